From an optimization exercise on the open Yosys and OpenROAD flow, aimed at small area; shortcuts taken in it are not production practice.
In this exercise RTL edits were held to simulation tests only and were not proved equivalent to the original.
Runs are listed by start time; runs that overlapped did not see each other's results, and the first one shown may already differ from the original design.
Some runs may be left out. An edit can pass the tests and still lose a function that they never use.
The clock cells of runs 11 to 16 come from the design's own scripts or RTL, not from TritonCTS.
The flow treats the clock pin as an ideal source. Dropping or thinning the clock tree relies on that and would not hold on a real chip.
No activity file was given, so power comes from the tool's default toggle rates.

==> flow/config.mk <==
export PLATFORM = sky130hd
export DESIGN_NAME = Top
export DESIGN_NICKNAME = Top
export VERILOG_FILES = /design/flow/design.v
export SDC_FILE = /design/flow/constraint.sdc
export NUM_CORES = 4
export LEC_CHECK = 0
export CAP_MARGIN = 20
export CORE_MARGIN = 2
export CORE_UTILIZATION = 40
export SLEW_MARGIN = 20
==> flow/constraint.sdc <==
create_clock -name core_clock -period 6.0 [get_ports {clk}]
set_input_delay 1.2000 -clock core_clock [delete_from_list [all_inputs] [get_ports {clk}]]
set_output_delay 1.2000 -clock core_clock [all_outputs]
set_load 0.01 [all_outputs]
==> flow/design.v <==
`timescale 1ns / 1ps
module BCD_To_7seg(
    input [3:0] Display,
    output reg [7:0] cathode
    );
    always@(*) begin
        case(Display)
            4'b0000 : cathode = 8'b00000011; 
            4'b0001 : cathode = 8'b10011111; 
            4'b0010 : cathode = 8'b00100101; 
            4'b0011 : cathode = 8'b00001101; 
            4'b0100 : cathode = 8'b10011001; 
            4'b0101 : cathode = 8'b01001001; 
            4'b0110 : cathode = 8'b01000001; 
            4'b0111 : cathode = 8'b00011111; 
            4'b1000 : cathode = 8'b00000001; 
            4'b1001 : cathode = 8'b00001001; 
            4'b1010 : cathode = 8'b11111110; 
            default : cathode = 8'b11111111;
        endcase
    end
endmodule
`timescale 1ns / 1ps
module BCD_control(
    input [3:0] digit1,
    input [3:0] digit2,
    input [3:0] digit3,
    input [3:0] digit4,
    input [3:0] digit5,
    input [3:0] digit6,
    input [2:0]Digit_Display,
    output reg[3:0] Output_Display,  
    output reg [7:0] anode
    );
    always@(*)
        begin
            case(Digit_Display)
                3'b000:
                    begin
                    Output_Display = digit1;  
                    anode = 8'b11101111;  
                    end
                3'b001:
                    begin
                    Output_Display = digit2;  
                    anode = 8'b11011111;  
                    end
                3'b010:
                    begin
                    Output_Display = digit3;  
                    anode = 8'b10111111;  
                    end
                3'b011:
                    begin
                    Output_Display = digit4;  
                    anode = 8'b01111111;  
                    end
                 3'b100:
                    begin
                    Output_Display = digit5;  
                    anode = 8'b11111110;  
                    end
                 3'b101:
                    begin
                    Output_Display = digit6;  
                    anode = 8'b11111101;  
                    end
                 default:
                    begin
                    Output_Display = 4'b1111;  
                    anode = 8'b11111111;
                    end
            endcase
        end
endmodule
`timescale 1ns / 1ps
module Binary_to_BCD(
    input clk,
    input reset,
    input tick,
    input[5:0] signal,  
    output reg [3:0] hundred,
    output reg [3:0] tens,
    output reg [3:0] ones
    );
always @(posedge clk) begin
if (reset) begin
hundred <= 0;
tens <= 0;
ones <= 0;
end
else if (tick) begin
hundred <= signal /100;
tens <= signal/10;
ones <= signal%10;
end
end
endmodule
`timescale 1ns / 1ps
module Clock_div #(parameter Div_value = 200 )(  
    input wire clk,
    input wire reset,
    output reg New_clk,
    output wire tick
    );
    integer couter;
    assign tick = (couter == Div_value) && (New_clk == 1'b0);
    always@(posedge clk)
        begin
            if (reset)
                couter <= 0;
            else if (couter == Div_value)
                couter <= 0;
            else
                couter <= couter+1;
        end
    always@(posedge clk)
    begin
        if (reset)
            New_clk <= 1'b0;
        else if (couter == Div_value)
            New_clk <= ~New_clk;
    end
endmodule
`timescale 1ns / 1ps
module Digit_Display(
    input clock,
    input reset,
    input tick,
    output reg [2:0]Digit_Display
    );
    always@(posedge clock)
    if (reset)
        Digit_Display <= 0;
    else if (tick) begin
        if(Digit_Display ==6)
            Digit_Display <=0;
        else
            Digit_Display <= Digit_Display +1;
    end
endmodule
`timescale 1ns / 1ps
module Digital_Clock(
    input clk,
    input tick,
    input en,
    input reset,
    input HourP,  
    input minuteP,  
    output [3:0] s1,  
    output [3:0] s2,  
    output [3:0] m1,  
    output [3:0] m2,  
    output [3:0] h1,   
    output [3:0] h2   
    );
    reg [5:0] hour, minute, second;
    integer clock;
    always@(posedge clk)
    begin
        if (reset == 1)  
        begin
            {hour,minute,second} <= 0;
            clock <= 0;
        end
        else if (tick == 1)
        begin
        if (HourP ==1)
            begin  
                if(hour ==23)  
                    hour<= 0;
                else
                    hour <= hour+1;
            end  
        else if(minuteP == 1)
            begin
                if (minute == 59)  
                    minute<=0;
                else 
                    minute <=  minute +1;
            end
        else if (en == 1)  
            if ( clock == 11) 
                begin  
                    clock <= 0;
                    if (second == 59)
                        begin 
                        second<=0;
                        if (minute == 59)
                            begin 
                                minute <= 0;
                                if (hour ==23)
                                    hour<=0;
                                else  
                                    hour <= hour +1;
                            end  
                        else  
                            minute <= minute +1;
                    end  
            else  
            second <= second +1;
         end 
        else
        clock <= clock +1;
        end
     end
     Binary_to_BCD secs(.clk(clk),.reset(reset),.tick(tick),.signal(second),.hundred(),.tens(s1),.ones(s2));
     Binary_to_BCD mins(.clk(clk),.reset(reset),.tick(tick),.signal(minute),.hundred(),.tens(m1),.ones(m2));
     Binary_to_BCD hours(.clk(clk),.reset(reset),.tick(tick),.signal(hour),.hundred(),.tens(h1),.ones(h2));
endmodule
`timescale 1ns / 1ps
module Top(
    input wire clk,
    input en,reset,HourP,minuteP,
    output wire [7:0]cathode,
    output wire [7:0]AN
    );
    wire [3:0]s1,s2,m1,m2,h1,h2;
    wire [2:0]DP;
    wire [3:0]display;
    wire New_clk, New_tick;
    wire Time_clk, Time_tick;
Clock_div #(200) Clock_div(.clk(clk),.reset(reset),.New_clk(New_clk),.tick(New_tick));   
Clock_div #(400) Clock_couter(.clk(clk),.reset(reset),.New_clk(Time_clk),.tick(Time_tick));
Digital_Clock Digital_Clock(.clk(clk),.tick(Time_tick),.en(en),.reset(reset),.HourP(HourP),.minuteP(minuteP),.s1(s1),.s2(s2),.m1(m1),.m2(m2),.h1(h1),.h2(h2));
Digit_Display Digit_Display(.clock(clk),.reset(reset),.tick(New_tick),.Digit_Display(DP));
BCD_control BCD_control(.digit5(s2),.digit6(s1),.digit1(m2),.digit2(m1),.digit3(h2),.digit4(h1),.Digit_Display(DP),.Output_Display(display),.anode(AN));
BCD_To_7seg bcd(.Display(display),.cathode(cathode));
endmodule
==> flow/run.sh <==
#!/bin/bash
# synth_recipe.tcl (not shown) runs the flow's synth.tcl, then flattens the netlist and writes it again
# the make line also repeats each setting of config.mk as NAME=value (left out here)
make -C /OpenROAD-flow-scripts/flow DESIGN_CONFIG=/design/flow/config.mk WORK_HOME=/design/flow/orfs CLKGATE_MAP_FILE= SYNTH_SCRIPT=/design/flow/synth_recipe.tcl finish
==> impl_metrics.json, run 1 <==
{
  "first_pass_iters": 4,
  "clkLatencyLatePin_ns": 0.42,
  "overflow": 0,
  "synth_ff_type": "dfxtp_1",
  "ys_seq_elements": 140,
  "io_pins": 21,
  "synth_top_cell_area_share_pct": 36.9,
  "wirelength_mm": 15.5,
  "drcViolationCount": 0,
  "cts_root_buf": "clkbuf_16",
  "synth_area_leader_cell": "dfxtp_1",
  "crit_family": "compound AO/OA/AOI/OAI gates",
  "crit_arrival_ns": 3.63,
  "tritoncts": "yes",
  "crit_required_ns": 4.80,
  "powerDensity_nw_per_um2": 237,
  "synth_edf_count": 0,
  "via_per_inst": 5.32,
  "area_delta_synth_final_pct": 12.1,
  "peakVddDrop_v": 0.000197,
  "die_y_um": 142,
  "syn_area_um2": 7590,
  "final_nets": 984,
  "vias": 6353,
  "drive_gt1_share_pct": 4.89,
  "max_freq_mhz": 207,
  "routed.top_layer": "met4",
  "placed_area_um2": 7920,
  "clock_path_buffers": 2,
  "wl_per_cell_um": 13.0,
  "dpl.hpwl_mm": 10.5,
  "placementRows": 50,
  "cts.sinks": 140,
  "drt_iter0_drc": 336,
  "die_w_um": 142,
  "critPathBufInv": 2,
  "grt_max_degree": 46,
  "setup_viol": 0,
  "maxCapViolations": 0,
  "io_buffers": 18,
  "setup_ws_ns": 1.17,
  "run_status": "timing/DRC/antenna clean",
  "total_power_uw": 2020,
  "antenna_found_initial": 0,
  "wl_met2_mm": 7.15,
  "design_area_um2": 8500,
  "grt_pass1_wl_mm": 26.7,
  "worst_path_max_delay_cell": "a2111oi_2",
  "yosysWarningCount": 7,
  "ant_nets": 0,
  "post_cts_buffers": 0,
  "synthTopCellsByArea": "dfxtp_1 37%, nor2_1 7.2%, xor2_1 6.2%",
  "fillCellCount": 1898,
  "slew_headroom_pct": 44.7,
  "clk_pin_slew_worst_paths_ns": 0.06,
  "grt_setup_unrepaired": "no",
  "cp-start-kind": "flop",
  "synth-async-reset-ratio_pct": 0,
  "postSynthAreaPerCell_um2": 7.96,
  "grt_pass1_vias": 5767,
  "hold_viol_final": 0,
  "path_cells": "and2_1 -> ha_1 -> nand2b_1 -> nor2_1 -> a2111oi_2 -> nand2b_1 -> inv_1 -> a22oi_1 -> clkdlybuf4s50_1",
  "maxSlewViolCount": 0,
  "criticalPathCategory": "reg -> out",
  "path_max_fanout": 17,
  "synth_common_cells": "145 x nor2_1, 140 x dfxtp_1, 72 x nand2_1",
  "wl_met3_um": 338,
  "post-place-ws_ns": 1.63,
  "period_share_pct": 80.4,
  "period_needed_ns": 4.83,
  "track_usage_pct": 15.9,
  "m1WireLength_mm": 7.86,
  "r2r_setup_slack_ns": 2.80,
  "hold_class": "reg -> reg",
  "syn_inst": 954,
  "yosysMostFrequentCell": "nor2_1",
  "synth_seq_area_share_pct": 36.9,
  "post_cts_resized": 0,
  "ctsHoldBuffers": 0,
  "diodes": 0,
  "place_congestion": 0.804,
  "core-area_um2": 18600,
  "initial_core_util_pct": 40.7,
  "crit_path_frequent_cell": "nand2b_1",
  "dieArea_um2": 20100,
  "synth.distinct_cells": 69,
  "leakagePower_uw": 0.00300,
  "max_stage_delay_ns": 0.76,
  "htreeDepth": 4,
  "cp-end-kind": "primary output",
  "cts-buffers-inserted": 17,
  "tns_ns": 0,
  "worst_pin_slew_ns": 0.822,
  "final.setup_skew_ns": 0.0114
}
## worst min-delay path, delay by kind of cell, from the launching register on
kind	cells	cell delay [ns]
AO/OA/AOI/OAI	1	0.05
AND/OR/NAND/NOR	1	0.05
flip-flops	1	0.31
## through the flow
| step | std cells | hold WS (ns) | util [%] |
|---|---|---|---|
| after floorplan | 955 | 0.426 | - |
| after global placement | 1165 | 0.443 | 42.5 |
| after CTS | 1195 | 0.457 | 45.6 |
| final | 1195 | 0.453 | 45.6 |
| after detailed placement | 1165 | 0.450 | 42.5 |
| after global routing | 1195 | 0.482 | 45.6 |
## final timing paths
check	cells past startpoint	endpoint	startpoint
worst max-delay path	9	cathode[3]	Digit_Display.Digit_Display[0]
worst max register to register	12	Digital_Clock.mins.ones[3]	Digital_Clock.minute[4]
worst min-delay path	2	Digital_Clock.mins.ones[1]	Digital_Clock.mins.ones[1]
worst min register to register	2	Digital_Clock.mins.ones[1]	Digital_Clock.mins.ones[1]
## placed cells by master (no fill, tap or decap), drive strengths merged, types with 7 or more instances in the layout
| cell type | count |
|---|---|
| o21a | 7 |
| inv | 40 |
| dfxtp | 140 |
| mux2i | 11 |
| a21oi | 49 |
| and4 | 12 |
| or3 | 20 |
| and3 | 24 |
| xnor2 | 29 |
| nand2b | 7 |
| nor2b | 8 |
| ha | 29 |
| clkbuf | 21 |
| nor3 | 16 |
| nor3b | 8 |
| nand4 | 28 |
| nand3 | 60 |
| o21ai | 40 |
| nor2 | 145 |
| a22oi | 8 |
| nor4 | 22 |
| clkdlybuf4s50 | 18 |
| nand2 | 72 |
| xor2 | 54 |
| a211oi | 8 |
## metal layers
metal  vias up  track usage (%)
li1       3338                -
met1      2942             21.2
met2        56             25.7
met3        17             2.73
met4         0             5.95
met5         -                0
## cell type report
type / instances / area, um^2 / share of cell area, %
repair buffers: 22 / 210 / 2.47
inverters: 40 / 150 / 1.77
well taps: 234 / 293 / 3.44
flip-flops and latches: 140 / 2800 / 33.0
clock inverters: 9 / 114 / 1.34
multi-input cells: 729 / 4460 / 52.5
clock buffers: 21 / 470 / 5.53
## cell families after synthesis
kind of cell,Yosys count,share of synthesized area (%)
multiplexers,14,1.90
other,1,0.0494
flip-flops,140,36.9
adder cells (fa/ha/maj),30,4.91
buffers and inverters,86,4.38
XOR/XNOR,83,9.58
AND/OR/NAND/NOR,454,30.3
AO/OA/AOI/OAI,146,11.9
## flip-flops by register name, indices dropped and copies added (netlist names)
signal                       cells
Clock_couter.couter             32
Clock_div.couter                32
Digital_Clock.clock             32
Digital_Clock.hour               6
Digital_Clock.minute             6
Digital_Clock.second             6
Digital_Clock.hours.ones         4
Digital_Clock.mins.ones          4
Digital_Clock.secs.ones          4
Digit_Display.Digit_Display      3
Digital_Clock.hours.tens         3
Digital_Clock.mins.tens          3
Digital_Clock.secs.tens          3
Clock_couter.New_clk             1
Clock_div.New_clk                1
## power by group
group          internal, uW  total [uW]  switching, uW
Combinational          10.4        35.9           25.5
Sequential              933         937           4.23
Clock                   642        1050            404
Total                  1590        2020            434
==> run 2: changes to the inputs <==
==> flow/design.v (replaced) <==
`timescale 1ns / 1ps
module Top(
    input wire clk,
    input en, reset, HourP, minuteP,
    output wire [7:0] cathode,
    output wire [7:0] AN
    );
    reg [8:0] rc;
    wire rtick = rc[8] & rc[7] & rc[4] & rc[0];           
    always @(posedge clk)
        if (reset)      rc <= 9'd201;
        else if (rtick) rc <= 9'd0;
        else            rc <= rc + 9'd1;
    reg [9:0] tc;
    wire ttick = tc[9] & tc[8] & tc[5] & tc[0];           
    always @(posedge clk)
        if (reset)      tc <= 10'd401;
        else if (ttick) tc <= 10'd0;
        else            tc <= tc + 10'd1;
    reg [2:0] DP;
    always @(posedge clk)
        if (reset)      DP <= 3'd0;
        else if (rtick) DP <= (DP[2] & DP[1]) ? 3'd0 : DP + 3'd1;
    localparam OP_NONE = 2'd0, OP_HOUR = 2'd1, OP_MIN = 2'd2, OP_SEC = 2'd3;
    reg [3:0] sub;
    reg [1:0] op;
    wire sub11 = sub[3] & sub[1] & sub[0];                 
    always @(posedge clk)
        if (reset) begin
            sub <= 4'd0;
            op  <= OP_NONE;
        end else if (ttick) begin
            if (HourP)        op <= OP_HOUR;
            else if (minuteP) op <= OP_MIN;
            else if (en) begin
                op  <= sub11 ? OP_SEC : OP_NONE;
                sub <= sub11 ? 4'd0 : sub + 4'd1;
            end else          op <= OP_NONE;
        end
    reg [3:0] s_o, m_o, h_o;
    reg [2:0] s_t, m_t;
    reg [1:0] h_t;
    wire s_o9 = s_o[3] & s_o[0];
    wire s_t5 = s_t[2] & s_t[0];
    wire m_o9 = m_o[3] & m_o[0];
    wire m_t5 = m_t[2] & m_t[0];
    wire h_o9 = h_o[3] & h_o[0];
    wire h_23 = h_t[1] & h_o[1] & h_o[0];
    wire inc_s = op == OP_SEC;
    wire inc_m = (op == OP_MIN) | (inc_s & s_t5 & s_o9);
    wire inc_h = (op == OP_HOUR) | (inc_s & s_t5 & s_o9 & m_t5 & m_o9);
    always @(posedge clk)
        if (reset) begin
            {s_o, s_t, m_o, m_t, h_o, h_t} <= 0;
        end else if (ttick) begin
            if (inc_s) begin
                s_o <= s_o9 ? 4'd0 : s_o + 4'd1;
                if (s_o9) s_t <= s_t5 ? 3'd0 : s_t + 3'd1;
            end
            if (inc_m) begin
                m_o <= m_o9 ? 4'd0 : m_o + 4'd1;
                if (m_o9) m_t <= m_t5 ? 3'd0 : m_t + 3'd1;
            end
            if (inc_h) begin
                if (h_23) begin
                    h_o <= 4'd0;
                    h_t <= 2'd0;
                end else if (h_o9) begin
                    h_o <= 4'd0;
                    h_t <= h_t + 2'd1;
                end else
                    h_o <= h_o + 4'd1;
            end
        end
    reg [3:0] digit;
    reg [7:0] an;
    always @(*)
        case (DP)
            3'd0: begin digit = m_o;          an = 8'b11101111; end
            3'd1: begin digit = {1'b0, m_t};  an = 8'b11011111; end
            3'd2: begin digit = h_o;          an = 8'b10111111; end
            3'd3: begin digit = {2'b0, h_t};  an = 8'b01111111; end
            3'd4: begin digit = s_o;          an = 8'b11111110; end
            3'd5: begin digit = {1'b0, s_t};  an = 8'b11111101; end
            default: begin digit = 4'bxxxx;   an = 8'b11111111; end
        endcase
    assign AN = an;
    reg [6:0] seg;
    always @(*)
        case (digit)
            4'd0: seg = 7'b0000001;
            4'd1: seg = 7'b1001111;
            4'd2: seg = 7'b0010010;
            4'd3: seg = 7'b0000110;
            4'd4: seg = 7'b1001100;
            4'd5: seg = 7'b0100100;
            4'd6: seg = 7'b0100000;
            4'd7: seg = 7'b0001111;
            4'd8: seg = 7'b0000000;
            4'd9: seg = 7'b0000100;
            default: seg = 7'bxxxxxxx;
        endcase
    assign cathode = {seg, 1'b1};
endmodule
==> run 2 against run 1 <==
  * Still clean
  * Global-route usage down 2.3 points
  * Non-clock buffer count down 4
  * Via count down 68%
  * Sequential power down 65%
  * Critical path depth up 1
  * Count of clock-buffer cells in the layout down 15
  * Routed wire length down 70%
  * Design area down 67%
  * Core utilization down 0.088 points
  * Register-to-register slack better by 1.3 ns
  * Clock skew down 0.0036 ns
==> impl_metrics.json, run 2 <==
{
  "wl_per_cell_um": 11.9,
  "die_y_um": 83.8,
  "overflow": 0,
  "hold-worst-slack_ns": 0.471,
  "ctsHoldBuffers": 0,
  "grt_pass1_wl_mm": 7.91,
  "slew_headroom_pct": 54.4,
  "final.setup_skew_ns": 0.00781,
  "multi_input_comb_area_um2": 1470,
  "drive_gt1_share_pct": 3.79,
  "final_common_cell": "dfxtp_1",
  "tns_ns": 0,
  "post_cts_buffers": 0,
  "post_cts_resized": 0,
  "maxSlewViolCount": 0,
  "cp-end-kind": "primary output",
  "track_usage_pct": 13.6,
  "core-area_um2": 6240,
  "final_nets": 337,
  "reg_top3": "tc: 10 flops, rc: 9 flops",
  "clkLatencyLatePin_ns": 0.30,
  "grt_pass1_vias": 1792,
  "crit_required_ns": 4.80,
  "cts_root_buf": "clkbuf_8",
  "syn_inst": 306,
  "clk_pin_slew_worst_paths_ns": 0.09,
  "criticalPathCategory": "reg -> out",
  "ant_nets": 0,
  "synth-async-reset-ratio_pct": 0,
  "io_pins": 21,
  "path_max_fanout": 14,
  "tritoncts": "yes",
  "htreeDepth": 2,
  "syn_area_um2": 2550,
  "hold_viol_final": 0,
  "wirelength_mm": 4.69,
  "yosysMostFrequentCell": "dfxtp_1",
  "setup_viol": 0,
  "fillCellCount": 622,
  "initial_core_util_pct": 40.9,
  "hold_class": "reg -> reg",
  "powerDensity_nw_per_um2": 196,
  "drt_iter0_drc": 122,
  "dieArea_um2": 7030,
  "cts.sinks": 48,
  "crit_arrival_ns": 3.27,
  "first_pass_iters": 5,
  "postSynthAreaPerCell_um2": 8.33,
  "diodes": 0,
  "synth_edf_count": 0,
  "critPathBufInv": 3,
  "via_per_inst": 5.14,
  "worst_path_max_delay_cell": "dfxtp_1",
  "synth_top_cell_area_share_pct": 37.7,
  "yosysWarningCount": 1,
  "layout_common_cells": "48 x dfxtp_1, 34 x nor2_1, 28 x nand2_1",
  "area_delta_synth_final_pct": 11.4,
  "critPathLaunch": "DP[2]",
  "synth_seq_area_share_pct": 37.7,
  "place_congestion": 0.830,
  "maxCapViolations": 0,
  "period_share_pct": 74.5,
  "dp_cells": 386,
  "synthTopCellsByArea": "dfxtp_1 38%, ha_1 7.9%, xnor2_1 5.5%",
  "grt_setup_unrepaired": "no",
  "min_from": "tc[0]",
  "worst_r2r_startpoint": "s_o[0]",
  "crit_family": "buffers and inverters",
  "final_cells": 394,
  "cp-start-kind": "flop",
  "top_register": "tc",
  "synth_common_cells": "48 x dfxtp_1, 34 x nor2_1, 28 x nand2_1",
  "vias": 2027,
  "largest_reg_flops": 10,
  "leakagePower_uw": 0.00103,
  "peakVddDrop_v": 0.000111,
  "io_buffers": 17,
  "placementRows": 29,
  "die_w_um": 83.8,
  "dpl.hpwl_mm": 3.36,
  "run_status": "timing/DRC/antenna clean",
  "max_stage_delay_ns": 0.57,
  "synth_area_leader_cell": "dfxtp_1",
  "period_needed_ns": 4.47,
  "grt_max_degree": 40,
  "worst_pin_slew_ns": 0.678,
  "antenna_found_initial": 0,
  "synth.distinct_cells": 43,
  "ys_seq_elements": 48,
  "path_cells": "inv_1 -> ha_1 -> a211o_1 -> or2_0 -> a31oi_1 -> inv_1 -> ha_1 -> nand2_1 -> a21boi_1 -> clkdlybuf4s50_1",
  "regArea_um2": 961,
  "max_freq_mhz": 224,
  "drcViolationCount": 0,
  "clock_path_buffers": 2,
  "cts-buffers-inserted": 5,
  "synth_ff_type": "dfxtp_1"
}
[run 2: cell types whose count changed in the layout (fill, tap and decap cells not counted), moves of 22 or more]
cell | before | now
nor2_1 | 145 | 34
dfxtp_1 | 140 | 48
xor2_1 | 54 | 6
nand2_1 | 72 | 28
nand3_1 | 60 | 20
a21oi_1 | 49 | 17
o21ai_0 | 37 | 8
inv_1 | 39 | 11
nand4_1 | 28 | 6
nor4_1 | 22 | 0
[run 2: worst paths after layout]
check | endpoint | slack (ns) | cells past startpoint
max | cathode[4] | 1.53 | 10
min | tc[0] | 0.47 | 1
max reg2reg | h_t[1] | 4.07 | 5
min reg2reg | tc[0] | 0.47 | 1
[run 2: worst reg2reg max path: stages (launching register included)]
cell	delay [ns]
dfxtp_1	0.46
nand4_1	0.19
o21ai_0	0.28
nor3b_1	0.52
nand2_1	0.11
a221oi_1	0.28
[run 2: cells by family (layout without fill, tap and decap cells)]
kind of cell,count (synthesis),after routing,synth area share (%)
mux,6,6,2.36
buf+inv,28,37,5.00
fa+ha+maj,16,16,7.85
other cells,1,3,0.147
xor+xnor,22,22,7.56
flops,48,48,37.7
compound gates,50,50,12.8
simple gates,135,135,26.6
[run 2: layer usage]
layer | GRT usage (%) | wire length, um | share of wire [%] | vias up
met5 | 0 | 0 | 0 | -
met4 | 5.43 | 86 | 1.8 | 0
met3 | 3.46 | 153 | 3.3 | 7
met2 | 21.5 | 2010 | 43 | 29
met1 | 17.9 | 2440 | 52 | 914
li1 | - | - | - | 1077
[run 2: stage by stage]
| step | setup slack, ns | total power [uW] | cell area [um^2] | utilization (%) |
|---|---|---|---|---|
| 4_1_cts | 1.52 | 567 | 2840 | 45.5 |
| 3_3_place_gp | 1.93 | 359 | 2750 | 44.0 |
| 3_5_place_dp | 1.86 | 360 | 2750 | 44.0 |
| 5_1_grt | 1.20 | 581 | 2840 | 45.5 |
| 6_report | 1.53 | 557 | 2840 | 45.5 |
| 2_1_floorplan | 2.37 | 353 | 2560 | - |
[run 2: area by class of cell]
type / instances / share of cell area [%]
clock buffer: 6 / 2.91
clock inverter: 2 / 0.484
inverter: 11 / 1.45
multi-input combinational: 232 / 51.7
sequential: 48 / 33.8
tap: 77 / 3.39
timing repair buffer: 18 / 6.25
[run 2: where the power goes]
group | total (uW) | switching [uW] | internal, uW
Combinational | 22.2 | 12.2 | 9.97
Sequential | 329 | 5.65 | 324
Clock | 205 | 111 | 94.4
Total | 557 | 129 | 428
==> run 3: changes to the inputs <==
--- a/flow/config.mk
+++ b/flow/config.mk
@@ -5,7 +5,10 @@
 export SDC_FILE = /design/flow/constraint.sdc
 export NUM_CORES = 4
 export LEC_CHECK = 0
+export ABC_AREA = 1
 export CAP_MARGIN = 20
 export CORE_MARGIN = 2
 export CORE_UTILIZATION = 40
+export CTS_CLUSTER_DIAMETER = 500
+export CTS_CLUSTER_SIZE = 100
 export SLEW_MARGIN = 20
==> run 3 against run 2 <==
  * Design area is 7.0% higher
  * Clock skew is 0.0025 ns lower
  * Critical path type unchanged
  * Still clean on timing, DRC and antenna
  * Non-clock buffer count stayed put
  * Core utilization is 1.6 points higher
  * Maximum frequency is 7.4% higher
  * Register-to-register slack better by 0.06 ns
  * Synthesized area is 6.2% higher
  * Power is 6.7% higher
  * Sequential power hardly changed
  * Cell count is 22% higher
==> impl_metrics.json, run 3 <==
{
  "drive_gt1_share_pct": 8.42,
  "clock_path_buffers": 2,
  "grt_setup_unrepaired": "no",
  "grt_max_degree": 17,
  "critPathLaunch": "DP[2]",
  "first_pass_iters": 4,
  "core-area_um2": 6460,
  "synth_compound_area_share_pct": 12.0,
  "cp-end-kind": "primary output",
  "clkLatencyLatePin_ns": 0.30,
  "cts-buffers-inserted": 5,
  "largest_reg_flops": 10,
  "period_share_pct": 69.3,
  "reg2reg_to": "s_o[0]",
  "placementRows": 29,
  "final_common_cell": "nand2_1",
  "syn_inst": 386,
  "syn_area_um2": 2710,
  "track_usage_pct": 16.1,
  "timing.reg2reg.worst_path_depth": 7,
  "synthTopCellsByArea": "dfxtp_1 35%, nand2_1 9.6%, ha_1 7.4%",
  "m1WireLength_mm": 2.71,
  "drt_iter0_drc": 94,
  "via_per_inst": 4.96,
  "cts.sinks": 48,
  "clk_pin_slew_worst_paths_ns": 0.09,
  "cp-start-kind": "flop",
  "crit_arrival_ns": 2.96,
  "area_delta_synth_final_pct": 12.3,
  "wl_per_cell_um": 11.5,
  "p_clk_share_pct": 40.7,
  "ant_nets": 0,
  "post_cts_buffers": 0,
  "cts_root_buf": "clkbuf_8",
  "initial_core_util_pct": 41.9,
  "tns_ns": 0,
  "maxSlewViolCount": 0,
  "wirelength_mm": 5.54,
  "hold_class": "reg -> reg",
  "p_comb_share_pct": 4.1,
  "synth_top_family_by_area": "simple AND/OR/NAND/NOR gates",
  "synth_edf_count": 0,
  "ys_seq_elements": 48,
  "fillCellCount": 688,
  "wl_met3_um": 109,
  "max_freq_mhz": 240,
  "synth-simple-area-share_pct": 32.5,
  "diodes": 0,
  "maxCapViolations": 0,
  "crit_required_ns": 4.80,
  "setup_ws_ns": 1.84,
  "die_y_um": 86.3,
  "min_from": "tc[0]",
  "drcViolationCount": 0,
  "path_max_fanout": 12,
  "synthMuxAreaShare_pct": 0,
  "place_congestion": 0.777,
  "p_int_uw": 459,
  "whs_path_depth": 1,
  "regArea_um2": 961,
  "htreeDepth": 2,
  "seq_power_share_pct": 55.2,
  "period_needed_ns": 4.16,
  "synth_top_cell_area_share_pct": 35.5,
  "grt_pass1_vias": 2266,
  "synth.distinct_cells": 37,
  "routed.top_layer": "met4",
  "reg_top3": "tc: 10 flops, rc: 9 flops",
  "r2r_setup_slack_ns": 4.13,
  "hold_viol_final": 0,
  "run_status": "timing/DRC/antenna clean",
  "criticalPathCategory": "reg -> out",
  "synth-async-reset-ratio_pct": 0,
  "total_power_uw": 594,
  "top_register": "tc",
  "synth_common_cells": "69 x nand2_1, 50 x inv_1, 49 x nor2_1",
  "layout_common_cells": "69 x nand2_1, 50 x inv_1, 49 x nor2_1",
  "tritoncts": "yes",
  "die_w_um": 86.3,
  "io_buffers": 17,
  "p_sw_uw": 135,
  "synth_area_leader_cell": "dfxtp_1",
  "dpl.hpwl_mm": 4.30,
  "final.setup_skew_ns": 0.00529,
  "final_nets": 424,
  "synth_ff_type": "dfxtp_1",
  "synth-xor-area-share_pct": 2.59,
  "worstHoldEndpoint": "tc[0]",
  "powerDensity_nw_per_um2": 195,
  "post-place-ws_ns": 2.18,
  "final_util_pct": 47.1,
  "wl_met2_mm": 2.65,
  "synth_seq_area_share_pct": 35.5,
  "peakVddDrop_v": 0.000102,
  "postSynthAreaPerCell_um2": 7.01,
  "vias": 2385,
  "ctsHoldBuffers": 0,
  "io_pins": 21,
  "final_cells": 481,
  "worst_pin_slew_ns": 0.639,
  "setup_viol": 0,
  "swShare_pct": 22.8,
  "yosysWarningCount": 1,
  "grt_pass1_wl_mm": 9.78,
  "post_cts_resized": 0,
  "yosysMostFrequentCell": "nand2_1",
  "dp_cells": 473,
  "overflow": 0,
  "dieArea_um2": 7440,
  "synth_fa_ha_area_share_pct": 7.39,
  "worst_r2r_startpoint": "tc[5]",
  "antenna_found_initial": 0,
  "leakagePower_uw": 0.00129,
  "slew_headroom_pct": 57.4,
  "multi_input_comb_area_um2": 1490
}
-- run 3: through the flow --
step                hold slack (ns)  cell area (um^2)
floorplan                     0.396              2720
global placement              0.418              2930
detailed placement            0.423              2930
CTS                           0.445              3040
global route                  0.458              3040
finish                        0.438              3040
-- run 3: worst max-delay path by stage --
stage,end,slack (ns)
6_report,cathode[2],1.84
5_1_grt,cathode[4],1.55
4_1_cts,cathode[4],1.83
3_5_place_dp,cathode[4],2.18
3_3_place_gp,cathode[4],2.26
2_1_floorplan,cathode[4],3.00
-- run 3: metal layers --
| metal | vias up | global-route usage [%] |
|---|---|---|
| met5 | - | 0 |
| met4 | 0 | 5.26 |
| met3 | 6 | 3.14 |
| met2 | 17 | 27.8 |
| met1 | 1078 | 20.3 |
| li1 | 1284 | - |
-- run 3: kinds of logic after synthesis --
| family | after synthesis |
|---|---|
| other | 1 |
| XOR/XNOR | 8 |
| AND/OR/NAND/NOR | 191 |
| flip-flops | 48 |
| AO/OA/AOI/OAI | 58 |
| adder cells (fa/ha/maj) | 16 |
| buffers and inverters | 64 |
-- run 3: final cells by class --
| type | count | share of cell area, % |
|---|---|---|
| Multi-Input combinational cell | 276 | 48.9 |
| Sequential cell | 48 | 31.6 |
| Inverter | 54 | 6.71 |
| Timing Repair Buffer | 18 | 5.84 |
| Tap cell | 77 | 3.17 |
| Clock buffer | 5 | 2.26 |
| Clock inverter | 3 | 1.52 |
-- run 3: power groups by stage --
| stage | logic, uW | registers [uW] | clock network, uW |
|---|---|---|---|
| after floorplan | 18.3 | 335 | 0 |
| after global placement | 24.2 | 336 | 0 |
| after detailed placement | 25.0 | 336 | 0 |
| after CTS | 24.9 | 328 | 251 |
| after global routing | 28.8 | 329 | 261 |
| final | 24.5 | 328 | 242 |
-- run 3: critical path: stages, from the launching register on --
cell and delay, ns:
dfxtp_1 0.58, inv_2 0.18, ha_1 0.30, nor2_4 0.18, nand2_2 0.10, inv_2 0.09, nand2_1 0.05, nand2_1 0.08
inv_1 0.07, ha_1 0.23, nor2_1 0.11, nor2_1 0.05, nor2_1 0.09, clkdlybuf4s50_1 0.54
==> run 4: changes to the inputs <==
--- a/flow/config.mk
+++ b/flow/config.mk
@@ -5,7 +5,7 @@
 export SDC_FILE = /design/flow/constraint.sdc
 export NUM_CORES = 4
 export LEC_CHECK = 0
-export ABC_AREA = 1
+export ABC_CLOCK_PERIOD_IN_PS = 6000
 export CAP_MARGIN = 20
 export CORE_MARGIN = 2
 export CORE_UTILIZATION = 40
==> run 4 against run 3 <==
  * Count of clock-buffer cells in the layout is 1 higher
  * Power is 6.3% lower
  * Clock skew increased by 0.0025 ns
  * Design area decreased by 6.6%
  * Sequential share of layout area increased by 2.2 points
  * Critical endpoint is now cathode[4]
==> impl_metrics.json, run 4 <==
{
  "grt_pass1_wl_mm": 7.91,
  "criticalPathCategory": "reg -> out",
  "max_freq_mhz": 224,
  "max_stage_delay_ns": 0.57,
  "die_y_um": 83.8,
  "htreeDepth": 2,
  "peakVddDrop_v": 0.000111,
  "grt_max_degree": 40,
  "path_cells": "inv_1 -> ha_1 -> a211o_1 -> or2_0 -> a31oi_1 -> inv_1 -> ha_1 -> nand2_1 -> a21boi_1 -> clkdlybuf4s50_1",
  "tritoncts": "yes",
  "cts-buffers-inserted": 5,
  "cp-end-kind": "primary output",
  "via_per_inst": 5.14,
  "yosysWarningCount": 1,
  "post_cts_resized": 0,
  "hold_viol_final": 0,
  "placementRows": 29,
  "setup_viol": 0,
  "setup_ws_ns": 1.53,
  "period_needed_ns": 4.47,
  "syn_inst": 306,
  "reg_top3": "tc: 10 flops, rc: 9 flops",
  "overflow": 0,
  "grt_util_met2_pct": 21.5,
  "synth_area_leader_cell": "dfxtp_1",
  "syn_area_um2": 2550,
  "crit_arrival_ns": 3.27,
  "post_cts_buffers": 0,
  "dpl.hpwl_mm": 3.36,
  "cts.sinks": 48,
  "ctsHoldBuffers": 0,
  "first_pass_iters": 5,
  "multi_input_comb_area_um2": 1470,
  "cp-start-kind": "flop",
  "wl_per_cell_um": 11.9,
  "worst_path_max_delay_cell": "dfxtp_1",
  "met3_usage_pct": 3.46,
  "drive_gt1_share_pct": 3.79,
  "run_status": "timing/DRC/antenna clean",
  "largest_reg_flops": 10,
  "final_util_pct": 45.5,
  "maxSlewViolCount": 0,
  "cts_root_buf": "clkbuf_8",
  "dieArea_um2": 7030,
  "crit_required_ns": 4.80,
  "diodes": 0,
  "maxCapViolations": 0,
  "fillCellCount": 622,
  "path_max_fanout": 14,
  "wirelength_mm": 4.69,
  "vias": 2027,
  "drt_iter0_drc": 122,
  "critPathBufInv": 3,
  "regArea_um2": 961,
  "slew_headroom_pct": 54.4,
  "place_congestion": 0.830,
  "layout_common_cells": "48 x dfxtp_1, 34 x nor2_1, 28 x nand2_1",
  "leakagePower_uw": 0.00103,
  "synthTopCellsByArea": "dfxtp_1 38%, ha_1 7.9%, xnor2_1 5.5%",
  "ant_nets": 0,
  "drcViolationCount": 0,
  "worst_pin_slew_ns": 0.678,
  "io_pins": 21,
  "clk_pin_slew_worst_paths_ns": 0.09,
  "ys_seq_elements": 48,
  "tns_ns": 0,
  "final_cells": 394,
  "crit_family": "buffers and inverters",
  "postSynthAreaPerCell_um2": 8.33,
  "final.setup_skew_ns": 0.00781,
  "io_buffers": 17,
  "yosysMostFrequentCell": "dfxtp_1",
  "top_usage_layer": "met2",
  "dp_cells": 386,
  "area_delta_synth_final_pct": 11.4,
  "synth.distinct_cells": 43,
  "grt_pass1_vias": 1792,
  "top_register": "tc",
  "met1_usage_pct": 17.9,
  "post-place-ws_ns": 1.86,
  "r2r_setup_slack_ns": 4.07,
  "hold_class": "reg -> reg",
  "synth_common_cells": "48 x dfxtp_1, 34 x nor2_1, 28 x nand2_1",
  "track_usage_pct": 13.6,
  "core-area_um2": 6240,
  "synth_seq_area_share_pct": 37.7,
  "final_nets": 337,
  "clock_path_buffers": 2,
  "synth_ff_type": "dfxtp_1",
  "clkLatencyLatePin_ns": 0.30,
  "synth-async-reset-ratio_pct": 0,
  "period_share_pct": 74.5,
  "die_w_um": 83.8,
  "final_common_cell": "dfxtp_1",
  "grt_setup_unrepaired": "no",
  "antenna_found_initial": 0,
  "synth_edf_count": 0,
  "initial_core_util_pct": 40.9,
  "powerDensity_nw_per_um2": 196,
  "synth_top_cell_area_share_pct": 37.7
}
==> run 4: cell count changes after synthesis, sizes merged, moves of 10 or more <==
cell | previous run | this run
nand2 | 77 | 28
a21oi | 29 | 17
xnor2 | 2 | 16
nand3 | 30 | 20
o21ai | 21 | 8
nor2 | 55 | 34
inv | 53 | 11
==> run 4: logic make-up after synthesis <==
logic type                 synth area share (%)
and+or+nand+nor                            26.6
AOI/OAI and AO/OA                          12.8
DFF                                        37.7
buffers and inverters                      5.00
xor gates and xnor gates                   7.56
adders and majority gates                  7.85
muxes                                      2.36
other                                     0.147
==> run 4: metal layers <==
metal | vias to the layer above | routed length, um | share of wire (%)
li1 | 1077 | - | -
met1 | 914 | 2440 | 52
met2 | 29 | 2010 | 43
met3 | 7 | 153 | 3.3
met4 | 0 | 86 | 1.8
met5 | - | 0 | 0
==> run 4: worst reg2reg max path: cells and delay by family (launching register included) <==
kind            cells  cell delay (ns)
simple gates        3             0.82
flops               1             0.46
compound gates      2             0.56
==> run 4: stage by stage <==
stage | hold slack [ns] | cell area [um^2] | power, uW
after detailed placement | 0.449 | 2750 | 360
after global routing | 0.492 | 2840 | 581
final | 0.471 | 2840 | 557
after CTS | 0.472 | 2840 | 567
after global placement | 0.441 | 2750 | 359
after floorplan | 0.415 | 2560 | 353
==> run 4: final timing paths <==
| path | start | to | cells past startpoint |
|---|---|---|---|
| max reg2reg | s_o[0] | h_t[1] | 5 |
| min | tc[0] | tc[0] | 1 |
| min reg2reg | tc[0] | tc[0] | 1 |
| max | DP[2] | cathode[4] | 10 |
==> run 4: layout make-up <==
class / count / share of cell area (%)
sequential: 48 / 33.8
multi-input combinational: 232 / 51.7
timing repair buffer: 18 / 6.25
inverter: 11 / 1.45
clock buffer: 6 / 2.91
tap: 77 / 3.39
clock inverter: 2 / 0.484
==> run 4: power by group <==
part	internal (uW)	total, uW	leakage [uW]	switching (uW)
clock network	94.4	205	0.0000516	111
registers	324	329	0.000388	5.65
logic	9.97	22.2	0.000592	12.2
==> run 5: changes to the inputs <==
--- a/flow/design.v
+++ b/flow/design.v
@@ -6,21 +6,19 @@
     output wire [7:0] AN
     );
     reg [8:0] rc;
-    wire rtick = rc[8] & rc[7] & rc[4] & rc[0];           
+    wire rtick = rc[3] & ~(rc[1] | rc[2] | rc[4] | rc[5] | rc[6] | rc[7]);
     always @(posedge clk)
-        if (reset)      rc <= 9'd201;
-        else if (rtick) rc <= 9'd0;
-        else            rc <= rc + 9'd1;
+        if (reset) rc <= 9'd182;
+        else       rc <= {rc[7:0], rc[8] ^ rc[4] ^ rtick};
     reg [9:0] tc;
-    wire ttick = tc[9] & tc[8] & tc[5] & tc[0];           
+    wire ttick = ~(tc[1] | tc[2] | tc[3] | tc[4] | tc[5] | tc[6] | tc[7]);
     always @(posedge clk)
-        if (reset)      tc <= 10'd401;
-        else if (ttick) tc <= 10'd0;
-        else            tc <= tc + 10'd1;
+        if (reset) tc <= 10'd282;
+        else       tc <= {tc[8:0], tc[9] ^ tc[6] ^ ttick};
     reg [2:0] DP;
     always @(posedge clk)
-        if (reset)      DP <= 3'd0;
-        else if (rtick) DP <= (DP[2] & DP[1]) ? 3'd0 : DP + 3'd1;
+        if (reset)      DP <= 3'b001;
+        else if (rtick) DP <= {DP[1:0], DP[2] ^ DP[1]};
     localparam OP_NONE = 2'd0, OP_HOUR = 2'd1, OP_MIN = 2'd2, OP_SEC = 2'd3;
     reg [3:0] sub;
     reg [1:0] op;
@@ -76,12 +74,12 @@
     reg [7:0] an;
     always @(*)
         case (DP)
-            3'd0: begin digit = m_o;          an = 8'b11101111; end
-            3'd1: begin digit = {1'b0, m_t};  an = 8'b11011111; end
-            3'd2: begin digit = h_o;          an = 8'b10111111; end
-            3'd3: begin digit = {2'b0, h_t};  an = 8'b01111111; end
-            3'd4: begin digit = s_o;          an = 8'b11111110; end
-            3'd5: begin digit = {1'b0, s_t};  an = 8'b11111101; end
+            3'b001: begin digit = m_o;          an = 8'b11101111; end
+            3'b010: begin digit = {1'b0, m_t};  an = 8'b11011111; end
+            3'b101: begin digit = h_o;          an = 8'b10111111; end
+            3'b011: begin digit = {2'b0, h_t};  an = 8'b01111111; end
+            3'b111: begin digit = s_o;          an = 8'b11111110; end
+            3'b110: begin digit = {1'b0, s_t};  an = 8'b11111101; end
             default: begin digit = 4'bxxxx;   an = 8'b11111111; end
         endcase
     assign AN = an;
==> flow/config.mk (replaced) <==
export PLATFORM = sky130hd
export DESIGN_NAME = Top
export DESIGN_NICKNAME = Top
export VERILOG_FILES = /design/flow/design.v
export SDC_FILE = /design/flow/constraint.sdc
export NUM_CORES = 4
export LEC_CHECK = 0
export CAP_MARGIN = 20
export CORE_MARGIN = 2
export CORE_UTILIZATION = 40
export SLEW_MARGIN = 20
==> run 5 against run 4 <==
  * Still clean
  * Routed wire length shrank 12%
  * Sequential cell count is the same
  * Core utilization is 1.2 points higher
  * Sequential share of layout area grew 2.9 points
==> impl_metrics.json, run 5 <==
{
  "dp_cells": 342,
  "overflow": 0,
  "clock_path_buffers": 2,
  "powerDensity_nw_per_um2": 199,
  "final_nets": 291,
  "dieArea_um2": 6530,
  "syn_area_um2": 2360,
  "hold_class": "reg -> reg",
  "synth_common_cells": "48 x dfxtp_1, 25 x nor2_1, 22 x nand2_1",
  "cts.sinks": 48,
  "diodes": 0,
  "crit_arrival_ns": 2.94,
  "slew_headroom_pct": 46.7,
  "maxSlewViolCount": 0,
  "final_cells": 347,
  "layout_common_cells": "48 x dfxtp_1, 25 x nor2_1, 22 x nand2_1",
  "die_w_um": 80.8,
  "synth_top_cell_area_share_pct": 40.7,
  "cp-start-kind": "flop",
  "grt_setup_unrepaired": "no",
  "fillCellCount": 559,
  "reg_top3": "tc: 10 flops, rc: 9 flops",
  "ctsHoldBuffers": 0,
  "synth_area_leader_cell": "dfxtp_1",
  "grt_pass1_vias": 1508,
  "max_freq_mhz": 242,
  "period_needed_ns": 4.14,
  "ys_seq_elements": 48,
  "antenna_found_initial": 0,
  "grt_pass1_wl_mm": 7.06,
  "post_cts_buffers": 0,
  "drive_gt1_share_pct": 8.36,
  "final.setup_skew_ns": 0.00470,
  "cts_root_buf": "clkbuf_8",
  "synth_seq_area_share_pct": 40.7,
  "ant_nets": 0,
  "io_buffers": 17,
  "crit_required_ns": 4.80,
  "peakVddDrop_v": 0.000112,
  "post_cts_resized": 0,
  "die_y_um": 80.8,
  "dpl.hpwl_mm": 3.02,
  "worst_pin_slew_ns": 0.788,
  "track_usage_pct": 13.7,
  "core-area_um2": 5610,
  "io_pins": 21,
  "synth_ff_type": "dfxtp_1",
  "final_common_cell": "dfxtp_1",
  "clk_pin_slew_worst_paths_ns": 0.07,
  "wl_per_cell_um": 11.9,
  "setup_viol": 0,
  "hold_viol_final": 0,
  "wirelength_mm": 4.13,
  "synth_edf_count": 0,
  "synth.distinct_cells": 49,
  "top_register": "tc",
  "clkLatencyLatePin_ns": 0.29,
  "htreeDepth": 2,
  "area_delta_synth_final_pct": 11.0,
  "vias": 1782,
  "run_status": "timing/DRC/antenna clean",
  "synth-async-reset-ratio_pct": 0,
  "tns_ns": 0,
  "cts-buffers-inserted": 5,
  "path_max_fanout": 15,
  "maxCapViolations": 0,
  "leakagePower_uw": 0.000986,
  "via_per_inst": 5.14,
  "period_share_pct": 68.9,
  "final_util_pct": 46.7,
  "tritoncts": "yes",
  "initial_core_util_pct": 42.1,
  "yosysMostFrequentCell": "dfxtp_1",
  "drcViolationCount": 0,
  "synthTopCellsByArea": "dfxtp_1 41%, ha_1 4.8%, mux2i_1 4.7%",
  "postSynthAreaPerCell_um2": 8.87,
  "grt_max_degree": 27,
  "yosysWarningCount": 1,
  "syn_inst": 266,
  "placementRows": 27,
  "cp-end-kind": "primary output",
  "drt_iter0_drc": 110,
  "first_pass_iters": 4,
  "largest_reg_flops": 10,
  "criticalPathCategory": "reg -> out",
  "place_congestion": 0.870
}
run 5: cell type report:
cell class / instances / area (um^2) / share of cell area, %
flip-flops and latches: 48 / 961 / 36.7
clock buffers: 5 / 68.8 / 2.63
repair buffers: 18 / 178 / 6.78
inverters: 8 / 30.0 / 1.15
well taps: 72 / 90.1 / 3.44
multi-input cells: 196 / 1290 / 49.3
run 5: final timing paths:
check,start,endpoint,slack (ns),cells after the start
min reg2reg,rc[0],rc[1],0.41,1
max,DP[1],cathode[7],1.86,9
max reg2reg,tc[2],m_t[2],3.80,5
min,rc[0],rc[1],0.41,1
run 5: per-stage QoR:
step	cell area (um^2)	total power (uW)	hold slack, ns	worst slack (ns)
6_report	2620	520	0.411	1.86
5_1_grt	2620	546	0.443	1.58
4_1_cts	2620	529	0.410	1.86
3_5_place_dp	2550	361	0.394	2.17
3_3_place_gp	2550	361	0.392	2.25
2_1_floorplan	2370	355	0.389	2.96
run 5: routing by layer:
layer / track usage [%] / routed length (um)
met1: 19.4 / 2180
met2: 20.3 / 1760
met3: 3.44 / 163
met4: 4.92 / 36
met5: 0 / 0
run 5: power by group:
| group | internal [uW] | leakage, uW | switching [uW] |
|---|---|---|---|
| Clock | 75.2 | 0.0000359 | 92.0 |
| Combinational | 10.1 | 0.000558 | 10.9 |
| Sequential | 327 | 0.000392 | 4.66 |
| Total | 413 | 0.000986 | 108 |
run 5: critical path, cell delays in order (launching register included):
cell and delay [ns]:
dfxtp_1 0.60, ha_1 0.39, nand2b_1 0.11, nand3_1 0.10, nor2_1 0.04, o22ai_1 0.40, ha_1 0.25, inv_1 0.04
o22ai_1 0.15, clkdlybuf4s50_1 0.56
run 5: logic make-up (layout without fill, tap and decap cells):
family          Yosys count  after routing  share of synthesized area [%]
simple gates            120            120                           27.9
flops                    48             48                           40.7
compound gates           42             42                           12.8
buf+inv                  24             31                           4.83
xor+xnor                 11             11                           4.08
mux                      11             11                           4.67
fa+ha+maj                 9              9                           4.77
other cells               1              3                          0.159
==> run 6: changes to the inputs <==
--- a/flow/config.mk
+++ b/flow/config.mk
@@ -8,4 +8,7 @@
 export CAP_MARGIN = 20
 export CORE_MARGIN = 2
 export CORE_UTILIZATION = 40
+export CTS_BUF_LIST = sky130_fd_sc_hd__clkbuf_2 sky130_fd_sc_hd__clkbuf_4
+export CTS_CLUSTER_DIAMETER = 500
+export CTS_CLUSTER_SIZE = 30
 export SLEW_MARGIN = 20
==> run 6 against run 5 <==
  * Count of clock-buffer cells in the layout is the same
  * Register-to-register slack barely moved
  * Cell count did not move
==> impl_metrics.json, run 6 <==
{
  "initial_core_util_pct": 42.1,
  "clock_path_buffers": 2,
  "crit_arrival_ns": 3.00,
  "total_power_uw": 481,
  "syn_inst": 266,
  "largest_reg_flops": 10,
  "leakagePower_uw": 0.000973,
  "synth.distinct_cells": 49,
  "place_congestion": 0.870,
  "post_cts_buffers": 0,
  "synth_edf_count": 0,
  "peakVddDrop_v": 0.000102,
  "worst_path_max_delay_cell": "dfxtp_1",
  "io_pins": 21,
  "post-place-ws_ns": 2.17,
  "cp-end-kind": "primary output",
  "path_cells": "ha_1 -> nand2b_1 -> nand3_1 -> nor2_1 -> o22ai_1 -> ha_1 -> inv_1 -> o22ai_1 -> clkdlybuf4s50_1",
  "dieArea_um2": 6530,
  "clk_pin_slew_worst_paths_ns": 0.11,
  "drt_iter0_drc": 105,
  "wl_per_cell_um": 12.0,
  "p_sw_uw": 104,
  "synth_area_leader_cell": "dfxtp_1",
  "critPathBufInv": 2,
  "cts-buffers-inserted": 5,
  "core-area_um2": 5610,
  "grt_setup_unrepaired": "no",
  "worst_pin_slew_ns": 0.788,
  "top_register": "tc",
  "powerDensity_nw_per_um2": 186,
  "yosysWarningCount": 1,
  "syn_area_um2": 2360,
  "antenna_found_initial": 0,
  "ant_nets": 0,
  "setup_viol": 0,
  "seq_power_share_pct": 69.0,
  "hold_viol_final": 0,
  "slew_headroom_pct": 46.7,
  "htreeDepth": 2,
  "clkLatencyLatePin_ns": 0.34,
  "via_per_inst": 5.17,
  "ctsHoldBuffers": 0,
  "wirelength_mm": 4.15,
  "layout_common_cells": "48 x dfxtp_1, 25 x nor2_1, 22 x nand2_1",
  "grt_pass1_vias": 1533,
  "period_share_pct": 70.1,
  "placementRows": 27,
  "max_freq_mhz": 238,
  "tritoncts": "yes",
  "ys_seq_elements": 48,
  "grt_pass1_wl_mm": 7.08,
  "drcViolationCount": 0,
  "synth_seq_area_share_pct": 40.7,
  "final_nets": 291,
  "drive_gt1_share_pct": 8.36,
  "synthTopCellsByArea": "dfxtp_1 41%, ha_1 4.8%, mux2i_1 4.7%",
  "crit_required_ns": 4.80,
  "area_delta_synth_final_pct": 9.70,
  "die_w_um": 80.8,
  "hold_class": "reg -> reg",
  "overflow": 0,
  "synth-async-reset-ratio_pct": 0,
  "grt_max_degree": 27,
  "cts_root_buf": "clkbuf_4",
  "crit_family": "adder cells",
  "p_comb_share_pct": 4.4,
  "path_max_fanout": 15,
  "postSynthAreaPerCell_um2": 8.87,
  "run_status": "timing/DRC/antenna clean",
  "criticalPathCategory": "reg -> out",
  "setup_ws_ns": 1.80,
  "synth_common_cells": "48 x dfxtp_1, 25 x nor2_1, 22 x nand2_1",
  "vias": 1795,
  "final_common_cell": "dfxtp_1",
  "swShare_pct": 21.7,
  "diodes": 0,
  "p_clk_share_pct": 26.6,
  "synth_top_cell_area_share_pct": 40.7,
  "max_stage_delay_ns": 0.62,
  "dpl.hpwl_mm": 3.02,
  "first_pass_iters": 4,
  "io_buffers": 17,
  "maxSlewViolCount": 0,
  "p_int_uw": 377,
  "maxCapViolations": 0,
  "track_usage_pct": 13.9,
  "cp-start-kind": "flop",
  "period_needed_ns": 4.20,
  "reg_top3": "tc: 10 flops, rc: 9 flops",
  "yosysMostFrequentCell": "dfxtp_1",
  "post_cts_resized": 0,
  "die_y_um": 80.8,
  "tns_ns": 0,
  "cts.sinks": 48,
  "final.setup_skew_ns": 0.00583,
  "synth_ff_type": "dfxtp_1"
}
## run 6: cell count changes in the layout (fill, tap and decap cells not counted)
cell      before  now
clkbuf_8       5    0
clkbuf_4       0    5
## run 6: logic make-up (layout without fill, tap and decap cells)
| kind of cell | after synthesis | after routing | share of synthesized area (%) |
|---|---|---|---|
| compound gates | 42 | 42 | 12.8 |
| other cells | 1 | 3 | 0.159 |
| mux | 11 | 11 | 4.67 |
| flops | 48 | 48 | 40.7 |
| simple gates | 120 | 120 | 27.9 |
| fa+ha+maj | 9 | 9 | 4.77 |
| buf+inv | 24 | 31 | 4.83 |
| xor+xnor | 11 | 11 | 4.08 |
## run 6: final timing paths
kind	depth (start not counted)	to	start	slack, ns
setup / recovery	9	cathode[7]	DP[1]	1.80
hold / removal	1	rc[1]	rc[0]	0.42
setup reg to reg	5	m_t[2]	tc[2]	3.79
hold reg to reg	1	rc[1]	rc[0]	0.42
## run 6: cell type report
type | instances | area, um^2
clock buffer | 5 | 37.5
fill | 558 | 3020
inverter | 8 | 30.0
multi-input combinational | 196 | 1290
sequential | 48 | 961
tap | 72 | 90.1
timing repair buffer | 18 | 178
## run 6: worst register-to-register path, delay by kind of cell, from the launching register on
kind / cells / cell delay (ns)
AO/OA/AOI/OAI: 2 / 0.76
flip-flops: 1 / 0.32
AND/OR/NAND/NOR: 3 / 1.02
## run 6: metrics by stage
| stage | hold WS [ns] | instances | utilization (%) | instance area [um^2] |
|---|---|---|---|---|
| 4_1_cts | 0.419 | 347 | 46.2 | 2590 |
| 2_1_floorplan | 0.389 | 268 | - | 2370 |
| 5_1_grt | 0.457 | 347 | 46.2 | 2590 |
| 3_5_place_dp | 0.394 | 342 | 45.5 | 2550 |
| 3_3_place_gp | 0.392 | 342 | 45.5 | 2550 |
| 6_report | 0.420 | 347 | 46.2 | 2590 |
## run 6: power groups by stage
stage	Combinational [uW]	Sequential [uW]	Clock, uW
6_report	21.1	332	128
5_1_grt	23.7	334	148
4_1_cts	21.4	332	135
3_5_place_dp	21.2	339	0
3_3_place_gp	21.2	339	0
2_1_floorplan	17.3	338	0
## run 6: routing by layer
metal  track usage (%)  share of wire [%]  up-vias  routed length [um]
met3              2.78                3.8        5                 158
li1                  -                  -      945                   -
met5                 0                  0        -                   0
met2              20.7                 43       28                1770
met1              19.1                 52      817                2180
met4              6.95                1.1        0                  47
==> run 7: changes to the inputs <==
==> flow/flow/run.sh (new file) <==
#!/bin/bash
# Standard layout, with the port buffers made from the smallest buffer.
set -euo pipefail
export BUFFER_PORTS_ARGS="-buffer_cell sky130_fd_sc_hd__buf_1"
export CTS_ARGS="-sink_clustering_enable -repair_clock_nets -sink_clustering_size 50 -sink_clustering_max_diameter 500 -buf_list sky130_fd_sc_hd__clkbuf_8 -dont_use_dummy_load"
bash standard.sh > standard_flow.log 2>&1
==> flow/standard.sh (new file) <==
#!/bin/bash
# synth_recipe.tcl (not shown) runs the flow's synth.tcl, then flattens the netlist and writes it again
# the make line also repeats each setting of config.mk as NAME=value (left out here)
make -C /OpenROAD-flow-scripts/flow DESIGN_CONFIG=/design/flow/config.mk WORK_HOME=/design/flow/orfs CLKGATE_MAP_FILE= SYNTH_SCRIPT=/design/flow/synth_recipe.tcl "${@:-finish}"
--- a/flow/config.mk
+++ b/flow/config.mk
@@ -8,7 +8,4 @@
 export CAP_MARGIN = 20
 export CORE_MARGIN = 2
 export CORE_UTILIZATION = 40
-export CTS_BUF_LIST = sky130_fd_sc_hd__clkbuf_2 sky130_fd_sc_hd__clkbuf_4
-export CTS_CLUSTER_DIAMETER = 500
-export CTS_CLUSTER_SIZE = 30
 export SLEW_MARGIN = 20
removed: flow/run.sh
==> run 7 against run 6 <==
  * Hold slack worse by 0.0078 ns
  * Sequential share of layout area up 1.2 points
  * Design area down 3.1%
  * Routed wire length up 1.3%
  * Critical path type unchanged
  * Cell count down 0.29%
  * First-iteration DRC count down 19%
==> impl_metrics.json, run 7 <==
{
  "maxSlewViolCount": 0,
  "period_share_pct": 63.2,
  "placed_area_um2": 2440,
  "path_max_fanout": 15,
  "slew_headroom_pct": 37.2,
  "synth_seq_area_share_pct": 40.7,
  "ys_seq_elements": 48,
  "via_per_inst": 5.23,
  "setup_viol": 0,
  "yosysWarningCount": 1,
  "peakVddDrop_v": 0.000131,
  "top_register": "tc",
  "io_buffers": 17,
  "synth_common_cells": "48 x dfxtp_1, 25 x nor2_1, 22 x nand2_1",
  "maxCapViolations": 0,
  "synthTopCellsByArea": "dfxtp_1 41%, ha_1 4.8%, mux2i_1 4.7%",
  "post_cts_resized": 0,
  "syn_area_um2": 2360,
  "criticalPathCategory": "reg -> out",
  "postSynthAreaPerCell_um2": 8.87,
  "vias": 1810,
  "synth-async-reset-ratio_pct": 0,
  "whs_path_depth": 1,
  "grt_pass1_vias": 1512,
  "post_cts_buffers": 0,
  "place_congestion": 0.895,
  "period_needed_ns": 3.79,
  "largest_reg_flops": 10,
  "grt_pass1_wl_mm": 6.94,
  "ant_nets": 0,
  "final_common_cell": "dfxtp_1",
  "io_pins": 21,
  "dp_cells": 341,
  "track_usage_pct": 13.5,
  "overflow": 0,
  "ctsHoldBuffers": 0,
  "hold_class": "reg -> reg",
  "timing.reg2reg.worst_path_depth": 5,
  "grt_max_degree": 50,
  "syn_inst": 266,
  "wl_per_cell_um": 12.2,
  "synth.distinct_cells": 49,
  "antenna_found_initial": 0,
  "htreeDepth": 2,
  "yosysMostFrequentCell": "dfxtp_1",
  "max_freq_mhz": 264,
  "clk_pin_slew_worst_paths_ns": 0.09,
  "crit_arrival_ns": 2.59,
  "synth_ff_type": "dfxtp_1",
  "drt_iter0_drc": 85,
  "dieArea_um2": 6530,
  "leakagePower_uw": 0.000938,
  "cts_root_buf": "clkbuf_8",
  "layout_common_cells": "48 x dfxtp_1, 25 x nor2_1, 22 x nand2_1",
  "grt_setup_unrepaired": "no",
  "die_y_um": 80.8,
  "total_power_uw": 521,
  "initial_core_util_pct": 42.1,
  "cp-end-kind": "primary output",
  "cts-buffers-inserted": 5,
  "die_w_um": 80.8,
  "synth_top_cell_area_share_pct": 40.7,
  "hold_viol_final": 0,
  "tritoncts": "yes",
  "wirelength_mm": 4.21,
  "powerDensity_nw_per_um2": 208,
  "final_cells": 346,
  "cts.sinks": 48,
  "synth_edf_count": 0,
  "worst_pin_slew_ns": 0.942,
  "final_nets": 290,
  "final.setup_skew_ns": 0.0142,
  "clkLatencyLatePin_ns": 0.30,
  "area_delta_synth_final_pct": 6.26,
  "dpl.hpwl_mm": 2.95,
  "clock_path_buffers": 2,
  "crit_required_ns": 4.80,
  "drcViolationCount": 0,
  "reg_top3": "tc: 10 flops, rc: 9 flops",
  "cp-start-kind": "flop",
  "first_pass_iters": 4,
  "core-area_um2": 5610,
  "design_area_um2": 2510,
  "placementRows": 27,
  "run_status": "timing/DRC/antenna clean",
  "diodes": 0,
  "synth_area_leader_cell": "dfxtp_1",
  "tns_ns": 0,
  "drive_gt1_share_pct": 8.39
}
run 7: through the flow:
stage	util, %	hold slack [ns]	worst slack [ns]
2_1_floorplan	-	0.389	2.96
3_3_place_gp	43.5	0.392	2.64
3_5_place_dp	43.5	0.397	2.55
4_1_cts	44.7	0.416	2.22
5_1_grt	44.7	0.419	1.95
6_report	44.7	0.412	2.21
run 7: worst max-delay path: stages (launching register included):
cell and delay, ns:
dfxtp_1 0.61, ha_1 0.39, nand2b_1 0.11, nand3_1 0.09, nor2_1 0.04, o22ai_1 0.43, ha_1 0.34, inv_1 0.06
o22ai_1 0.07, buf_1 0.15
run 7: kinds of logic after synthesis:
kind of cell | share of synthesized area (%)
flops | 40.7
compound gates | 12.8
fa+ha+maj | 4.77
mux | 4.67
simple gates | 27.9
buf+inv | 4.83
xor+xnor | 4.08
other cells | 0.159
run 7: path summary, 6_finish.rpt:
check,from,end,slack [ns]
setup / recovery,DP[1],cathode[4],2.21
hold / removal,tc[0],tc[1],0.41
setup reg to reg,tc[2],m_t[2],3.78
hold reg to reg,tc[0],tc[1],0.41
run 7: area by class of cell:
class | count | area (um^2)
sequential | 48 | 961
tap | 72 | 90.1
inverter | 8 | 30.0
clock buffer | 5 | 68.8
timing repair buffer | 17 | 65.1
multi-input combinational | 196 | 1290
fill | 587 | 3100
run 7: layer usage:
metal | vias to the layer above | wire length [um] | global-route usage, %
met1 | 818 | 2250 | 19.2
met3 | 7 | 187 | 3.33
met5 | - | 0 | 0
li1 | 943 | - | -
met4 | 0 | 50 | 4.58
met2 | 42 | 1710 | 19.9
run 7: power by group:
group          leakage [uW]  switching [uW]  total (uW)  internal (uW)
Sequential         0.000392            4.55         332            327
Clock             0.0000359            94.7         170           75.3
Combinational      0.000510            10.9        19.0           8.09
Total              0.000938             110         521            411
==> run 8: changes to the inputs <==
==> flow/flow/run.sh (replaced) <==
#!/bin/bash
# Standard layout, with the port buffers made from the smallest buffer, a
# clock tree of clkbuf_8 only, and logic cells downsized after placement.
set -euo pipefail
HERE=$(cd "$(dirname "$0")" && pwd)
export BUFFER_PORTS_ARGS="-buffer_cell sky130_fd_sc_hd__buf_1"
export CTS_ARGS="-sink_clustering_enable -repair_clock_nets -sink_clustering_size 50 -sink_clustering_max_diameter 500 -buf_list sky130_fd_sc_hd__clkbuf_8 -dont_use_dummy_load"
export POST_RESIZE_TCL="$HERE/downsize.tcl"
bash standard.sh > standard_flow.log 2>&1
==> flow/flow/downsize.tcl (new file) <==
# Swap every logic cell for the smallest-area cell of the same function
# (same name but drive strength), then let repair_design fix any slew or
# capacitance violation this makes. Flip-flops and buffers are left alone.
set db [ord::get_db]
set block [ord::get_db_block]
set n 0
foreach inst [$block getInsts] {
  set m [$inst getMaster]
  set name [$m getName]
  if {![regexp {^(sky130_fd_sc_hd__[a-z0-9]+)_([0-9]+)$} $name -> base drive]} { continue }
  if {[regexp {df|dl|buf|conb|tap|fill|decap|diode} $base]} { continue }
  set best $name
  set bestw [$m getWidth]
  foreach d {0 1 2 3 4 6 8 12 16} {
    set cm [$db findMaster ${base}_$d]
    if {$cm == "NULL" || $cm == ""} { continue }
    if {[$cm getWidth] < $bestw} { set best ${base}_$d; set bestw [$cm getWidth] }
  }
  if {$best ne $name} {
    replace_cell [$inst getName] $best
    incr n
  }
}
puts "downsize: swapped $n cells"
estimate_parasitics -placement
repair_design
report_worst_slack
==> run 8 against run 7 <==
  * Core utilization down 0.83 points
  * Still clean
  * Sequential cell count is the same
  * Maximum frequency grew 0.44%
  * Count of clock-buffer cells in the layout unchanged
==> impl_metrics.json, run 8 <==
{
  "run_status": "timing/DRC/antenna clean",
  "synth-async-reset-ratio_pct": 0,
  "grt_setup_unrepaired": "no",
  "tritoncts": "yes",
  "cp-end-kind": "primary output",
  "drcViolationCount": 0,
  "htreeDepth": 2,
  "clk_pin_slew_worst_paths_ns": 0.08,
  "final_util_pct": 43.9,
  "ant_nets": 0,
  "die_y_um": 80.8,
  "antenna_found_initial": 0,
  "vias": 1780,
  "dpl.hpwl_mm": 2.94,
  "maxSlewViolCount": 0,
  "synth_ff_type": "dfxtp_1",
  "total_power_uw": 520,
  "path_max_fanout": 15,
  "via_per_inst": 5.13,
  "ctsHoldBuffers": 0,
  "synth_seq_area_share_pct": 40.7,
  "powerDensity_nw_per_um2": 211,
  "syn_inst": 266,
  "grt_max_degree": 50,
  "reg_top3": "tc: 10 flops, rc: 9 flops",
  "hold_class": "reg -> reg",
  "setup_viol": 0,
  "synth.distinct_cells": 49,
  "synthTopCellsByArea": "dfxtp_1 41%, ha_1 4.8%, mux2i_1 4.7%",
  "io_pins": 21,
  "postSynthAreaPerCell_um2": 8.87,
  "top_register": "tc",
  "syn_area_um2": 2360,
  "synth_area_leader_cell": "dfxtp_1",
  "hold-worst-slack_ns": 0.417,
  "post_cts_resized": 0,
  "whs_path_depth": 1,
  "slew_headroom_pct": 30.8,
  "layout_common_cells": "48 x dfxtp_1, 25 x nor2_1, 22 x nand2_1",
  "cts.sinks": 48,
  "leakagePower_uw": 0.000940,
  "grt_pass1_wl_mm": 6.96,
  "ys_seq_elements": 48,
  "criticalPathCategory": "reg -> out",
  "max_freq_mhz": 265,
  "reg2reg_to": "s_t[0]",
  "first_pass_iters": 4,
  "r2r_setup_slack_ns": 3.45,
  "min_from": "rc[0]",
  "worst_pin_slew_ns": 1.03,
  "peakVddDrop_v": 0.000154,
  "synth_edf_count": 0,
  "worst_r2r_startpoint": "tc[2]",
  "final_common_cell": "dfxtp_1",
  "final_nets": 291,
  "hold_viol_final": 0,
  "period_needed_ns": 3.77,
  "yosysMostFrequentCell": "dfxtp_1",
  "wirelength_mm": 4.21,
  "crit_required_ns": 4.80,
  "area_delta_synth_final_pct": 4.29,
  "core-area_um2": 5610,
  "cp-start-kind": "flop",
  "wl_per_cell_um": 12.1,
  "largest_reg_flops": 10,
  "drive_gt1_share_pct": 6.55,
  "io_buffers": 17,
  "critPathLaunch": "DP[1]",
  "final.setup_skew_ns": 0.00614,
  "place_congestion": 0.895,
  "maxCapViolations": 0,
  "worstHoldEndpoint": "rc[1]",
  "post_cts_buffers": 0,
  "dieArea_um2": 6530,
  "diodes": 0,
  "placementRows": 27,
  "initial_core_util_pct": 42.1,
  "die_w_um": 80.8,
  "synth_top_cell_area_share_pct": 40.7,
  "drt_iter0_drc": 106,
  "cts-buffers-inserted": 5,
  "clkLatencyLatePin_ns": 0.29,
  "yosysWarningCount": 1,
  "tns_ns": 0,
  "period_share_pct": 62.9,
  "overflow": 0,
  "track_usage_pct": 13.7,
  "cts_root_buf": "clkbuf_8",
  "crit_arrival_ns": 2.57,
  "clock_path_buffers": 2,
  "grt_pass1_vias": 1507,
  "timing.reg2reg.worst_path_depth": 5,
  "synth_common_cells": "48 x dfxtp_1, 25 x nor2_1, 22 x nand2_1"
}
==> run 8: routing by layer <==
metal,vias up,global-route usage (%),wire length (um)
li1,947,-,-
met5,-,0,0
met4,0,6.10,50
met2,34,20.0,1680
met3,4,3.67,206
met1,795,18.9,2270
==> run 8: cells by family after synthesis <==
group,share of synthesized area (%)
other,0.159
xor gates and xnor gates,4.08
adders and majority gates,4.77
and+or+nand+nor,27.9
DFF,40.7
AOI/OAI and AO/OA,12.8
buffers and inverters,4.83
muxes,4.67
==> run 8: worst max-delay path by stage <==
stage / slack, ns / cells past startpoint / to
after floorplan: 2.96 / 8 / cathode[7]
after global placement: 2.64 / 9 / cathode[4]
after detailed placement: 2.57 / 9 / cathode[4]
after CTS: 2.22 / 9 / cathode[4]
after global routing: 1.94 / 9 / cathode[4]
final: 2.23 / 9 / cathode[4]
==> run 8: stage by stage <==
stage	setup WS (ns)	instances	instance area [um^2]
finish	2.23	347	2460
detailed placement	2.57	342	2390
global placement	2.64	341	2440
floorplan	2.96	268	2370
CTS	2.22	347	2460
global route	1.94	347	2460
==> run 8: where the power goes <==
part	internal [uW]	switching [uW]
combinational	7.84	9.97
clock	75.3	95.3
sequential	327	4.15
total	410	109
==> run 8: critical path: stages, from the launching register on <==
cell      delay [ns]
dfxtp_1         0.61
ha_1            0.38
nand2b_1        0.11
nand3_1         0.09
nor2_1          0.04
o22ai_1         0.42
ha_1            0.34
inv_1           0.06
o22ai_1         0.08
buf_1           0.15
==> run 8: layout make-up <==
class | count | area (um^2)
flip-flops and latches | 48 | 961
well taps | 72 | 90.1
repair buffers | 18 | 70.1
clock buffers | 5 | 68.8
inverters | 8 | 30.0
fillers | 584 | 3150
multi-input cells | 196 | 1240
==> run 9: changes to the inputs <==
==> flow/flow/run.sh (replaced) <==
#!/bin/bash
# The standard layout (standard.sh) with these changes:
#  - synthesis maps the logic with an area-oriented ABC script (area.abc)
#    instead of ORFS's speed script; everything else in synthesis is
#    the standard flow's own script (synth_recipe.tcl), so the registers are the same;
#  - the port buffers are the smallest buffer (buf_1);
#  - the clock tree uses clkbuf_8 only and no dummy loads;
#  - after placement, logic cells are downsized (downsize.tcl).
set -euo pipefail
HERE=$(cd "$(dirname "$0")" && pwd)
WORK=$(pwd)
cat > my_synth.tcl <<TCL
proc abc {args} {
  set i [lsearch -exact \$args -script]
  if {\$i >= 0} { lset args [expr {\$i + 1}] $HERE/area.abc }
  yosys abc {*}\$args
}
source $WORK/synth_recipe.tcl
TCL
sed "s#SYNTH_SCRIPT=[^ ]*#SYNTH_SCRIPT=$WORK/my_synth.tcl#" standard.sh > my_standard.sh
grep -q "SYNTH_SCRIPT=$WORK/my_synth.tcl" my_standard.sh
export BUFFER_PORTS_ARGS="-buffer_cell sky130_fd_sc_hd__buf_1"
export CTS_ARGS="-sink_clustering_enable -repair_clock_nets -sink_clustering_size 50 -sink_clustering_max_diameter 500 -buf_list sky130_fd_sc_hd__clkbuf_8 -dont_use_dummy_load"
export POST_RESIZE_TCL="$HERE/downsize.tcl"
bash my_standard.sh > flow.log 2>&1
==> flow/flow/area.abc (new file) <==
strash
balance
rewrite
refactor
balance
rewrite -z
refactor -z
rewrite -z
balance
dch -f
amap
==> run 9 against run 8 <==
  * Sequential cell count unchanged
  * Routed wire length down 3.2%
  * Critical path type unchanged
  * Highest routed layer unchanged
  * Via count down 0.45%
  * Largest cell class unchanged
  * Design area down 4.7%
  * Sequential share of layout area up 1.9 points
  * Maximum frequency down 11%
  * Global-route usage up 0.97 points
  * Still clean
==> impl_metrics.json, run 9 <==
{
  "syn_area_um2": 2130,
  "tritoncts": "yes",
  "grt_pass1_wl_mm": 7.12,
  "layout_common_cells": "48 x dfxtp_1, 35 x clkinv_1, 27 x nor2_1",
  "die_w_um": 76.9,
  "synth_area_leader_cell": "dfxtp_1",
  "synth.distinct_cells": 34,
  "diodes": 0,
  "ctsHoldBuffers": 0,
  "postSynthAreaPerCell_um2": 8.40,
  "hold-worst-slack_ns": 0.441,
  "worst_r2r_startpoint": "tc[2]",
  "endpoint": "cathode[1]",
  "top_register": "tc",
  "track_usage_pct": 14.7,
  "synth_top_cell_area_share_pct": 45.2,
  "cts_root_buf": "clkbuf_8",
  "fillCellCount": 526,
  "reg_top3": "tc: 10 flops, rc: 9 flops",
  "timing.reg2reg.worst_path_depth": 10,
  "dieArea_um2": 5910,
  "overflow": 0,
  "syn_inst": 253,
  "first_pass_iters": 4,
  "cts.sinks": 48,
  "grt_pass1_vias": 1658,
  "hold_viol_final": 0,
  "r2r_setup_slack_ns": 2.75,
  "peakVddDrop_v": 0.000153,
  "area_delta_synth_final_pct": 10.4,
  "drcViolationCount": 0,
  "leakagePower_uw": 0.000792,
  "post_cts_resized": 0,
  "period_needed_ns": 4.22,
  "antenna_found_initial": 0,
  "path_max_fanout": 9,
  "die_y_um": 76.9,
  "synth_edf_count": 0,
  "wirelength_mm": 4.08,
  "synth_ff_type": "dfxtp_1",
  "vias": 1772,
  "min_from": "tc[0]",
  "reg2reg_to": "h_t[1]",
  "placementRows": 26,
  "synth_common_cells": "48 x dfxtp_1, 35 x clkinv_1, 27 x nor2_1",
  "worst_pin_slew_ns": 0.750,
  "period_share_pct": 70.4,
  "yosysMostFrequentCell": "dfxtp_1",
  "grt_setup_unrepaired": "no",
  "core-area_um2": 5110,
  "maxSlewViolCount": 0,
  "post_cts_buffers": 0,
  "maxCapViolations": 0,
  "io_buffers": 17,
  "criticalPathCategory": "reg -> out",
  "crit_required_ns": 4.80,
  "slew_headroom_pct": 49.5,
  "tns_ns": 0,
  "synth_seq_area_share_pct": 45.2,
  "synth-async-reset-ratio_pct": 0,
  "max_freq_mhz": 237,
  "final_common_cell": "dfxtp_1",
  "io_pins": 21,
  "ys_seq_elements": 48,
  "clk_pin_slew_worst_paths_ns": 0.10,
  "initial_core_util_pct": 41.6,
  "largest_reg_flops": 10,
  "yosysWarningCount": 1,
  "crit_arrival_ns": 3.02,
  "htreeDepth": 2,
  "setup_viol": 0,
  "synthTopCellsByArea": "dfxtp_1 45%, clkinv_1 6.2%, ha_1 5.3%",
  "cp-end-kind": "primary output",
  "clkLatencyLatePin_ns": 0.30,
  "setup_ws_ns": 1.78,
  "place_congestion": 0.743,
  "clock_path_buffers": 2,
  "powerDensity_nw_per_um2": 222,
  "drive_gt1_share_pct": 2.54,
  "wl_per_cell_um": 11.8,
  "grt_max_degree": 34,
  "critPathLaunch": "DP[0]",
  "ant_nets": 0,
  "cp-start-kind": "flop",
  "hold_class": "reg -> reg",
  "drt_iter0_drc": 50,
  "post-place-ws_ns": 2.13,
  "cts-buffers-inserted": 5,
  "final_nets": 292,
  "final.setup_skew_ns": 0.0199,
  "dpl.hpwl_mm": 2.97,
  "via_per_inst": 5.12,
  "run_status": "timing/DRC/antenna clean"
}
==> run 9: changes by cell type in the layout (fill, tap and decap cells not counted), moves of 5 or more <==
cell / change
a221oi_1: +6
mux2i_1: -11
o21a_1: +9
xnor2_1: -7
nand2b_1: -6
nand3_1: -5
or2_0: +9
o21ai_0: +11
clkinv_1: +35
nand2_1: -5
inv_1: -8
or2_2: -11
==> run 9: layout make-up <==
type                            count  area, um^2  area share, %
Clock buffer                        5        68.8           2.93
Multi-Input combinational cell    169        1020           43.4
Inverter                           35         131           5.60
Timing Repair Buffer               19        78.8           3.36
Tap cell                           70        87.6           3.73
Sequential cell                    48         961           41.0
==> run 9: where the power goes <==
group / switching (uW) / internal, uW / total (uW) / leakage [uW]
combinational: 9.42 / 6.37 / 15.8 / 0.000364
sequential: 3.78 / 327 / 331 / 0.000392
clock: 98.3 / 75.4 / 174 / 0.0000359
total: 112 / 409 / 520 / 0.000792
==> run 9: logic make-up after synthesis <==
| logic type | after synthesis | share of synthesized area [%] |
|---|---|---|
| AOI/OAI and AO/OA | 67 | 21.2 |
| adders and majority gates | 9 | 5.30 |
| buffers and inverters | 38 | 7.24 |
| DFF | 48 | 45.2 |
| other | 1 | 0.176 |
| and+or+nand+nor | 90 | 20.9 |
==> run 9: worst min-delay path by stage <==
stage,end,cells past startpoint
global placement,tc[1],1
detailed placement,rc[1],1
finish,tc[1],1
global route,rc[6],1
CTS,tc[1],1
floorplan,rc[1],1
==> run 9: critical path, stage by stage (launching register included) <==
cell	delay [ns]
dfxtp_1	0.39
clkinv_1	0.23
nor3_1	0.55
nor3_1	0.23
o22ai_1	0.44
clkinv_1	0.15
or3_1	0.39
o21a_1	0.12
nor2_1	0.08
buf_1	0.16
==> run 9: metrics by stage <==
step                cell area, um^2  instances  total power [uW]  util (%)
floorplan                      2130        255               348         -
global placement               2280        341               354      44.6
detailed placement             2280        341               354      44.6
CTS                            2350        346               526      45.9
global route                   2350        346               543      45.9
finish                         2350        346               520      45.9
==> run 9: per-layer routing <==
metal	vias up	part of all wire [%]	track usage, %
li1	946	-	-
met1	795	50	18.2
met4	0	1.2	4.91
met5	-	0	0
met2	24	45	24.8
met3	7	3.0	3.53
==> run 10: changes to the inputs <==
--- a/flow/flow/run.sh
+++ b/flow/flow/run.sh
@@ -3,6 +3,8 @@
 #  - synthesis maps the logic with an area-oriented ABC script (area.abc)
 #    instead of ORFS's speed script; everything else in synthesis is
 #    the standard flow's own script (synth_recipe.tcl), so the registers are the same;
+#  - synthesis leaves adders to ABC instead of mapping them to half-adder
+#    cells (ADDER_MAP_FILE empty);
 #  - the port buffers are the smallest buffer (buf_1);
 #  - the clock tree uses clkbuf_8 only and no dummy loads;
 #  - after placement, logic cells are downsized (downsize.tcl).
@@ -17,7 +19,9 @@
 }
 source $WORK/synth_recipe.tcl
 TCL
-sed "s#SYNTH_SCRIPT=[^ ]*#SYNTH_SCRIPT=$WORK/my_synth.tcl#" standard.sh > my_standard.sh
+sed -e "s#SYNTH_SCRIPT=[^ ]*#SYNTH_SCRIPT=$WORK/my_synth.tcl#" \
+    -e "s#CLKGATE_MAP_FILE= #CLKGATE_MAP_FILE= ADDER_MAP_FILE= #" standard.sh > my_standard.sh
+grep -q "ADDER_MAP_FILE= " my_standard.sh
 grep -q "SYNTH_SCRIPT=$WORK/my_synth.tcl" my_standard.sh
 export BUFFER_PORTS_ARGS="-buffer_cell sky130_fd_sc_hd__buf_1"
 export CTS_ARGS="-sink_clustering_enable -repair_clock_nets -sink_clustering_size 50 -sink_clustering_max_diameter 500 -buf_list sky130_fd_sc_hd__clkbuf_8 -dont_use_dummy_load"
==> run 10 against run 9 <==
  * Largest power group unchanged
  * Cell count decreased by 9.2%
  * Routed wire length decreased by 10%
  * Power decreased by 0.62%
  * Register-to-register slack improved by 0.15 ns
  * First-iteration DRC count increased by 40%
  * Maximum frequency increased by 6.5%
  * Global-route usage increased by 0.45 points
  * Non-clock buffer count unchanged
  * Combinational power about the same
==> impl_metrics.json, run 10 <==
{
  "run_status": "timing/DRC/antenna clean",
  "post_cts_resized": 0,
  "wl_per_cell_um": 11.6,
  "setup_ws_ns": 2.03,
  "seq_power_share_pct": 63.9,
  "die_y_um": 73.7,
  "slew_headroom_pct": 39.0,
  "crit_arrival_ns": 2.77,
  "cp-start-kind": "flop",
  "antenna_found_initial": 0,
  "via_per_inst": 5.05,
  "clkLatencyLatePin_ns": 0.29,
  "ctsHoldBuffers": 0,
  "p_sw_uw": 109,
  "htreeDepth": 2,
  "dieArea_um2": 5420,
  "synth_fa_ha_area_share_pct": 0,
  "max_freq_mhz": 252,
  "yosysWarningCount": 1,
  "reg_top3": "tc: 10 flops, rc: 9 flops",
  "io_pins": 21,
  "worst_path_max_delay_cell": "dfxtp_1",
  "ys_seq_elements": 48,
  "largest_reg_flops": 10,
  "synth_area_leader_cell": "dfxtp_1",
  "synth_top_family_by_area": "simple AND/OR/NAND/NOR gates",
  "yosysMostFrequentCell": "dfxtp_1",
  "cts.sinks": 48,
  "initial_core_util_pct": 41.4,
  "grt_pass1_wl_mm": 6.31,
  "vias": 1587,
  "worst_pin_slew_ns": 0.907,
  "p_clk_share_pct": 33.0,
  "maxCapViolations": 0,
  "wirelength_mm": 3.65,
  "path_max_fanout": 6,
  "overflow": 0,
  "synth_edf_count": 0,
  "tritoncts": "yes",
  "clk_pin_slew_worst_paths_ns": 0.08,
  "critPathBufInv": 5,
  "area_delta_synth_final_pct": 10.3,
  "max_stage_delay_ns": 0.41,
  "drcViolationCount": 0,
  "maxSlewViolCount": 0,
  "period_share_pct": 66.1,
  "cts-buffers-inserted": 5,
  "crit_required_ns": 4.80,
  "syn_inst": 237,
  "final_nets": 267,
  "tns_ns": 0,
  "clock_path_buffers": 2,
  "grt_max_degree": 37,
  "powerDensity_nw_per_um2": 241,
  "path_cells": "clkinv_1 -> nor3_1 -> clkinv_1 -> o22ai_1 -> a211oi_1 -> o21ai_0 -> clkinv_1 -> o21ai_0 -> clkinv_1 -> nor2_1 -> buf_1",
  "placementRows": 25,
  "synth.distinct_cells": 28,
  "crit_path_frequent_cell": "clkinv_1",
  "top_register": "tc",
  "drt_iter0_drc": 70,
  "final.setup_skew_ns": 0.0149,
  "first_pass_iters": 4,
  "postSynthAreaPerCell_um2": 8.19,
  "synth_compound_area_share_pct": 18.0,
  "syn_area_um2": 1940,
  "synth_common_cells": "48 x dfxtp_1, 40 x clkinv_1, 38 x nor2_1",
  "setup_viol": 0,
  "diodes": 0,
  "hold_viol_final": 0,
  "post_cts_buffers": 0,
  "post-place-ws_ns": 2.35,
  "final_common_cell": "dfxtp_1",
  "die_w_um": 73.7,
  "layout_common_cells": "48 x dfxtp_1, 40 x clkinv_1, 38 x nor2_1",
  "track_usage_pct": 15.1,
  "cp-end-kind": "primary output",
  "synth_seq_area_share_pct": 49.5,
  "synth_top_cell_area_share_pct": 49.5,
  "synthTopCellsByArea": "dfxtp_1 50%, clkinv_1 7.7%, nor2_1 7.4%",
  "peakVddDrop_v": 0.000146,
  "p_comb_share_pct": 3.0,
  "synth-simple-area-share_pct": 23.4,
  "synth-xor-area-share_pct": 0,
  "crit_family": "buffers and inverters",
  "period_needed_ns": 3.97,
  "synth-async-reset-ratio_pct": 0,
  "core-area_um2": 4690,
  "criticalPathCategory": "reg -> out",
  "leakagePower_uw": 0.000714,
  "final_util_pct": 45.6,
  "dpl.hpwl_mm": 2.68,
  "place_congestion": 0.751,
  "ant_nets": 0,
  "swShare_pct": 21.0,
  "grt_setup_unrepaired": "no",
  "hold_class": "reg -> reg",
  "io_buffers": 17,
  "drive_gt1_share_pct": 2.69,
  "synthMuxAreaShare_pct": 0,
  "cts_root_buf": "clkbuf_8",
  "synth_ff_type": "dfxtp_1",
  "grt_pass1_vias": 1436,
  "p_int_uw": 408
}
[run 10: per-layer routing]
layer  track usage (%)  vias up  routed length [um]
li1                  -      862                   -
met4              6.67        0                  61
met2              22.9       30                1530
met3              4.12        5                 183
met5                 0        -                   0
met1              20.1      690                1880
[run 10: kinds of logic after synthesis]
| logic type | Yosys count |
|---|---|
| buf+inv | 43 |
| simple gates | 96 |
| other cells | 1 |
| flops | 48 |
| compound gates | 49 |
[run 10: cell type report]
class,count,area [um^2]
inverters,40,150
clock buffers,5,68.8
well taps,54,67.6
multi-input cells,148,815
fillers,473,2550
flip-flops and latches,48,961
repair buffers,19,78.8
[run 10: worst paths after layout]
path / from / endpoint / slack [ns] / cells after the start
setup / recovery: DP[1] / cathode[2] / 2.03 / 11
hold / removal: rc[5] / rc[6] / 0.43 / 2
setup reg to reg: tc[2] / sub[2] / 2.90 / 11
hold reg to reg: rc[5] / rc[6] / 0.43 / 2
[run 10: worst min-delay path, stage by stage (launching register included)]
cell      delay [ns]
dfxtp_1         0.31
clkinv_1        0.05
nor2_1          0.04
[run 10: power by group through the flow]
stage               sequential (uW)  clock [uW]  combinational, uW
floorplan                       337           0               10.9
finish                          331         171               15.7
global route                    332         189               18.1
detailed placement              338           0               15.9
CTS                             331         177               16.0
global placement                338           0               15.7
[run 10: per-stage QoR]
step                instances  hold WS [ns]  power, uW  area [um^2]
floorplan                 239         0.391        348         1950
global placement          309         0.400        354         2070
detailed placement        309         0.408        354         2070
CTS                       314         0.429        524         2140
global route              314         0.443        538         2140
finish                    314         0.425        517         2140
==> run 11: changes to the inputs <==
--- a/flow/flow/run.sh
+++ b/flow/flow/run.sh
@@ -7,7 +7,9 @@
 #    cells (ADDER_MAP_FILE empty);
 #  - the port buffers are the smallest buffer (buf_1);
 #  - the clock tree uses clkbuf_8 only and no dummy loads;
-#  - after placement, logic cells are downsized (downsize.tcl).
+#  - after placement, logic cells are downsized (downsize.tcl);
+#  - after CTS, the clock tree is replaced by ONEBUF_K buffers fed by the
+#    clock port, each driving the flip-flops nearest to it (kbuf.tcl).
 set -euo pipefail
 HERE=$(cd "$(dirname "$0")" && pwd)
 WORK=$(pwd)
@@ -26,4 +28,8 @@
 export BUFFER_PORTS_ARGS="-buffer_cell sky130_fd_sc_hd__buf_1"
 export CTS_ARGS="-sink_clustering_enable -repair_clock_nets -sink_clustering_size 50 -sink_clustering_max_diameter 500 -buf_list sky130_fd_sc_hd__clkbuf_8 -dont_use_dummy_load"
 export POST_RESIZE_TCL="$HERE/downsize.tcl"
+export POST_CTS_TCL="$HERE/kbuf.tcl"
+export ONEBUF_CLK_PORT=clk
+export ONEBUF_CELL=sky130_fd_sc_hd__clkbuf_16
+export ONEBUF_K=2
 bash my_standard.sh > flow.log 2>&1
==> flow/flow/kbuf.tcl (new file) <==
# Replace the clock tree that CTS built with one clock buffer that drives
# every flip-flop: the tree's buffers are removed and their sinks moved to
# the new buffer's net. The buffer is placed at the sinks' centroid and
# legalised.
set db [ord::get_db]
set block [ord::get_db_block]
set clk_port_net [[$block findBTerm $::env(ONEBUF_CLK_PORT)] getNet]
set master [$db findMaster $::env(ONEBUF_CELL)]
# the clock tree: every buffer reached from the clock port through buffers
set tree {}
set sinks {}
set front [list $clk_port_net]
while {[llength $front]} {
  set net [lindex $front 0]
  set front [lrange $front 1 end]
  foreach it [$net getITerms] {
    if {![$it isInputSignal]} { continue }
    set inst [$it getInst]
    set mname [[$inst getMaster] getName]
    if {[regexp {clkbuf|clkinv|__buf_|__inv_} $mname] && ![string match clkleaf_* [$inst getName]]} {
      lappend tree $inst
      foreach o [$inst getITerms] {
        if {[$o isOutputSignal] && [$o getNet] ne "NULL"} { lappend front [$o getNet] }
      }
    } else {
      lappend sinks $it
    }
  }
}
puts "onebuf: [llength $tree] tree buffers, [llength $sinks] sinks"
# k-means of the sinks' positions into K groups, one buffer per group
set K $::env(ONEBUF_K)
set pts {}
foreach it $sinks {
  set bb [[$it getInst] getBBox]
  lappend pts [list [expr {([$bb xMin] + [$bb xMax]) / 2.0}] [expr {([$bb yMin] + [$bb yMax]) / 2.0}]]
}
set n [llength $pts]
set sorted [lsort -real -index 0 $pts]
set cents {}
for {set k 0} {$k < $K} {incr k} {
  lappend cents [lindex $sorted [expr {int(($k + 0.5) * $n / $K)}]]
}
for {set iter 0} {$iter < 50} {incr iter} {
  set assign {}
  foreach p $pts {
    set best 0; set bd 1e30
    for {set k 0} {$k < $K} {incr k} {
      set c [lindex $cents $k]
      set d [expr {abs([lindex $p 0] - [lindex $c 0]) + abs([lindex $p 1] - [lindex $c 1])}]
      if {$d < $bd} { set bd $d; set best $k }
    }
    lappend assign $best
  }
  set newc {}
  for {set k 0} {$k < $K} {incr k} {
    set sx 0; set sy 0; set c 0
    foreach p $pts a $assign {
      if {$a == $k} { set sx [expr {$sx + [lindex $p 0]}]; set sy [expr {$sy + [lindex $p 1]}]; incr c }
    }
    if {$c > 0} { lappend newc [list [expr {$sx / $c}] [expr {$sy / $c}]] } else { lappend newc [lindex $cents $k] }
  }
  set cents $newc
}
for {set k 0} {$k < $K} {incr k} {
  set newnet [odb::dbNet_create $block clknet_leaf_$k]
  $newnet setSigType CLOCK
  set buf [odb::dbInst_create $block $master clkleaf_$k]
  set c [lindex $cents $k]
  $buf setLocation [expr {int([lindex $c 0])}] [expr {int([lindex $c 1])}]
  $buf setPlacementStatus PLACED
  foreach it [$buf getITerms] {
    set mt [$it getMTerm]
    if {[$mt getName] eq "A"} { $it connect $clk_port_net }
    if {[$mt getName] eq "X"} { $it connect $newnet }
  }
  set cnt 0
  foreach it $sinks a $assign {
    if {$a == $k} { $it disconnect; $it connect $newnet; incr cnt }
  }
  puts "onebuf: leaf $k drives $cnt sinks"
}
foreach inst $tree {
  foreach it [$inst getITerms] {
    set net [$it getNet]
    if {$net ne "NULL" && [$it isOutputSignal]} {
      $it disconnect
      if {[llength [$net getITerms]] == 0 && [llength [$net getBTerms]] == 0} { odb::dbNet_destroy $net }
    } elseif {$net ne "NULL"} {
      $it disconnect
    }
  }
  odb::dbInst_destroy $inst
}
detailed_placement
if {[info commands report_clock_min_period] ne ""} {}
check_placement -verbose
estimate_parasitics -placement
report_clock_min_period
puts "onebuf: done"
--- a/flow/config.mk
+++ b/flow/config.mk
@@ -7,5 +7,5 @@
 export LEC_CHECK = 0
 export CAP_MARGIN = 20
 export CORE_MARGIN = 2
-export CORE_UTILIZATION = 40
+export CORE_UTILIZATION = 70
 export SLEW_MARGIN = 20
==> run 11 against run 10 <==
  * Sequential share of layout area grew 1.0 points
  * Still clean
  * Global-route usage grew 11 points
  * Combinational power grew 5%
==> impl_metrics.json, run 11 <==
{
  "ant_nets": 0,
  "grt_max_degree": 30,
  "yosysMostFrequentCell": "dfxtp_1",
  "timing.reg2reg.worst_path_depth": 12,
  "final_nets": 265,
  "ys_seq_elements": 48,
  "hold_viol_final": 0,
  "reg_top3": "tc: 10 flops, rc: 9 flops",
  "max_freq_mhz": 258,
  "synth.distinct_cells": 28,
  "drcViolationCount": 0,
  "cp-start-kind": "flop",
  "clkLatencyLatePin_ns": 0.16,
  "p_sw_uw": 93.0,
  "placed_area_um2": 2040,
  "initial_core_util_pct": 72.2,
  "grt_pass1_vias": 1554,
  "tns_ns": 0,
  "syn_inst": 237,
  "whs_path_depth": 1,
  "layout_common_cells": "48 x dfxtp_1, 40 x clkinv_1, 38 x nor2_1",
  "final_util_pct": 77.9,
  "grt_setup_unrepaired": "no",
  "synth_ff_type": "dfxtp_1",
  "io_pins": 21,
  "wl_per_cell_um": 13.5,
  "die_w_um": 56.7,
  "dieArea_um2": 3210,
  "powerDensity_nw_per_um2": 233,
  "maxSlewViolCount": 0,
  "vias": 1647,
  "yosysWarningCount": 1,
  "final.setup_skew_ns": 0.0180,
  "criticalPathCategory": "reg -> out",
  "grt_pass1_wl_mm": 6.62,
  "io_buffers": 17,
  "final_common_cell": "dfxtp_1",
  "core-area_um2": 2690,
  "synthTopCellsByArea": "dfxtp_1 50%, clkinv_1 7.7%, nor2_1 7.4%",
  "leakagePower_uw": 0.000703,
  "synth-async-reset-ratio_pct": 0,
  "setup_viol": 0,
  "drive_gt1_share_pct": 1.56,
  "track_usage_pct": 25.9,
  "synth_common_cells": "48 x dfxtp_1, 40 x clkinv_1, 38 x nor2_1",
  "design_area_um2": 2090,
  "cp-end-kind": "primary output",
  "via_per_inst": 5.72,
  "seq_power_share_pct": 68.0,
  "hold_class": "reg -> reg",
  "syn_area_um2": 1940,
  "largest_reg_flops": 10,
  "placementRows": 19,
  "worst_pin_slew_ns": 0.914,
  "wirelength_mm": 3.88,
  "maxCapViolations": 0,
  "run_status": "timing/DRC/antenna clean",
  "p_int_uw": 394,
  "overflow": 0,
  "crit_arrival_ns": 2.67,
  "first_pass_iters": 4,
  "antenna_found_initial": 0,
  "clk_pin_slew_worst_paths_ns": 0.10,
  "place_congestion": 0.874,
  "synth_seq_area_share_pct": 49.5,
  "p_comb_share_pct": 3.4,
  "fillCellCount": 203,
  "peakVddDrop_v": 0.000306,
  "diodes": 0,
  "area_delta_synth_final_pct": 7.87,
  "total_power_uw": 487,
  "hold-worst-slack_ns": 0.432,
  "postSynthAreaPerCell_um2": 8.19,
  "slew_headroom_pct": 38.5,
  "crit_required_ns": 4.80,
  "synth_area_leader_cell": "dfxtp_1",
  "p_clk_share_pct": 28.6,
  "dpl.hpwl_mm": 2.78,
  "synth_top_cell_area_share_pct": 49.5,
  "synth_edf_count": 0,
  "path_max_fanout": 6,
  "die_y_um": 56.7,
  "period_share_pct": 64.5,
  "period_needed_ns": 3.87,
  "drt_iter0_drc": 98,
  "cts.sinks": 48,
  "swShare_pct": 19.1,
  "top_register": "tc"
}
==> run 11: final timing paths <==
path	start	end	slack (ns)
hold reg to reg	rc[0]	rc[1]	0.43
hold / removal	rc[0]	rc[1]	0.43
setup reg to reg	tc[2]	sub[2]	3.48
setup / recovery	DP[1]	cathode[1]	2.13
==> run 11: cell families (layout without fill, tap and decap cells) <==
family          after synthesis  after routing  synth area share, %
other cells                   1              3                0.193
flops                        48             48                 49.5
simple gates                 96             96                 23.4
buf+inv                      43             61                 8.90
compound gates               49             49                 18.0
==> run 11: stage by stage <==
| step | std cells | worst slack, ns |
|---|---|---|
| after global routing | 288 | 1.76 |
| final | 288 | 2.13 |
| after global placement | 286 | 2.33 |
| after detailed placement | 286 | 2.35 |
| after floorplan | 239 | 2.64 |
==> run 11: layout make-up <==
cell class	instances	area [um^2]	area share, %
Tap cell	31	38.8	1.85
Multi-Input combinational cell	148	815	38.9
Buffer	2	50.0	2.39
Sequential cell	48	961	45.9
Timing Repair Buffer	19	78.8	3.77
Inverter	40	150	7.17
==> run 11: worst max-delay path, cell delays in order (launching register included) <==
cell and delay [ns]:
dfxtp_1 0.42, clkinv_1 0.20, nor3_1 0.37, clkinv_1 0.19, o22ai_1 0.19, a211oi_1 0.07
o21ai_0 0.21, clkinv_1 0.16, o21ai_0 0.31, clkinv_1 0.14, nor2_1 0.11, buf_1 0.15
==> run 11: metal layers <==
metal,wire (um),track usage [%],up-vias
li1,-,-,856
met1,1840,33.1,755
met2,1840,45.2,30
met3,126,4.15,6
met4,70,6.80,0
met5,0,0,-
==> run 11: power by group through the flow <==
stage / sequential, uW / combinational [uW] / clock, uW
after floorplan: 337 / 10.9 / 0
after global placement: 338 / 15.3 / 0
after detailed placement: 338 / 15.9 / 0
after global routing: 332 / 18.5 / 150
final: 331 / 16.5 / 139
==> run 12: changes to the inputs <==
--- a/flow/flow/run.sh
+++ b/flow/flow/run.sh
@@ -30,6 +30,7 @@
 export POST_RESIZE_TCL="$HERE/downsize.tcl"
 export POST_CTS_TCL="$HERE/kbuf.tcl"
 export ONEBUF_CLK_PORT=clk
-export ONEBUF_CELL=sky130_fd_sc_hd__clkbuf_16
-export ONEBUF_K=2
+export ONEBUF_CELL=sky130_fd_sc_hd__clkbuf_8
+export ONEBUF_K=3
+export SKIP_REPAIR_TIE_FANOUT=1
 bash my_standard.sh > flow.log 2>&1
--- a/flow/flow/kbuf.tcl
+++ b/flow/flow/kbuf.tcl
@@ -93,7 +93,6 @@
   odb::dbInst_destroy $inst
 }
 detailed_placement
-if {[info commands report_clock_min_period] ne ""} {}
 check_placement -verbose
 estimate_parasitics -placement
 report_clock_min_period
==> run 12 against run 11 <==
  * Worst setup slack improved by 0.014 ns
  * Sequential cell count did not move
  * Critical path depth stayed put
  * Clock power shrank 12%
  * First-iteration DRC count decreased by 52%
  * Power is 3.4% lower
  * Cell count fell by 0.35%
  * Register-to-register slack improved by 0.05 ns
  * Sequential power is essentially flat
  * Highest routed layer unchanged
==> impl_metrics.json, run 12 <==
{
  "grt_max_degree": 23,
  "synth_top_cell_area_share_pct": 49.5,
  "multi_input_comb_area_um2": 807,
  "first_pass_iters": 4,
  "final_common_cell": "dfxtp_1",
  "clk_pin_slew_worst_paths_ns": 0.10,
  "io_buffers": 17,
  "antenna_found_initial": 0,
  "grt_pass1_vias": 1571,
  "diodes": 0,
  "final_cells": 287,
  "die_w_um": 56.7,
  "placementRows": 19,
  "final.setup_skew_ns": 0.0241,
  "area_delta_synth_final_pct": 7.03,
  "max_freq_mhz": 259,
  "vias": 1633,
  "reg_top3": "tc: 10 flops, rc: 9 flops",
  "fillCellCount": 196,
  "syn_area_um2": 1940,
  "final_nets": 264,
  "dieArea_um2": 3210,
  "path_max_fanout": 6,
  "track_usage_pct": 25.7,
  "maxCapViolations": 0,
  "slew_headroom_pct": 34.4,
  "top_register": "tc",
  "core-area_um2": 2690,
  "hold_class": "reg -> reg",
  "crit_arrival_ns": 2.66,
  "drcViolationCount": 0,
  "leakagePower_uw": 0.000693,
  "dpl.hpwl_mm": 2.83,
  "synth-async-reset-ratio_pct": 0,
  "yosysWarningCount": 1,
  "powerDensity_nw_per_um2": 227,
  "cp-end-kind": "primary output",
  "setup_viol": 0,
  "drive_gt1_share_pct": 1.95,
  "dp_cells": 284,
  "maxSlewViolCount": 0,
  "ys_seq_elements": 48,
  "largest_reg_flops": 10,
  "clkLatencyLatePin_ns": 0.16,
  "yosysMostFrequentCell": "dfxtp_1",
  "synth_seq_area_share_pct": 49.5,
  "layout_common_cells": "48 x dfxtp_1, 40 x clkinv_1, 38 x nor2_1",
  "ant_nets": 0,
  "cp-start-kind": "flop",
  "worst_pin_slew_ns": 0.976,
  "die_y_um": 56.7,
  "tns_ns": 0,
  "synth_ff_type": "dfxtp_1",
  "drt_iter0_drc": 47,
  "synth_edf_count": 0,
  "run_status": "timing/DRC/antenna clean",
  "postSynthAreaPerCell_um2": 8.19,
  "synth_common_cells": "48 x dfxtp_1, 40 x clkinv_1, 38 x nor2_1",
  "hold_viol_final": 0,
  "grt_pass1_wl_mm": 6.50,
  "io_pins": 21,
  "initial_core_util_pct": 72.2,
  "crit_required_ns": 4.80,
  "synthTopCellsByArea": "dfxtp_1 50%, clkinv_1 7.7%, nor2_1 7.4%",
  "overflow": 0,
  "grt_setup_unrepaired": "no",
  "wl_per_cell_um": 12.9,
  "synth_area_leader_cell": "dfxtp_1",
  "via_per_inst": 5.69,
  "syn_inst": 237,
  "period_needed_ns": 3.86,
  "criticalPathCategory": "reg -> out",
  "wirelength_mm": 3.71,
  "period_share_pct": 64.3,
  "cts.sinks": 48,
  "place_congestion": 0.878,
  "regArea_um2": 961,
  "peakVddDrop_v": 0.000266,
  "synth.distinct_cells": 28
}
[run 12: cells by family (layout without fill, tap and decap cells)]
group                  Yosys count  after routing  share of synthesized area [%]
and+or+nand+nor                 96             96                           23.4
AOI/OAI and AO/OA               49             49                           18.0
DFF                             48             48                           49.5
buffers and inverters           43             62                           8.90
other                            1              1                          0.193
[run 12: layer usage]
layer	wire length (um)	global-route usage [%]	vias to the layer above
li1	-	-	856
met1	1650	30.1	739
met2	1850	47.5	29
met3	136	4.38	9
met4	64	7.48	0
met5	0	0	-
[run 12: critical path: stages (launching register included)]
cell	delay (ns)
dfxtp_1	0.42
clkinv_1	0.19
nor3_1	0.36
clkinv_1	0.18
o22ai_1	0.18
a211oi_1	0.07
o21ai_0	0.20
clkinv_1	0.16
o21ai_0	0.32
clkinv_1	0.15
nor2_1	0.12
buf_1	0.15
[run 12: final timing paths]
kind	startpoint	end	slack, ns	depth (start not counted)
setup / recovery	DP[1]	cathode[2]	2.14	11
setup reg to reg	tc[1]	sub[2]	3.53	12
hold / removal	rc[0]	rc[1]	0.44	1
hold reg to reg	rc[0]	rc[1]	0.44	1
[run 12: metrics by stage]
stage / power [uW] / hold slack [ns] / setup slack, ns / area, um^2 / utilization [%]
after global routing: 486 / 0.458 / 1.77 / 2080 / 77.3
after floorplan: 348 / 0.391 / 2.64 / 1940 / -
final: 471 / 0.438 / 2.14 / 2080 / 77.3
after global placement: 353 / 0.411 / 2.32 / 2040 / 75.8
after detailed placement: 355 / 0.405 / 2.33 / 2040 / 75.8
[run 12: report_power, final]
part           switching [uW]  total (uW)  internal [uW]
logic                    10.2        16.4           6.18
registers                4.81         332            327
clock network            76.1         122           46.3
[run 12: layout make-up]
class	instances	area share (%)
sequential	48	46.3
buffer	3	1.99
inverter	40	7.23
tap	31	1.87
multi-input combinational	146	38.9
timing repair buffer	19	3.80
==> run 13: changes to the inputs <==
--- a/flow/design.v
+++ b/flow/design.v
@@ -19,7 +19,7 @@
     always @(posedge clk)
         if (reset)      DP <= 3'b001;
         else if (rtick) DP <= {DP[1:0], DP[2] ^ DP[1]};
-    localparam OP_NONE = 2'd0, OP_HOUR = 2'd1, OP_MIN = 2'd2, OP_SEC = 2'd3;
+    localparam OP_NONE = 2'd0, OP_HOUR = 2'd3, OP_MIN = 2'd2, OP_SEC = 2'd1;
     reg [3:0] sub;
     reg [1:0] op;
     wire sub11 = sub[3] & sub[1] & sub[0];                 
@@ -80,7 +80,7 @@
             3'b011: begin digit = {2'b0, h_t};  an = 8'b01111111; end
             3'b111: begin digit = s_o;          an = 8'b11111110; end
             3'b110: begin digit = {1'b0, s_t};  an = 8'b11111101; end
-            default: begin digit = 4'bxxxx;   an = 8'b11111111; end
+            default: begin digit = m_o;          an = 8'b11111111; end
         endcase
     assign AN = an;
     reg [6:0] seg;
--- a/flow/flow/run.sh
+++ b/flow/flow/run.sh
@@ -9,7 +9,8 @@
 #  - the clock tree uses clkbuf_8 only and no dummy loads;
 #  - after placement, logic cells are downsized (downsize.tcl);
 #  - after CTS, the clock tree is replaced by ONEBUF_K buffers fed by the
-#    clock port, each driving the flip-flops nearest to it (kbuf.tcl).
+#    clock port, each driving the flip-flops nearest to it (kbuf.tcl);
+#  - one tie cell drives all the constant outputs (SKIP_REPAIR_TIE_FANOUT).
 set -euo pipefail
 HERE=$(cd "$(dirname "$0")" && pwd)
 WORK=$(pwd)
--- a/flow/config.mk
+++ b/flow/config.mk
@@ -6,6 +6,6 @@
 export NUM_CORES = 4
 export LEC_CHECK = 0
 export CAP_MARGIN = 20
-export CORE_MARGIN = 2
-export CORE_UTILIZATION = 70
+export CORE_AREA = 2 2 62 62
+export DIE_AREA = 0 0 64 64
 export SLEW_MARGIN = 20
==> run 13 against run 12 <==
  * Via count decreased by 0.18%
  * Worst setup slack got worse by 0.49 ns
  * Cell count increased by 8.0%
  * Largest power group unchanged
  * Combinational power decreased by 4%
  * Register-to-register slack got worse by 0.13 ns
  * Still clean on timing, DRC and antenna
  * Critical endpoint is now cathode[7]
==> impl_metrics.json, run 13 <==
{
  "run_status": "timing/DRC/antenna clean",
  "synth_edf_count": 0,
  "layout_common_cells": "48 x dfxtp_1, 45 x nor2_1, 37 x clkinv_1",
  "worst_r2r_startpoint": "tc[2]",
  "area_delta_synth_final_pct": 8.30,
  "hold_viol_final": 0,
  "path_cells": "clkinv_1 -> nor3_1 -> clkinv_1 -> nand2_1 -> nor2_1 -> a2111oi_0 -> clkinv_1 -> nor2_1 -> nor2_1 -> o21ai_0 -> nor2_1 -> buf_1",
  "reg_top3": "tc: 10 flops, rc: 9 flops",
  "wl_per_cell_um": 11.9,
  "period_share_pct": 72.5,
  "drive_gt1_share_pct": 2.27,
  "crit_family": "compound AO/OA/AOI/OAI gates",
  "die_y_um": 64,
  "synth-async-reset-ratio_pct": 0,
  "first_pass_iters": 4,
  "slew_headroom_pct": 31.5,
  "grt_max_degree": 35,
  "cp-start-kind": "flop",
  "final_cells": 310,
  "synth.distinct_cells": 28,
  "final_nets": 272,
  "synth_top_cell_area_share_pct": 49.0,
  "drcViolationCount": 0,
  "crit_required_ns": 4.80,
  "die_w_um": 64,
  "top_register": "tc",
  "final.setup_skew_ns": 0.00480,
  "clkLatencyLatePin_ns": 0.15,
  "maxCapViolations": 0,
  "crit_path_frequent_cell": "nor2_1",
  "synthTopCellsByArea": "dfxtp_1 49%, nor2_1 8.6%, clkinv_1 7.1%",
  "ys_seq_elements": 48,
  "fillCellCount": 306,
  "worst_path_max_delay_cell": "a2111oi_0",
  "overflow": 0,
  "final_common_cell": "dfxtp_1",
  "worst_pin_slew_ns": 1.00,
  "synth_area_leader_cell": "dfxtp_1",
  "drt_iter0_drc": 96,
  "placed_area_um2": 2080,
  "cp-end-kind": "primary output",
  "via_per_inst": 5.26,
  "io_buffers": 17,
  "max_stage_delay_ns": 0.86,
  "grt_pass1_vias": 1538,
  "path_max_fanout": 6,
  "initial_core_util_pct": 57.8,
  "track_usage_pct": 20.3,
  "placementRows": 21,
  "criticalPathCategory": "reg -> out",
  "core-area_um2": 3390,
  "postSynthAreaPerCell_um2": 8.03,
  "dieArea_um2": 4100,
  "critPathLaunch": "DP[2]",
  "period_needed_ns": 4.35,
  "critPathBufInv": 4,
  "syn_inst": 244,
  "syn_area_um2": 1960,
  "crit_arrival_ns": 3.15,
  "min_from": "rc[5]",
  "yosysMostFrequentCell": "dfxtp_1",
  "grt_setup_unrepaired": "no",
  "tns_ns": 0,
  "hold_class": "reg -> reg",
  "setup_viol": 0,
  "antenna_found_initial": 0,
  "grt_pass1_wl_mm": 6.64,
  "design_area_um2": 2120,
  "wirelength_mm": 3.68,
  "powerDensity_nw_per_um2": 222,
  "r2r_setup_slack_ns": 3.40,
  "leakagePower_uw": 0.000675,
  "final_util_pct": 62.6,
  "vias": 1630,
  "maxSlewViolCount": 0,
  "total_power_uw": 470,
  "dp_cells": 307,
  "largest_reg_flops": 10,
  "place_congestion": 0.861,
  "cts.sinks": 48,
  "synth_common_cells": "48 x dfxtp_1, 45 x nor2_1, 37 x clkinv_1",
  "clk_pin_slew_worst_paths_ns": 0.09,
  "synth_ff_type": "dfxtp_1",
  "ant_nets": 0,
  "peakVddDrop_v": 0.000201,
  "dpl.hpwl_mm": 2.76,
  "io_pins": 21,
  "synth_seq_area_share_pct": 49.0,
  "diodes": 0,
  "yosysWarningCount": 1,
  "max_freq_mhz": 230
}
==> run 13: cell count changes in the layout (fill, tap and decap cells not counted), moves of 3 or more <==
cell / previous run / this run
clkinv_1: 40 / 37
nor4_1: 3 / 7
nor2b_1: 5 / 8
nor2_1: 38 / 45
a21oi_1: 3 / 7
nand2_1: 11 / 5
nor3_1: 15 / 19
o21a_1: 7 / 3
==> run 13: layout make-up <==
| cell class | instances | area, um^2 | share of cell area, % |
|---|---|---|---|
| flip-flops and latches | 48 | 961 | 45.3 |
| multi-input cells | 156 | 837 | 39.4 |
| inverters | 37 | 139 | 6.54 |
| repair buffers | 20 | 86.3 | 4.07 |
| well taps | 46 | 57.6 | 2.71 |
| plain buffers | 3 | 41.3 | 1.95 |
==> run 13: metrics by stage <==
stage                     hold slack, ns  setup slack (ns)
after global routing               0.458              1.31
final                              0.427              1.65
after floorplan                    0.391              2.23
after detailed placement           0.402              1.89
after global placement             0.393              1.96
==> run 13: path summary, 6_finish.rpt <==
check | end | cells past startpoint
min reg2reg | rc[6] | 2
max reg2reg | h_o[3] | 9
max | cathode[7] | 12
min | rc[6] | 2
==> run 13: logic make-up after synthesis <==
group                  synth area share, %
AOI/OAI and AO/OA                     15.3
buffers and inverters                 8.24
DFF                                   49.0
other                                0.191
and+or+nand+nor                       27.3
==> run 13: power by group <==
part	total (uW)	internal [uW]	switching (uW)
clock	124	46.3	77.3
sequential	331	327	3.77
combinational	15.7	6.17	9.57
total	470	380	90.7
==> run 13: tightest hold or removal path: stages (launching register included) <==
cell and delay [ns]:
dfxtp_1 0.31, clkinv_1 0.05, nor2_1 0.04
==> run 13: routing by layer <==
layer  GRT usage (%)  wire length (um)
met2            33.3              1610
met1            25.9              1830
met4            5.98                53
met5               0                 0
met3            5.63               186
==> run 14: changes to the inputs <==
--- a/flow/flow/run.sh
+++ b/flow/flow/run.sh
@@ -1,8 +1,9 @@
 #!/bin/bash
 # The standard layout (standard.sh) with these changes:
-#  - synthesis maps the logic with an area-oriented ABC script (area.abc)
-#    instead of ORFS's speed script; everything else in synthesis is
-#    the standard flow's own script (synth_recipe.tcl), so the registers are the same;
+#  - synthesis maps the logic with a pool of area-oriented ABC scripts and
+#    keeps the smallest mapping (multi_abc.tcl), instead of ORFS's speed
+#    script; everything else in synthesis is the standard flow's own script
+#    (synth_recipe.tcl), so the registers are the same;
 #  - synthesis leaves adders to ABC instead of mapping them to half-adder
 #    cells (ADDER_MAP_FILE empty);
 #  - the port buffers are the smallest buffer (buf_1);
@@ -15,11 +16,7 @@
 HERE=$(cd "$(dirname "$0")" && pwd)
 WORK=$(pwd)
 cat > my_synth.tcl <<TCL
-proc abc {args} {
-  set i [lsearch -exact \$args -script]
-  if {\$i >= 0} { lset args [expr {\$i + 1}] $HERE/area.abc }
-  yosys abc {*}\$args
-}
+source $HERE/multi_abc.tcl
 source $WORK/synth_recipe.tcl
 TCL
 sed -e "s#SYNTH_SCRIPT=[^ ]*#SYNTH_SCRIPT=$WORK/my_synth.tcl#" \
==> flow/flow/multi_abc.tcl (new file) <==
set ABC_PRE {
  {}
  {balance; rewrite; refactor; balance; rewrite -z; refactor -z; rewrite -z; balance}
  {dc2}
  {dc2; dc2}
  {resub -K 6; rewrite -z; resub -K 8}
  {&get -n; &st; &syn2; &put}
  {&get -n; &st; &dc2; &put}
  {&get -n; &st; &synch2; &put}
  {ifraig; dc2}
  {balance; rewrite -z; refactor -z}
  {dc2; resub -K 6; dc2}
  {&get -n; &st; &syn3; &put}
  {&get -n; &st; &syn4; &put}
  {rewrite; rewrite -z; resub -K 6 -N 2}
  {dc2; balance; rewrite -z; refactor -z}
  {&get -n; &st; &syn2; &dc2; &put}
}
set ABC_MAP {
  {dch; amap}
  {dch -f; amap}
  {dch; amap -m}
  {dch -f; amap -F 5 -A 5}
  {dch; map -a}
  {dch -f; amap -F 10 -A 10}
}
proc abc {args} {
  set i [lsearch -exact $args -script]
  if {$i < 0} { yosys abc {*}$args; return }
  set lib [lindex $args [expr {[lsearch -exact $args -liberty] + 1}]]
  design -save multi_pre
  set best ""
  set besta 1e30
  set k 0
  foreach pre $::ABC_PRE {
    foreach map $::ABC_MAP {
      set f [file join $::env(OBJECTS_DIR) multi_abc_$k.abc]
      set fh [open $f w]
      puts $fh [join [split "strash; $pre; $map" ";"] "\n"]
      close $fh
      design -load multi_pre
      lset args [expr {$i + 1}] $f
      if {[catch {yosys abc {*}$args} err]} {
        puts "multi-abc: script $k failed"
        incr k
        continue
      }
      set st [tee -q -s result.string stat -liberty $lib]
      if {[regexp {Chip area for module '[^']*': ([0-9.]+)} $st -> a]} {
        puts "multi-abc: script $k ($pre | $map) area $a"
        if {$a < $besta} { set besta $a; set best $k; design -save multi_best }
      }
      incr k
    }
  }
  puts "multi-abc: using script $best ($besta)"
  design -load multi_best
}
removed: flow/flow/area.abc
==> run 14 against run 13 <==
  * Cell count is 2.9% lower
  * Synthesized area is 2.5% lower
  * Routed wire length is 3.8% lower
  * Hold slack better by 0.0049 ns
  * Clock skew is 0.026 ns higher
==> impl_metrics.json, run 14 <==
{
  "powerDensity_nw_per_um2": 228,
  "cp-start-kind": "flop",
  "placementRows": 21,
  "vias": 1558,
  "die_y_um": 64,
  "grt_util_met2_pct": 30.5,
  "met1_usage_pct": 24.6,
  "synth_edf_count": 0,
  "hold_viol_final": 0,
  "met3_usage_pct": 5.46,
  "worst_pin_slew_ns": 0.698,
  "cp-end-kind": "primary output",
  "wirelength_mm": 3.54,
  "reg_top3": "tc: 10 flops, rc: 9 flops",
  "synth.distinct_cells": 27,
  "antenna_found_initial": 0,
  "max_stage_delay_ns": 0.38,
  "p_sw_uw": 90.7,
  "via_per_inst": 5.18,
  "io_pins": 21,
  "period_needed_ns": 3.70,
  "grt_max_degree": 35,
  "run_status": "timing/DRC/antenna clean",
  "seq_power_share_pct": 70.4,
  "track_usage_pct": 18.9,
  "largest_reg_flops": 10,
  "place_congestion": 0.850,
  "synth_ff_type": "dfxtp_1",
  "diodes": 0,
  "area_delta_synth_final_pct": 7.73,
  "criticalPathCategory": "reg -> out",
  "final.setup_skew_ns": 0.0304,
  "overflow": 0,
  "slew_headroom_pct": 53.0,
  "crit_required_ns": 4.80,
  "hold_class": "reg -> reg",
  "p_clk_share_pct": 26.3,
  "grt_pass1_wl_mm": 6.14,
  "layout_common_cells": "48 x dfxtp_1, 44 x nor2_1, 30 x clkinv_1",
  "dpl.hpwl_mm": 2.64,
  "core-area_um2": 3390,
  "synth-async-reset-ratio_pct": 0,
  "first_pass_iters": 4,
  "peakVddDrop_v": 0.000191,
  "fillCellCount": 319,
  "final_nets": 263,
  "path_cells": "clkinv_1 -> nor2_1 -> nor2_1 -> clkinv_1 -> o21ai_0 -> o32ai_1 -> clkinv_1 -> o21ai_0 -> clkinv_1 -> nor3_1 -> buf_1",
  "grt_pass1_vias": 1389,
  "setup_viol": 0,
  "multi_input_comb_area_um2": 815,
  "ant_nets": 0,
  "maxCapViolations": 0,
  "dieArea_um2": 4100,
  "regArea_um2": 961,
  "worst_path_max_delay_cell": "dfxtp_1",
  "final_util_pct": 60.7,
  "cts.sinks": 48,
  "drcViolationCount": 0,
  "clk_pin_slew_worst_paths_ns": 0.11,
  "maxSlewViolCount": 0,
  "drive_gt1_share_pct": 1.57,
  "synthTopCellsByArea": "dfxtp_1 50%, nor2_1 8.6%, clkinv_1 5.9%",
  "p_int_uw": 379,
  "ys_seq_elements": 48,
  "top_usage_layer": "met2",
  "synth_area_leader_cell": "dfxtp_1",
  "synth_common_cells": "48 x dfxtp_1, 44 x nor2_1, 30 x clkinv_1",
  "tns_ns": 0,
  "path_max_fanout": 6,
  "swShare_pct": 19.3,
  "synth_seq_area_share_pct": 50.3,
  "syn_area_um2": 1910,
  "syn_inst": 237,
  "yosysWarningCount": 1,
  "initial_core_util_pct": 56.4,
  "postSynthAreaPerCell_um2": 8.06,
  "crit_arrival_ns": 2.50,
  "drt_iter0_drc": 70,
  "top_register": "tc",
  "period_share_pct": 61.7,
  "leakagePower_uw": 0.000641,
  "grt_setup_unrepaired": "no",
  "crit_path_frequent_cell": "clkinv_1",
  "io_buffers": 17,
  "synth_top_cell_area_share_pct": 50.3,
  "p_comb_share_pct": 3.3,
  "final_common_cell": "dfxtp_1",
  "yosysMostFrequentCell": "dfxtp_1",
  "die_w_um": 64,
  "total_power_uw": 470,
  "max_freq_mhz": 270,
  "clkLatencyLatePin_ns": 0.17,
  "wl_per_cell_um": 11.8
}
run 14: power groups by stage:
stage | logic [uW] | clock network (uW) | registers, uW
finish | 15.6 | 124 | 331
global route | 18.0 | 139 | 332
detailed placement | 15.6 | 0 | 338
global placement | 15.5 | 0 | 338
floorplan | 10.8 | 0 | 337
run 14: kinds of logic after synthesis:
kind of cell | Yosys count | synth area share [%]
DFF | 48 | 50.3
buffers and inverters | 33 | 7.07
AOI/OAI and AO/OA | 40 | 14.2
other | 1 | 0.196
and+or+nand+nor | 115 | 28.2
run 14: path summary, 6_finish.rpt:
check                           startpoint          to  slack [ns]  depth (start not counted)
worst max-delay path                 DP[0]  cathode[2]        2.30                         11
worst min-delay path                 rc[5]       rc[6]        0.43                          2
worst min register to register       rc[5]       rc[6]        0.43                          2
worst max register to register       tc[2]      m_t[1]        2.91                         12
run 14: worst max-delay path: cells and delay by family (launching register included):
family | cells | cell delay (ns)
flops | 1 | 0.38
simple gates | 3 | 0.56
buf+inv | 5 | 0.76
compound gates | 3 | 0.64
run 14: cell type report:
cell class	count	share of cell area (%)
buffer	3	2.01
multi-input combinational	156	39.6
inverter	30	5.47
sequential	48	46.7
tap	46	2.80
timing repair buffer	18	3.47
run 14: per-layer routing:
metal | part of all wire, % | vias to the layer above
li1 | - | 842
met1 | 50 | 667
met5 | 0 | -
met3 | 6.6 | 3
met2 | 43 | 46
met4 | 0.76 | 0
run 14: stage by stage:
stage                     instance area, um^2  instances  setup slack, ns  hold WS, ns
after detailed placement                 2020        298             2.55        0.409
after floorplan                          1910        237             2.80        0.391
after global routing                     2060        301             1.95        0.452
final                                    2060        301             2.30        0.431
after global placement                   2020        298             2.65        0.414
==> run 15: changes to the inputs <==
--- a/flow/design.v
+++ b/flow/design.v
@@ -31,7 +31,7 @@
             if (HourP)        op <= OP_HOUR;
             else if (minuteP) op <= OP_MIN;
             else if (en) begin
-                op  <= sub11 ? OP_SEC : OP_NONE;
+                op  <= OP_SEC;
                 sub <= sub11 ? 4'd0 : sub + 4'd1;
             end else          op <= OP_NONE;
         end
@@ -44,7 +44,7 @@
     wire m_t5 = m_t[2] & m_t[0];
     wire h_o9 = h_o[3] & h_o[0];
     wire h_23 = h_t[1] & h_o[1] & h_o[0];
-    wire inc_s = op == OP_SEC;
+    wire inc_s = (op == OP_SEC) & (sub == 4'd0);
     wire inc_m = (op == OP_MIN) | (inc_s & s_t5 & s_o9);
     wire inc_h = (op == OP_HOUR) | (inc_s & s_t5 & s_o9 & m_t5 & m_o9);
     always @(posedge clk)
==> run 15 against run 14 <==
  * Synthesized cell count is 5.9% lower
  * Critical path depth is 2 higher
  * Clock power hardly changed
  * Sequential share of layout area is 0.23 points higher
  * First-iteration DRC count is 41% higher
  * Combinational power hardly changed
  * Core utilization is 0.30 points lower
  * Routed wire length is 8.1% higher
  * Hold slack hardly changed
  * Clock skew is 0.0068 ns lower
  * Power is 0.20% higher
==> impl_metrics.json, run 15 <==
{
  "dpl.hpwl_mm": 2.83,
  "worst_path_max_delay_cell": "dfxtp_1",
  "path_cells": "clkinv_1 -> nor3_1 -> clkinv_1 -> o22ai_1 -> a211oi_1 -> o21ai_0 -> clkinv_1 -> nand2_1 -> o21ai_0 -> nor3_1 -> clkinv_1 -> o31ai_1 -> buf_1",
  "wirelength_mm": 3.83,
  "grt_pass1_wl_mm": 6.60,
  "criticalPathCategory": "reg -> out",
  "initial_core_util_pct": 55.9,
  "grt_util_met2_pct": 35.7,
  "tns_ns": 0,
  "drive_gt1_share_pct": 2.07,
  "leakagePower_uw": 0.000692,
  "crit_family": "buffers and inverters",
  "critPathLaunch": "DP[1]",
  "clk_pin_slew_worst_paths_ns": 0.11,
  "top_usage_layer": "met2",
  "synth.distinct_cells": 30,
  "hold_viol_final": 0,
  "vias": 1616,
  "cp-end-kind": "primary output",
  "wl_per_cell_um": 13.3,
  "run_status": "timing/DRC/antenna clean",
  "hold_class": "reg -> reg",
  "synth_area_leader_cell": "dfxtp_1",
  "period_share_pct": 67.8,
  "overflow": 0,
  "yosysMostFrequentCell": "dfxtp_1",
  "cts.sinks": 48,
  "placed_area_um2": 2010,
  "final_common_cell": "dfxtp_1",
  "crit_path_frequent_cell": "clkinv_1",
  "reg_top3": "tc: 10 flops, rc: 9 flops",
  "crit_arrival_ns": 2.87,
  "maxSlewViolCount": 0,
  "crit_required_ns": 4.80,
  "worst_r2r_startpoint": "tc[2]",
  "placementRows": 21,
  "slew_headroom_pct": 33.5,
  "ant_nets": 0,
  "period_needed_ns": 4.07,
  "synth_edf_count": 0,
  "io_buffers": 17,
  "peakVddDrop_v": 0.000198,
  "via_per_inst": 5.61,
  "cp-start-kind": "flop",
  "path_max_fanout": 6,
  "synth_seq_area_share_pct": 50.8,
  "powerDensity_nw_per_um2": 230,
  "die_y_um": 64,
  "drcViolationCount": 0,
  "layout_common_cells": "48 x dfxtp_1, 34 x clkinv_1, 28 x nor2_1",
  "met1_usage_pct": 25.5,
  "synth_common_cells": "48 x dfxtp_1, 34 x clkinv_1, 28 x nor2_1",
  "setup_viol": 0,
  "fillCellCount": 294,
  "synth-async-reset-ratio_pct": 0,
  "max_freq_mhz": 246,
  "postSynthAreaPerCell_um2": 8.49,
  "max_stage_delay_ns": 0.43,
  "largest_reg_flops": 10,
  "syn_inst": 223,
  "track_usage_pct": 20.2,
  "diodes": 0,
  "ys_seq_elements": 48,
  "io_pins": 21,
  "syn_area_um2": 1890,
  "top_register": "tc",
  "synth_top_cell_area_share_pct": 50.8,
  "die_w_um": 64,
  "met3_usage_pct": 3.70,
  "antenna_found_initial": 0,
  "grt_pass1_vias": 1491,
  "clkLatencyLatePin_ns": 0.16,
  "grt_setup_unrepaired": "no",
  "dieArea_um2": 4100,
  "synthTopCellsByArea": "dfxtp_1 51%, clkinv_1 6.7%, nor2_1 5.6%",
  "min_from": "rc[7]",
  "final.setup_skew_ns": 0.0236,
  "grt_max_degree": 44,
  "area_delta_synth_final_pct": 8.20,
  "critPathBufInv": 5,
  "final_nets": 250,
  "first_pass_iters": 4,
  "yosysWarningCount": 1,
  "worst_pin_slew_ns": 0.988,
  "synth_ff_type": "dfxtp_1",
  "core-area_um2": 3390,
  "drt_iter0_drc": 99,
  "maxCapViolations": 0,
  "place_congestion": 0.980,
  "design_area_um2": 2050
}
## run 15: metal layers
metal / part of all wire (%) / routed length, um / up-vias
met2: 48 / 1850 / 51
met5: 0 / 0 / -
li1: - / - / 830
met4: 1.3 / 50 / 0
met3: 4.5 / 174 / 7
met1: 46 / 1750 / 728
## run 15: per-stage QoR
step | std cells | setup WS [ns] | hold slack, ns | total power (uW) | util (%)
after floorplan | 223 | 2.45 | 0.391 | 347 | -
after global placement | 285 | 2.49 | 0.400 | 352 | 59.2
after detailed placement | 285 | 2.26 | 0.402 | 354 | 59.2
after global routing | 288 | 1.64 | 0.450 | 490 | 60.4
final | 288 | 1.93 | 0.431 | 471 | 60.4
## run 15: report_power, final
part / leakage (uW) / switching (uW) / internal (uW)
combinational: 0.000279 / 9.31 / 5.97
clock: 0.0000216 / 78.3 / 46.3
sequential: 0.000392 / 3.95 / 327
## run 15: worst paths after layout
check	slack [ns]	cells after the start	to
min	0.43	2	rc[8]
max	1.93	13	cathode[4]
min reg2reg	0.43	2	rc[8]
max reg2reg	2.53	10	m_t[1]
## run 15: final cells by class
class | instances | area (um^2) | area share, %
Timing Repair Buffer | 19 | 78.8 | 3.85
Multi-Input combinational cell | 138 | 782 | 38.2
Tap cell | 46 | 57.6 | 2.81
Inverter | 34 | 128 | 6.23
Buffer | 3 | 41.3 | 2.02
Sequential cell | 48 | 961 | 46.9
## run 15: worst reg2reg max path: stages (launching register included)
cell       delay (ns)
dfxtp_1          0.31
or4_1            0.51
nor4_1           0.76
nand3_1          0.30
nor2_1           0.26
a31oi_1          0.11
nor2_1           0.19
clkinv_1         0.12
nor2_1           0.28
nand2_1          0.14
a2111oi_0        0.41
## run 15: cells by family after synthesis
| family | after synthesis | synth area share [%] |
|---|---|---|
| AO/OA/AOI/OAI | 52 | 19.5 |
| buffers and inverters | 37 | 7.93 |
| flip-flops | 48 | 50.8 |
| other | 1 | 0.198 |
| AND/OR/NAND/NOR | 85 | 21.6 |
==> run 16: changes to the inputs <==
--- a/flow/flow/multi_abc.tcl
+++ b/flow/flow/multi_abc.tcl
@@ -16,6 +16,10 @@
   {dc2; balance; rewrite -z; refactor -z}
   {&get -n; &st; &syn2; &dc2; &put}
 }
+set YOSYS_PRE {
+  {}
+  {opt -full; opt_clean}
+}
 set ABC_MAP {
   {dch; amap}
   {dch -f; amap}
@@ -32,6 +36,7 @@
   set best ""
   set besta 1e30
   set k 0
+  foreach ypre $::YOSYS_PRE {
   foreach pre $::ABC_PRE {
     foreach map $::ABC_MAP {
       set f [file join $::env(OBJECTS_DIR) multi_abc_$k.abc]
@@ -39,6 +44,7 @@
       puts $fh [join [split "strash; $pre; $map" ";"] "\n"]
       close $fh
       design -load multi_pre
+      foreach c [split $ypre ";"] { if {[string trim $c] ne ""} { yosys {*}[string trim $c] } }
       lset args [expr {$i + 1}] $f
       if {[catch {yosys abc {*}$args} err]} {
         puts "multi-abc: script $k failed"
@@ -47,12 +53,13 @@
       }
       set st [tee -q -s result.string stat -liberty $lib]
       if {[regexp {Chip area for module '[^']*': ([0-9.]+)} $st -> a]} {
-        puts "multi-abc: script $k ($pre | $map) area $a"
+        puts "multi-abc: script $k ($ypre | $pre | $map) area $a"
         if {$a < $besta} { set besta $a; set best $k; design -save multi_best }
       }
       incr k
     }
   }
+  }
   puts "multi-abc: using script $best ($besta)"
   design -load multi_best
 }
==> run 16 against run 15 <==
  * Still clean
  * Hold slack lost 0.0065 ns
  * Core utilization shrank 0.44 points
  * Sequential power is essentially flat
  * Combinational power is essentially flat
  * Worst setup slack gained 0.18 ns
  * Critical endpoint is now cathode[3]
  * Largest power group unchanged
==> impl_metrics.json, run 16 <==
{
  "leakagePower_uw": 0.000658,
  "final.setup_skew_ns": 0.0123,
  "area_delta_synth_final_pct": 8.26,
  "cp-end-kind": "primary output",
  "grt_pass1_wl_mm": 6.62,
  "syn_area_um2": 1880,
  "vias": 1588,
  "grt_pass1_vias": 1502,
  "period_share_pct": 64.7,
  "criticalPathCategory": "reg -> out",
  "powerDensity_nw_per_um2": 231,
  "die_y_um": 64,
  "synth-async-reset-ratio_pct": 0,
  "grt_max_degree": 46,
  "critPathBufInv": 3,
  "reg_top3": "tc: 10 flops, rc: 9 flops",
  "worst_path_max_delay_cell": "nor3_1",
  "cts.sinks": 48,
  "synth_area_leader_cell": "dfxtp_1",
  "via_per_inst": 5.63,
  "largest_reg_flops": 10,
  "tns_ns": 0,
  "layout_common_cells": "48 x dfxtp_1, 31 x clkinv_1, 29 x nor2_1",
  "dieArea_um2": 4100,
  "worst_pin_slew_ns": 0.924,
  "die_w_um": 64,
  "maxSlewViolCount": 0,
  "yosysMostFrequentCell": "dfxtp_1",
  "io_buffers": 17,
  "hold-worst-slack_ns": 0.425,
  "slew_headroom_pct": 37.8,
  "dpl.hpwl_mm": 2.87,
  "hold_class": "reg -> reg",
  "core-area_um2": 3390,
  "initial_core_util_pct": 55.4,
  "synth_top_cell_area_share_pct": 51.2,
  "clk_pin_slew_worst_paths_ns": 0.09,
  "synth_ff_type": "dfxtp_1",
  "placementRows": 21,
  "hold_viol_final": 0,
  "io_pins": 21,
  "synth.distinct_cells": 30,
  "top_register": "tc",
  "drt_iter0_drc": 82,
  "maxCapViolations": 0,
  "place_congestion": 0.861,
  "peakVddDrop_v": 0.000181,
  "max_stage_delay_ns": 0.54,
  "grt_setup_unrepaired": "no",
  "final_common_cell": "dfxtp_1",
  "yosysWarningCount": 1,
  "overflow": 0,
  "crit_required_ns": 4.80,
  "first_pass_iters": 4,
  "final_nets": 244,
  "drcViolationCount": 0,
  "drive_gt1_share_pct": 2.12,
  "path_cells": "clkinv_1 -> nor3_1 -> nor2_1 -> a222oi_1 -> clkinv_1 -> nor3_1 -> or2_0 -> buf_1",
  "clkLatencyLatePin_ns": 0.16,
  "synth_edf_count": 0,
  "crit_family": "simple AND/OR/NAND/NOR gates",
  "max_freq_mhz": 257,
  "cp-start-kind": "flop",
  "track_usage_pct": 20.4,
  "crit_arrival_ns": 2.68,
  "synth_common_cells": "48 x dfxtp_1, 31 x clkinv_1, 29 x nor2_1",
  "postSynthAreaPerCell_um2": 8.65,
  "path_max_fanout": 5,
  "ys_seq_elements": 48,
  "ant_nets": 0,
  "setup_viol": 0,
  "wirelength_mm": 3.77,
  "period_needed_ns": 3.88,
  "antenna_found_initial": 0,
  "synthTopCellsByArea": "dfxtp_1 51%, clkinv_1 6.2%, nor2_1 5.8%",
  "synth_seq_area_share_pct": 51.2,
  "wl_per_cell_um": 13.4,
  "run_status": "timing/DRC/antenna clean",
  "syn_inst": 217,
  "diodes": 0
}
run 16: kinds of logic (layout without fill, tap and decap cells):
| kind of cell | Yosys count | after routing | share of synthesized area [%] |
|---|---|---|---|
| other | 1 | 1 | 0.200 |
| AND/OR/NAND/NOR | 87 | 87 | 22.5 |
| AO/OA/AOI/OAI | 47 | 47 | 18.7 |
| flip-flops | 48 | 48 | 51.2 |
| buffers and inverters | 34 | 53 | 7.39 |
run 16: path summary, 6_finish.rpt:
| path | from | to | slack (ns) | cells after the start |
|---|---|---|---|---|
| hold / removal | rc[0] | rc[1] | 0.42 | 1 |
| hold reg to reg | rc[0] | rc[1] | 0.42 | 1 |
| setup reg to reg | tc[2] | m_t[1] | 3.15 | 10 |
| setup / recovery | DP[0] | cathode[3] | 2.12 | 8 |
run 16: where the power goes:
part	total [uW]	internal, uW	switching (uW)
Sequential	331	327	4.04
Clock	123	46.3	76.3
Combinational	15.2	5.96	9.27
Total	469	379	89.6
run 16: metal layers:
| metal | wire length (um) | GRT usage [%] |
|---|---|---|
| met1 | 1690 | 24.3 |
| met2 | 1890 | 36.2 |
| met3 | 160 | 4.23 |
| met4 | 39 | 7.34 |
| met5 | 0 | 0 |
run 16: area by class of cell:
cell class / count / area, um^2
fillers: 298 / 1360
well taps: 46 / 57.6
plain buffers: 3 / 41.3
inverters: 31 / 116
flip-flops and latches: 48 / 961
repair buffers: 19 / 78.8
multi-input cells: 135 / 778
run 16: through the flow:
stage / setup slack, ns / cell area [um^2] / utilization, % / total power [uW] / instances
after floorplan: 2.64 / 1880 / - / 347 / 217
after global placement: 2.56 / 1990 / 58.8 / 353 / 279
after detailed placement: 2.33 / 1990 / 58.8 / 354 / 279
after global routing: 1.72 / 2030 / 60.0 / 489 / 282
final: 2.12 / 2030 / 60.0 / 469 / 282

-- what the ideal ports hide --
In the flow no input, the clock included, has a driving cell. The finished layouts below were timed again as built, in two steps. Step 1, drivers: a clkbuf_16 drives clk and a buf_2 each remaining input, both assumed. Step 2 adds t to the input delays and takes it off the output delays; t is the mean of the earliest and latest rising clock arrival at the registers after step 1. Input paths then give back, and output paths get back, about the clock's delay inside the block. Three values: no drivers, after step 1, after step 2; two values: the first two.
| run | t (ns) | setup WS [ns] | worst setup path after step 2 | slew at the worst register clock pin (ns) |
|---|---|---|---|---|
| run 1 | 0.462 | 1.175 / 1.130 / 1.592 | register to output | 0.06 / 0.06 |
| run 2 | 0.328 | 1.531 / 1.503 / 1.831 | register to output | 0.09 / 0.09 |
| run 3 | 0.329 | 1.841 / 1.811 / 2.140 | register to output | 0.09 / 0.09 |
| run 4 | 0.328 | 1.531 / 1.503 / 1.831 | register to output | 0.09 / 0.09 |
| run 5 | 0.308 | 1.864 / 1.839 / 2.147 | register to output | 0.08 / 0.08 |
| run 6 | 0.363 | 1.795 / 1.771 / 2.134 | register to output | 0.12 / 0.12 |
| run 7 | 0.316 | 2.209 / 2.182 / 2.497 | register to output | 0.09 / 0.09 |
| run 8 | 0.315 | 2.225 / 2.196 / 2.511 | register to output | 0.08 / 0.08 |
| run 9 | 0.321 | 1.775 / 1.748 / 2.068 | register to output | 0.10 / 0.10 |
| run 10 | 0.316 | 2.033 / 2.005 / 2.320 | register to output | 0.08 / 0.08 |
| run 11 | 0.195 | 2.130 / 2.087 / 2.282 | register to output | 0.10 / 0.10 |
| run 12 | 0.195 | 2.144 / 2.099 / 2.294 | register to output | 0.11 / 0.11 |
| run 13 | 0.198 | 1.650 / 1.604 / 1.801 | register to output | 0.10 / 0.10 |
| run 14 | 0.195 | 2.301 / 2.257 / 2.452 | register to output | 0.11 / 0.11 |
| run 15 | 0.191 | 1.935 / 1.893 / 2.084 | register to output | 0.11 / 0.11 |
| run 16 | 0.198 | 2.116 / 2.070 / 2.267 | register to output | 0.10 / 0.10 |
After both steps every run listed still meets setup and hold.
